Context: an optimization exercise on an open-source flow, tuned for small area, a short achievable clock period and few clock cycles. The choices shown serve that exercise and are no tape-out recipe. Function was checked by simulation only, so behaviour that the tests miss may differ from the original. Order is by start time. A run may have started before the one above it ended, and the first run may already hold edits. Some runs may be left out. An edit can pass the tests and still lose a function that they never use. No activity file was given, so power comes from the tool's default toggle rates.

$ cat design/flow/config.mk
export PLATFORM = sky130hd
export DESIGN_NAME = lcs
export DESIGN_NICKNAME = lcs
export VERILOG_FILES = /design/flow/design.v
export SDC_FILE = /design/flow/constraint.sdc
export NUM_CORES = 4
export LEC_CHECK = 0
export CAP_MARGIN = 20
export CORE_MARGIN = 2
export CORE_UTILIZATION = 25
export PLACE_DENSITY = 0.45
export SLEW_MARGIN = 20
$ cat design/flow/constraint.sdc
create_clock -name core_clock -period 8.0 [get_ports {ap_clk}]
set_input_delay 1.6000 -clock core_clock [delete_from_list [all_inputs] [get_ports {ap_clk}]]
set_output_delay 1.6000 -clock core_clock [all_outputs]
set_load 0.01 [all_outputs]
$ cat design/flow/design.v
`timescale 1 ns / 1 ps 
module trace_back (
        ap_clk,
        ap_rst,
        ap_start,
        ap_done,
        ap_idle,
        ap_ready,
        n,
        m,
        seq0_address0,
        seq0_ce0,
        seq0_q0,
        subseq_address0,
        subseq_ce0,
        subseq_we0,
        subseq_d0,
        trace_address0,
        trace_ce0,
        trace_q0,
        ap_return
);
parameter    ap_ST_fsm_state1 = 4'd1;
parameter    ap_ST_fsm_state2 = 4'd2;
parameter    ap_ST_fsm_state3 = 4'd4;
parameter    ap_ST_fsm_state4 = 4'd8;
input   ap_clk;
input   ap_rst;
input   ap_start;
output   ap_done;
output   ap_idle;
output   ap_ready;
input  [31:0] n;
input  [31:0] m;
output  [2:0] seq0_address0;
output   seq0_ce0;
input  [7:0] seq0_q0;
output  [2:0] subseq_address0;
output   subseq_ce0;
output   subseq_we0;
output  [7:0] subseq_d0;
output  [5:0] trace_address0;
output   trace_ce0;
input  [6:0] trace_q0;
output  [31:0] ap_return;
reg ap_done;
reg ap_idle;
reg ap_ready;
reg seq0_ce0;
reg[2:0] subseq_address0;
reg subseq_ce0;
reg subseq_we0;
reg[7:0] subseq_d0;
reg trace_ce0;
(* fsm_encoding = "none" *) reg   [3:0] ap_CS_fsm;
wire    ap_CS_fsm_state1;
wire   [31:0] cnt_fu_143_p2;
reg   [31:0] j_0_load_reg_353;
wire    ap_CS_fsm_state2;
wire   [0:0] icmp_ln63_fu_169_p2;
reg   [31:0] i_0_load_reg_359;
wire   [0:0] or_ln64_fu_193_p2;
wire   [0:0] icmp_ln70_fu_236_p2;
reg   [0:0] icmp_ln70_reg_373;
wire    ap_CS_fsm_state3;
wire   [31:0] cnt_1_fu_309_p2;
wire    ap_CS_fsm_state4;
reg   [31:0] cnt_0_reg_109;
wire  signed [63:0] sext_ln68_fu_231_p1;
wire  signed [63:0] sext_ln71_fu_272_p1;
wire   [2:0] subseq_addr_1_gep_fu_100_p3;
reg   [31:0] j_0_fu_32;
wire   [31:0] j_2_fu_255_p3;
wire   [31:0] grp_fu_132_p2;
reg   [31:0] i_0_fu_36;
wire   [31:0] i_2_fu_248_p3;
wire   [31:0] grp_fu_127_p2;
reg   [31:0] len_1_fu_40;
wire   [31:0] len_fu_293_p2;
reg   [63:0] p_0_idx_fu_44;
wire   [63:0] add_ln71_1_fu_287_p2;
wire   [31:0] add_ln63_fu_137_p2;
wire   [0:0] icmp_ln64_fu_181_p2;
wire   [0:0] icmp_ln64_1_fu_187_p2;
wire   [3:0] trunc_ln68_2_fu_207_p1;
wire   [6:0] sext_ln68_2_cast_fu_211_p3;
wire   [6:0] trunc_ln68_1_fu_203_p1;
wire   [6:0] trunc_ln68_fu_199_p1;
wire   [6:0] sub_ln68_fu_219_p2;
wire   [6:0] add_ln68_fu_225_p2;
wire   [0:0] icmp_ln76_fu_242_p2;
wire  signed [31:0] sext_ln71_fu_272_p0;
reg   [3:0] ap_NS_fsm;
always @ (posedge ap_clk) begin
    if (ap_rst == 1'b1) begin
        ap_CS_fsm <= ap_ST_fsm_state1;
    end else begin
        ap_CS_fsm <= ap_NS_fsm;
    end
end
always @ (posedge ap_clk) begin
    if ((1'b1 == ap_CS_fsm_state4)) begin
        cnt_0_reg_109 <= cnt_1_fu_309_p2;
    end else if (((ap_start == 1'b1) & (1'b1 == ap_CS_fsm_state1))) begin
        cnt_0_reg_109 <= cnt_fu_143_p2;
    end
end
always @ (posedge ap_clk) begin
    if (((icmp_ln70_fu_236_p2 == 1'd1) & (1'b1 == ap_CS_fsm_state3))) begin
        i_0_fu_36 <= grp_fu_127_p2;
    end else if (((icmp_ln70_fu_236_p2 == 1'd0) & (1'b1 == ap_CS_fsm_state3))) begin
        i_0_fu_36 <= i_2_fu_248_p3;
    end else if (((ap_start == 1'b1) & (1'b1 == ap_CS_fsm_state1))) begin
        i_0_fu_36 <= n;
    end
end
always @ (posedge ap_clk) begin
    if (((icmp_ln70_fu_236_p2 == 1'd1) & (1'b1 == ap_CS_fsm_state3))) begin
        j_0_fu_32 <= grp_fu_132_p2;
    end else if (((icmp_ln70_fu_236_p2 == 1'd0) & (1'b1 == ap_CS_fsm_state3))) begin
        j_0_fu_32 <= j_2_fu_255_p3;
    end else if (((ap_start == 1'b1) & (1'b1 == ap_CS_fsm_state1))) begin
        j_0_fu_32 <= m;
    end
end
always @ (posedge ap_clk) begin
    if (((icmp_ln70_reg_373 == 1'd1) & (1'b1 == ap_CS_fsm_state4))) begin
        len_1_fu_40 <= len_fu_293_p2;
    end else if (((ap_start == 1'b1) & (1'b1 == ap_CS_fsm_state1))) begin
        len_1_fu_40 <= 32'd0;
    end
end
always @ (posedge ap_clk) begin
    if (((icmp_ln70_reg_373 == 1'd1) & (1'b1 == ap_CS_fsm_state4))) begin
        p_0_idx_fu_44 <= add_ln71_1_fu_287_p2;
    end else if (((ap_start == 1'b1) & (1'b1 == ap_CS_fsm_state1))) begin
        p_0_idx_fu_44 <= 64'd0;
    end
end
always @ (posedge ap_clk) begin
    if (((icmp_ln63_fu_169_p2 == 1'd1) & (1'b1 == ap_CS_fsm_state2))) begin
        i_0_load_reg_359 <= i_0_fu_36;
        j_0_load_reg_353 <= j_0_fu_32;
    end
end
always @ (posedge ap_clk) begin
    if ((1'b1 == ap_CS_fsm_state3)) begin
        icmp_ln70_reg_373 <= icmp_ln70_fu_236_p2;
    end
end
always @ (*) begin
    if ((((1'b1 == ap_CS_fsm_state2) & ((or_ln64_fu_193_p2 == 1'd1) | (icmp_ln63_fu_169_p2 == 1'd0))) | ((ap_start == 1'b0) & (1'b1 == ap_CS_fsm_state1)))) begin
        ap_done = 1'b1;
    end else begin
        ap_done = 1'b0;
    end
end
always @ (*) begin
    if (((ap_start == 1'b0) & (1'b1 == ap_CS_fsm_state1))) begin
        ap_idle = 1'b1;
    end else begin
        ap_idle = 1'b0;
    end
end
always @ (*) begin
    if (((1'b1 == ap_CS_fsm_state2) & ((or_ln64_fu_193_p2 == 1'd1) | (icmp_ln63_fu_169_p2 == 1'd0)))) begin
        ap_ready = 1'b1;
    end else begin
        ap_ready = 1'b0;
    end
end
always @ (*) begin
    if ((1'b1 == ap_CS_fsm_state3)) begin
        seq0_ce0 = 1'b1;
    end else begin
        seq0_ce0 = 1'b0;
    end
end
always @ (*) begin
    if ((1'b1 == ap_CS_fsm_state4)) begin
        subseq_address0 = subseq_addr_1_gep_fu_100_p3;
    end else if ((1'b1 == ap_CS_fsm_state2)) begin
        subseq_address0 = p_0_idx_fu_44;
    end else begin
        subseq_address0 = 'bx;
    end
end
always @ (*) begin
    if (((1'b1 == ap_CS_fsm_state4) | (1'b1 == ap_CS_fsm_state2))) begin
        subseq_ce0 = 1'b1;
    end else begin
        subseq_ce0 = 1'b0;
    end
end
always @ (*) begin
    if ((1'b1 == ap_CS_fsm_state4)) begin
        subseq_d0 = seq0_q0;
    end else if ((1'b1 == ap_CS_fsm_state2)) begin
        subseq_d0 = 8'd0;
    end else begin
        subseq_d0 = 'bx;
    end
end
always @ (*) begin
    if ((((icmp_ln70_reg_373 == 1'd1) & (1'b1 == ap_CS_fsm_state4)) | ((or_ln64_fu_193_p2 == 1'd1) & (icmp_ln63_fu_169_p2 == 1'd1) & (1'b1 == ap_CS_fsm_state2)))) begin
        subseq_we0 = 1'b1;
    end else begin
        subseq_we0 = 1'b0;
    end
end
always @ (*) begin
    if ((1'b1 == ap_CS_fsm_state2)) begin
        trace_ce0 = 1'b1;
    end else begin
        trace_ce0 = 1'b0;
    end
end
always @ (*) begin
    case (ap_CS_fsm)
        ap_ST_fsm_state1 : begin
            if (((ap_start == 1'b1) & (1'b1 == ap_CS_fsm_state1))) begin
                ap_NS_fsm = ap_ST_fsm_state2;
            end else begin
                ap_NS_fsm = ap_ST_fsm_state1;
            end
        end
        ap_ST_fsm_state2 : begin
            if (((1'b1 == ap_CS_fsm_state2) & ((or_ln64_fu_193_p2 == 1'd1) | (icmp_ln63_fu_169_p2 == 1'd0)))) begin
                ap_NS_fsm = ap_ST_fsm_state1;
            end else begin
                ap_NS_fsm = ap_ST_fsm_state3;
            end
        end
        ap_ST_fsm_state3 : begin
            ap_NS_fsm = ap_ST_fsm_state4;
        end
        ap_ST_fsm_state4 : begin
            ap_NS_fsm = ap_ST_fsm_state2;
        end
        default : begin
            ap_NS_fsm = 'bx;
        end
    endcase
end
assign add_ln63_fu_137_p2 = (m + 32'd1);
assign add_ln68_fu_225_p2 = (trunc_ln68_fu_199_p1 + sub_ln68_fu_219_p2);
assign add_ln71_1_fu_287_p2 = (p_0_idx_fu_44 + 64'd1);
assign ap_CS_fsm_state1 = ap_CS_fsm[32'd0];
assign ap_CS_fsm_state2 = ap_CS_fsm[32'd1];
assign ap_CS_fsm_state3 = ap_CS_fsm[32'd2];
assign ap_CS_fsm_state4 = ap_CS_fsm[32'd3];
assign ap_return = len_1_fu_40;
assign cnt_1_fu_309_p2 = ($signed(cnt_0_reg_109) + $signed(32'd4294967295));
assign cnt_fu_143_p2 = (add_ln63_fu_137_p2 + n);
assign grp_fu_127_p2 = ($signed(i_0_load_reg_359) + $signed(32'd4294967295));
assign grp_fu_132_p2 = ($signed(j_0_load_reg_353) + $signed(32'd4294967295));
assign i_2_fu_248_p3 = ((icmp_ln76_fu_242_p2[0:0] === 1'b1) ? grp_fu_127_p2 : i_0_load_reg_359);
assign icmp_ln63_fu_169_p2 = (($signed(cnt_0_reg_109) > $signed(32'd0)) ? 1'b1 : 1'b0);
assign icmp_ln64_1_fu_187_p2 = ((j_0_fu_32 == 32'd0) ? 1'b1 : 1'b0);
assign icmp_ln64_fu_181_p2 = ((i_0_fu_36 == 32'd0) ? 1'b1 : 1'b0);
assign icmp_ln70_fu_236_p2 = ((trace_q0 == 7'd68) ? 1'b1 : 1'b0);
assign icmp_ln76_fu_242_p2 = ((trace_q0 == 7'd85) ? 1'b1 : 1'b0);
assign j_2_fu_255_p3 = ((icmp_ln76_fu_242_p2[0:0] === 1'b1) ? j_0_load_reg_353 : grp_fu_132_p2);
assign len_fu_293_p2 = (len_1_fu_40 + 32'd1);
assign or_ln64_fu_193_p2 = (icmp_ln64_fu_181_p2 | icmp_ln64_1_fu_187_p2);
assign seq0_address0 = sext_ln71_fu_272_p1;
assign sext_ln68_2_cast_fu_211_p3 = {{trunc_ln68_2_fu_207_p1}, {3'd0}};
assign sext_ln68_fu_231_p1 = $signed(add_ln68_fu_225_p2);
assign sext_ln71_fu_272_p0 = grp_fu_127_p2;
assign sext_ln71_fu_272_p1 = sext_ln71_fu_272_p0;
assign sub_ln68_fu_219_p2 = (sext_ln68_2_cast_fu_211_p3 - trunc_ln68_1_fu_203_p1);
assign subseq_addr_1_gep_fu_100_p3 = p_0_idx_fu_44;
assign trace_address0 = sext_ln68_fu_231_p1;
assign trunc_ln68_1_fu_203_p1 = i_0_fu_36[6:0];
assign trunc_ln68_2_fu_207_p1 = i_0_fu_36[3:0];
assign trunc_ln68_fu_199_p1 = j_0_fu_32[6:0];
endmodule  
`timescale 1 ns / 1 ps
module lcs_alnmat_ram (addr0, ce0, d0, we0, q0, addr1, ce1, q1,  clk);
parameter DWIDTH = 32;
parameter AWIDTH = 6;
parameter MEM_SIZE = 56;
input[AWIDTH-1:0] addr0;
input ce0;
input[DWIDTH-1:0] d0;
input we0;
output reg[DWIDTH-1:0] q0;
input[AWIDTH-1:0] addr1;
input ce1;
output reg[DWIDTH-1:0] q1;
input clk;
(* ram_style = "block" *)reg [DWIDTH-1:0] ram[0:MEM_SIZE-1];
always @(posedge clk)  
begin 
    if (ce0) begin
        if (we0) 
            ram[addr0] <= d0; 
        q0 <= ram[addr0];
    end
end
always @(posedge clk)  
begin 
    if (ce1) begin
        q1 <= ram[addr1];
    end
end
endmodule
`timescale 1 ns / 1 ps
module lcs_alnmat(
    reset,
    clk,
    address0,
    ce0,
    we0,
    d0,
    q0,
    address1,
    ce1,
    q1);
parameter DataWidth = 32'd32;
parameter AddressRange = 32'd56;
parameter AddressWidth = 32'd6;
input reset;
input clk;
input[AddressWidth - 1:0] address0;
input ce0;
input we0;
input[DataWidth - 1:0] d0;
output[DataWidth - 1:0] q0;
input[AddressWidth - 1:0] address1;
input ce1;
output[DataWidth - 1:0] q1;
lcs_alnmat_ram lcs_alnmat_ram_U(
    .clk( clk ),
    .addr0( address0 ),
    .ce0( ce0 ),
    .we0( we0 ),
    .d0( d0 ),
    .q0( q0 ),
    .addr1( address1 ),
    .ce1( ce1 ),
    .q1( q1 ));
endmodule
`timescale 1 ns / 1 ps
module lcs_seq0_ram (addr0, ce0, d0, we0, q0,  clk);
parameter DWIDTH = 8;
parameter AWIDTH = 3;
parameter MEM_SIZE = 7;
input[AWIDTH-1:0] addr0;
input ce0;
input[DWIDTH-1:0] d0;
input we0;
output reg[DWIDTH-1:0] q0;
input clk;
(* ram_style = "distributed" *)reg [DWIDTH-1:0] ram[0:MEM_SIZE-1];
always @(posedge clk)  
begin 
    if (ce0) begin
        if (we0) 
            ram[addr0] <= d0; 
        q0 <= ram[addr0];
    end
end
endmodule
`timescale 1 ns / 1 ps
module lcs_seq0(
    reset,
    clk,
    address0,
    ce0,
    we0,
    d0,
    q0);
parameter DataWidth = 32'd8;
parameter AddressRange = 32'd7;
parameter AddressWidth = 32'd3;
input reset;
input clk;
input[AddressWidth - 1:0] address0;
input ce0;
input we0;
input[DataWidth - 1:0] d0;
output[DataWidth - 1:0] q0;
lcs_seq0_ram lcs_seq0_ram_U(
    .clk( clk ),
    .addr0( address0 ),
    .ce0( ce0 ),
    .we0( we0 ),
    .d0( d0 ),
    .q0( q0 ));
endmodule
`timescale 1 ns / 1 ps
module lcs_seq1_ram (addr0, ce0, d0, we0, q0,  clk);
parameter DWIDTH = 8;
parameter AWIDTH = 3;
parameter MEM_SIZE = 6;
input[AWIDTH-1:0] addr0;
input ce0;
input[DWIDTH-1:0] d0;
input we0;
output reg[DWIDTH-1:0] q0;
input clk;
(* ram_style = "distributed" *)reg [DWIDTH-1:0] ram[0:MEM_SIZE-1];
always @(posedge clk)  
begin 
    if (ce0) begin
        if (we0) 
            ram[addr0] <= d0; 
        q0 <= ram[addr0];
    end
end
endmodule
`timescale 1 ns / 1 ps
module lcs_seq1(
    reset,
    clk,
    address0,
    ce0,
    we0,
    d0,
    q0);
parameter DataWidth = 32'd8;
parameter AddressRange = 32'd6;
parameter AddressWidth = 32'd3;
input reset;
input clk;
input[AddressWidth - 1:0] address0;
input ce0;
input we0;
input[DataWidth - 1:0] d0;
output[DataWidth - 1:0] q0;
lcs_seq1_ram lcs_seq1_ram_U(
    .clk( clk ),
    .addr0( address0 ),
    .ce0( ce0 ),
    .we0( we0 ),
    .d0( d0 ),
    .q0( q0 ));
endmodule
`timescale 1 ns / 1 ps
module lcs_subseq_ram (addr0, ce0, d0, we0, q0,  clk);
parameter DWIDTH = 8;
parameter AWIDTH = 3;
parameter MEM_SIZE = 8;
input[AWIDTH-1:0] addr0;
input ce0;
input[DWIDTH-1:0] d0;
input we0;
output reg[DWIDTH-1:0] q0;
input clk;
(* ram_style = "distributed" *)reg [DWIDTH-1:0] ram[0:MEM_SIZE-1];
always @(posedge clk)  
begin 
    if (ce0) begin
        if (we0) 
            ram[addr0] <= d0; 
        q0 <= ram[addr0];
    end
end
endmodule
`timescale 1 ns / 1 ps
module lcs_subseq(
    reset,
    clk,
    address0,
    ce0,
    we0,
    d0,
    q0);
parameter DataWidth = 32'd8;
parameter AddressRange = 32'd8;
parameter AddressWidth = 32'd3;
input reset;
input clk;
input[AddressWidth - 1:0] address0;
input ce0;
input we0;
input[DataWidth - 1:0] d0;
output[DataWidth - 1:0] q0;
lcs_subseq_ram lcs_subseq_ram_U(
    .clk( clk ),
    .addr0( address0 ),
    .ce0( ce0 ),
    .we0( we0 ),
    .d0( d0 ),
    .q0( q0 ));
endmodule
`timescale 1 ns / 1 ps
module lcs_trace_ram (addr0, ce0, d0, we0, q0,  clk);
parameter DWIDTH = 7;
parameter AWIDTH = 6;
parameter MEM_SIZE = 56;
input[AWIDTH-1:0] addr0;
input ce0;
input[DWIDTH-1:0] d0;
input we0;
output reg[DWIDTH-1:0] q0;
input clk;
(* ram_style = "distributed" *)reg [DWIDTH-1:0] ram[0:MEM_SIZE-1];
always @(posedge clk)  
begin 
    if (ce0) begin
        if (we0) 
            ram[addr0] <= d0; 
        q0 <= ram[addr0];
    end
end
endmodule
`timescale 1 ns / 1 ps
module lcs_trace(
    reset,
    clk,
    address0,
    ce0,
    we0,
    d0,
    q0);
parameter DataWidth = 32'd7;
parameter AddressRange = 32'd56;
parameter AddressWidth = 32'd6;
input reset;
input clk;
input[AddressWidth - 1:0] address0;
input ce0;
input we0;
input[DataWidth - 1:0] d0;
output[DataWidth - 1:0] q0;
lcs_trace_ram lcs_trace_ram_U(
    .clk( clk ),
    .addr0( address0 ),
    .ce0( ce0 ),
    .we0( we0 ),
    .d0( d0 ),
    .q0( q0 ));
endmodule
`timescale 1 ns / 1 ps 
(* CORE_GENERATION_INFO="lcs,hls_ip_2019_2,{HLS_INPUT_TYPE=c,HLS_INPUT_FLOAT=0,HLS_INPUT_FIXED=0,HLS_INPUT_PART=xc7a75ti-ftg256-1L,HLS_INPUT_CLOCK=10.000000,HLS_INPUT_ARCH=others,HLS_SYN_CLOCK=7.359000,HLS_SYN_LAT=-1,HLS_SYN_TPT=none,HLS_SYN_MEM=2,HLS_SYN_DSP=0,HLS_SYN_FF=1215,HLS_SYN_LUT=1930,HLS_VERSION=2019_2}" *)
module lcs (
        ap_clk,
        ap_rst,
        ap_start,
        ap_done,
        ap_idle,
        ap_ready,
        data_in_address0,
        data_in_ce0,
        data_in_q0,
        data_out_address0,
        data_out_ce0,
        data_out_we0,
        data_out_d0,
        n,
        m
);
parameter    ap_ST_fsm_state1 = 22'd1;
parameter    ap_ST_fsm_state2 = 22'd2;
parameter    ap_ST_fsm_state3 = 22'd4;
parameter    ap_ST_fsm_state4 = 22'd8;
parameter    ap_ST_fsm_state5 = 22'd16;
parameter    ap_ST_fsm_state6 = 22'd32;
parameter    ap_ST_fsm_state7 = 22'd64;
parameter    ap_ST_fsm_state8 = 22'd128;
parameter    ap_ST_fsm_state9 = 22'd256;
parameter    ap_ST_fsm_state10 = 22'd512;
parameter    ap_ST_fsm_state11 = 22'd1024;
parameter    ap_ST_fsm_state12 = 22'd2048;
parameter    ap_ST_fsm_state13 = 22'd4096;
parameter    ap_ST_fsm_state14 = 22'd8192;
parameter    ap_ST_fsm_state15 = 22'd16384;
parameter    ap_ST_fsm_state16 = 22'd32768;
parameter    ap_ST_fsm_state17 = 22'd65536;
parameter    ap_ST_fsm_state18 = 22'd131072;
parameter    ap_ST_fsm_state19 = 22'd262144;
parameter    ap_ST_fsm_state20 = 22'd524288;
parameter    ap_ST_fsm_state21 = 22'd1048576;
parameter    ap_ST_fsm_state22 = 22'd2097152;
input   ap_clk;
input   ap_rst;
input   ap_start;
output   ap_done;
output   ap_idle;
output   ap_ready;
output  [3:0] data_in_address0;
output   data_in_ce0;
input  [7:0] data_in_q0;
output  [2:0] data_out_address0;
output   data_out_ce0;
output   data_out_we0;
output  [7:0] data_out_d0;
input  [31:0] n;
input  [31:0] m;
reg ap_done;
reg ap_idle;
reg ap_ready;
reg[3:0] data_in_address0;
reg data_in_ce0;
reg[2:0] data_out_address0;
reg data_out_ce0;
reg data_out_we0;
reg[7:0] data_out_d0;
(* fsm_encoding = "none" *) reg   [21:0] ap_CS_fsm;
wire    ap_CS_fsm_state1;
reg   [5:0] trace_address0;
reg    trace_ce0;
reg    trace_we0;
wire   [6:0] trace_q0;
wire   [30:0] i_fu_345_p2;
reg   [30:0] i_reg_709;
wire    ap_CS_fsm_state2;
wire   [63:0] zext_ln10_fu_351_p1;
reg   [63:0] zext_ln10_reg_714;
wire   [0:0] icmp_ln9_fu_340_p2;
wire   [30:0] i_4_fu_365_p2;
reg   [30:0] i_4_reg_727;
wire    ap_CS_fsm_state4;
wire   [0:0] icmp_ln13_fu_360_p2;
wire   [31:0] i_5_fu_391_p2;
reg   [31:0] i_5_reg_740;
wire    ap_CS_fsm_state6;
wire   [6:0] sub_ln24_fu_413_p2;
reg   [6:0] sub_ln24_reg_745;
wire   [0:0] icmp_ln22_fu_386_p2;
wire   [31:0] j_fu_424_p2;
wire    ap_CS_fsm_state7;
wire   [31:0] add_ln30_fu_449_p2;
reg   [31:0] add_ln30_reg_761;
wire    ap_CS_fsm_state8;
wire   [0:0] icmp_ln28_fu_444_p2;
wire   [6:0] trunc_ln30_fu_480_p1;
reg   [6:0] trunc_ln30_reg_772;
wire    ap_CS_fsm_state9;
wire  signed [36:0] sext_ln30_fu_484_p1;
reg  signed [36:0] sext_ln30_reg_777;
wire   [35:0] sub_ln36_fu_504_p2;
reg   [35:0] sub_ln36_reg_782;
wire   [6:0] trunc_ln36_fu_510_p1;
reg   [6:0] trunc_ln36_reg_787;
wire   [7:0] seq0_q0;
reg   [7:0] seq0_load_reg_792;
wire  signed [35:0] add_ln30_3_fu_538_p2;
reg  signed [35:0] add_ln30_3_reg_800;
wire    ap_CS_fsm_state10;
wire   [0:0] icmp_ln29_fu_514_p2;
reg   [5:0] alnmat_addr_4_reg_806;
wire   [31:0] i_7_fu_553_p2;
wire  signed [36:0] add_ln30_2_fu_563_p2;
reg  signed [36:0] add_ln30_2_reg_821;
wire    ap_CS_fsm_state11;
wire   [0:0] icmp_ln31_fu_577_p2;
reg   [0:0] icmp_ln31_reg_836;
wire   [31:0] alnmat_q0;
reg   [31:0] alnmat_load_1_reg_840;
wire    ap_CS_fsm_state12;
wire   [31:0] alnmat_q1;
reg   [31:0] alnmat_load_3_reg_845;
wire   [36:0] select_ln87_fu_591_p3;
reg   [36:0] select_ln87_reg_850;
wire    ap_CS_fsm_state13;
reg   [5:0] trace_addr_reg_860;
wire    ap_CS_fsm_state14;
reg   [5:0] alnmat_addr_3_reg_865;
reg   [31:0] alnmat_load_4_reg_871;
wire   [31:0] add_ln32_1_fu_617_p2;
reg   [31:0] add_ln32_1_reg_877;
wire    ap_CS_fsm_state15;
wire   [6:0] select_ln37_fu_644_p3;
wire    ap_CS_fsm_state18;
wire   [0:0] icmp_ln35_fu_634_p2;
wire   [31:0] j_4_fu_652_p2;
reg   [31:0] j_4_reg_891;
wire   [31:0] grp_trace_back_fu_326_ap_return;
reg  signed [31:0] len_reg_896;
wire    ap_CS_fsm_state20;
wire    grp_trace_back_fu_326_ap_ready;
wire    grp_trace_back_fu_326_ap_done;
wire   [31:0] i_6_fu_663_p2;
reg   [31:0] i_6_reg_902;
wire    ap_CS_fsm_state21;
wire   [31:0] j_3_fu_675_p2;
reg   [31:0] j_3_reg_910;
wire   [0:0] icmp_ln49_fu_669_p2;
reg   [2:0] seq0_address0;
reg    seq0_ce0;
reg    seq0_we0;
reg   [2:0] seq1_address0;
reg    seq1_ce0;
reg    seq1_we0;
wire   [7:0] seq1_q0;
reg   [2:0] subseq_address0;
reg    subseq_ce0;
reg    subseq_we0;
wire   [7:0] subseq_q0;
reg   [5:0] alnmat_address0;
reg    alnmat_ce0;
reg    alnmat_we0;
reg   [31:0] alnmat_d0;
reg   [5:0] alnmat_address1;
reg    alnmat_ce1;
wire    grp_trace_back_fu_326_ap_start;
wire    grp_trace_back_fu_326_ap_idle;
wire   [2:0] grp_trace_back_fu_326_seq0_address0;
wire    grp_trace_back_fu_326_seq0_ce0;
wire   [2:0] grp_trace_back_fu_326_subseq_address0;
wire    grp_trace_back_fu_326_subseq_ce0;
wire    grp_trace_back_fu_326_subseq_we0;
wire   [7:0] grp_trace_back_fu_326_subseq_d0;
wire   [5:0] grp_trace_back_fu_326_trace_address0;
wire    grp_trace_back_fu_326_trace_ce0;
reg   [30:0] i_0_reg_236;
wire    ap_CS_fsm_state3;
reg   [30:0] i_1_reg_247;
wire    ap_CS_fsm_state5;
reg   [31:0] i_2_reg_259;
wire   [0:0] icmp_ln23_fu_419_p2;
reg   [31:0] j_0_reg_270;
reg  signed [31:0] i_3_reg_281;
reg  signed [31:0] j_1_reg_293;
wire    ap_CS_fsm_state19;
reg   [6:0] storemerge_reg_305;
reg   [31:0] i_4_in_reg_317;
wire    ap_CS_fsm_state22;
reg    grp_trace_back_fu_326_ap_start_reg;
wire  signed [63:0] sext_ln14_fu_376_p1;
wire   [63:0] zext_ln14_fu_381_p1;
wire  signed [63:0] sext_ln24_fu_439_p1;
wire   [63:0] zext_ln30_fu_455_p1;
wire  signed [63:0] sext_ln32_fu_548_p1;
wire   [63:0] zext_ln30_1_fu_525_p1;
wire  signed [63:0] sext_ln30_1_fu_568_p1;
wire  signed [63:0] sext_ln30_3_fu_573_p1;
wire  signed [63:0] sext_ln87_fu_598_p1;
wire  signed [63:0] sext_ln36_3_fu_611_p1;
wire  signed [63:0] sext_ln48_fu_658_p1;
wire   [63:0] zext_ln51_fu_680_p1;
wire  signed [63:0] sext_ln51_fu_685_p1;
wire    ap_CS_fsm_state16;
wire   [31:0] select_ln87_1_fu_627_p3;
wire    ap_CS_fsm_state17;
wire   [31:0] zext_ln9_fu_336_p1;
wire   [31:0] zext_ln13_fu_356_p1;
wire   [31:0] add_ln14_fu_371_p2;
wire   [3:0] trunc_ln24_1_fu_401_p1;
wire   [6:0] sext_ln24_2_cast_fu_405_p3;
wire   [6:0] trunc_ln24_fu_397_p1;
wire   [6:0] trunc_ln24_2_fu_430_p1;
wire   [6:0] add_ln24_fu_434_p2;
wire   [34:0] tmp_1_fu_463_p3;
wire   [35:0] zext_ln30_3_fu_470_p1;
wire   [35:0] zext_ln30_2_fu_460_p1;
wire  signed [35:0] sub_ln30_fu_474_p2;
wire   [34:0] tmp_2_fu_492_p3;
wire  signed [35:0] sext_ln36_1_fu_500_p1;
wire  signed [35:0] sext_ln36_fu_488_p1;
wire   [31:0] add_ln30_1_fu_519_p2;
wire   [35:0] zext_ln30_4_fu_534_p1;
wire   [6:0] trunc_ln30_1_fu_530_p1;
wire   [6:0] add_ln32_fu_543_p2;
wire  signed [36:0] sext_ln36_2_fu_559_p1;
wire   [0:0] icmp_ln87_fu_585_p2;
wire  signed [36:0] sext_ln30_2_fu_582_p1;
wire   [6:0] trunc_ln36_1_fu_602_p1;
wire   [6:0] add_ln36_fu_606_p2;
wire   [0:0] icmp_ln87_1_fu_623_p2;
wire   [0:0] icmp_ln37_fu_639_p2;
wire  signed [31:0] sext_ln48_fu_658_p0;
reg   [21:0] ap_NS_fsm;
lcs_trace #(
    .DataWidth( 7 ),
    .AddressRange( 56 ),
    .AddressWidth( 6 ))
trace_U(
    .clk(ap_clk),
    .reset(ap_rst),
    .address0(trace_address0),
    .ce0(trace_ce0),
    .we0(trace_we0),
    .d0(storemerge_reg_305),
    .q0(trace_q0)
);
lcs_seq0 #(
    .DataWidth( 8 ),
    .AddressRange( 7 ),
    .AddressWidth( 3 ))
seq0_U(
    .clk(ap_clk),
    .reset(ap_rst),
    .address0(seq0_address0),
    .ce0(seq0_ce0),
    .we0(seq0_we0),
    .d0(data_in_q0),
    .q0(seq0_q0)
);
lcs_seq1 #(
    .DataWidth( 8 ),
    .AddressRange( 6 ),
    .AddressWidth( 3 ))
seq1_U(
    .clk(ap_clk),
    .reset(ap_rst),
    .address0(seq1_address0),
    .ce0(seq1_ce0),
    .we0(seq1_we0),
    .d0(data_in_q0),
    .q0(seq1_q0)
);
lcs_subseq #(
    .DataWidth( 8 ),
    .AddressRange( 8 ),
    .AddressWidth( 3 ))
subseq_U(
    .clk(ap_clk),
    .reset(ap_rst),
    .address0(subseq_address0),
    .ce0(subseq_ce0),
    .we0(subseq_we0),
    .d0(grp_trace_back_fu_326_subseq_d0),
    .q0(subseq_q0)
);
lcs_alnmat #(
    .DataWidth( 32 ),
    .AddressRange( 56 ),
    .AddressWidth( 6 ))
alnmat_U(
    .clk(ap_clk),
    .reset(ap_rst),
    .address0(alnmat_address0),
    .ce0(alnmat_ce0),
    .we0(alnmat_we0),
    .d0(alnmat_d0),
    .q0(alnmat_q0),
    .address1(alnmat_address1),
    .ce1(alnmat_ce1),
    .q1(alnmat_q1)
);
trace_back grp_trace_back_fu_326(
    .ap_clk(ap_clk),
    .ap_rst(ap_rst),
    .ap_start(grp_trace_back_fu_326_ap_start),
    .ap_done(grp_trace_back_fu_326_ap_done),
    .ap_idle(grp_trace_back_fu_326_ap_idle),
    .ap_ready(grp_trace_back_fu_326_ap_ready),
    .n(n),
    .m(m),
    .seq0_address0(grp_trace_back_fu_326_seq0_address0),
    .seq0_ce0(grp_trace_back_fu_326_seq0_ce0),
    .seq0_q0(seq0_q0),
    .subseq_address0(grp_trace_back_fu_326_subseq_address0),
    .subseq_ce0(grp_trace_back_fu_326_subseq_ce0),
    .subseq_we0(grp_trace_back_fu_326_subseq_we0),
    .subseq_d0(grp_trace_back_fu_326_subseq_d0),
    .trace_address0(grp_trace_back_fu_326_trace_address0),
    .trace_ce0(grp_trace_back_fu_326_trace_ce0),
    .trace_q0(trace_q0),
    .ap_return(grp_trace_back_fu_326_ap_return)
);
always @ (posedge ap_clk) begin
    if (ap_rst == 1'b1) begin
        ap_CS_fsm <= ap_ST_fsm_state1;
    end else begin
        ap_CS_fsm <= ap_NS_fsm;
    end
end
always @ (posedge ap_clk) begin
    if (ap_rst == 1'b1) begin
        grp_trace_back_fu_326_ap_start_reg <= 1'b0;
    end else begin
        if (((icmp_ln28_fu_444_p2 == 1'd1) & (1'b1 == ap_CS_fsm_state8))) begin
            grp_trace_back_fu_326_ap_start_reg <= 1'b1;
        end else if ((grp_trace_back_fu_326_ap_ready == 1'b1)) begin
            grp_trace_back_fu_326_ap_start_reg <= 1'b0;
        end
    end
end
always @ (posedge ap_clk) begin
    if ((1'b1 == ap_CS_fsm_state3)) begin
        i_0_reg_236 <= i_reg_709;
    end else if (((ap_start == 1'b1) & (1'b1 == ap_CS_fsm_state1))) begin
        i_0_reg_236 <= 31'd0;
    end
end
always @ (posedge ap_clk) begin
    if (((icmp_ln9_fu_340_p2 == 1'd0) & (1'b1 == ap_CS_fsm_state2))) begin
        i_1_reg_247 <= 31'd0;
    end else if ((1'b1 == ap_CS_fsm_state5)) begin
        i_1_reg_247 <= i_4_reg_727;
    end
end
always @ (posedge ap_clk) begin
    if (((icmp_ln13_fu_360_p2 == 1'd0) & (1'b1 == ap_CS_fsm_state4))) begin
        i_2_reg_259 <= 32'd0;
    end else if (((icmp_ln23_fu_419_p2 == 1'd1) & (1'b1 == ap_CS_fsm_state7))) begin
        i_2_reg_259 <= i_5_reg_740;
    end
end
always @ (posedge ap_clk) begin
    if (((icmp_ln22_fu_386_p2 == 1'd1) & (1'b1 == ap_CS_fsm_state6))) begin
        i_3_reg_281 <= 32'd1;
    end else if (((icmp_ln29_fu_514_p2 == 1'd1) & (1'b1 == ap_CS_fsm_state10))) begin
        i_3_reg_281 <= i_7_fu_553_p2;
    end
end
always @ (posedge ap_clk) begin
    if ((1'b1 == ap_CS_fsm_state22)) begin
        i_4_in_reg_317 <= i_6_reg_902;
    end else if (((grp_trace_back_fu_326_ap_done == 1'b1) & (1'b1 == ap_CS_fsm_state20))) begin
        i_4_in_reg_317 <= grp_trace_back_fu_326_ap_return;
    end
end
always @ (posedge ap_clk) begin
    if (((1'b1 == ap_CS_fsm_state6) & (icmp_ln22_fu_386_p2 == 1'd0))) begin
        j_0_reg_270 <= 32'd0;
    end else if (((1'b1 == ap_CS_fsm_state7) & (icmp_ln23_fu_419_p2 == 1'd0))) begin
        j_0_reg_270 <= j_fu_424_p2;
    end
end
always @ (posedge ap_clk) begin
    if ((1'b1 == ap_CS_fsm_state9)) begin
        j_1_reg_293 <= 32'd1;
    end else if ((1'b1 == ap_CS_fsm_state19)) begin
        j_1_reg_293 <= j_4_reg_891;
    end
end
always @ (posedge ap_clk) begin
    if ((1'b1 == ap_CS_fsm_state18)) begin
        if ((icmp_ln35_fu_634_p2 == 1'd1)) begin
                        storemerge_reg_305[0] <= 1'b1;
            storemerge_reg_305[3] <= 1'b0;
            storemerge_reg_305[4] <= 1'b1;
        end else if ((icmp_ln35_fu_634_p2 == 1'd0)) begin
                        storemerge_reg_305[0] <= select_ln37_fu_644_p3[0];
            storemerge_reg_305[4 : 3] <= select_ln37_fu_644_p3[4 : 3];
        end
    end
end
always @ (posedge ap_clk) begin
    if ((1'b1 == ap_CS_fsm_state11)) begin
        add_ln30_2_reg_821 <= add_ln30_2_fu_563_p2;
        icmp_ln31_reg_836 <= icmp_ln31_fu_577_p2;
    end
end
always @ (posedge ap_clk) begin
    if (((1'b1 == ap_CS_fsm_state10) & (icmp_ln29_fu_514_p2 == 1'd0))) begin
        add_ln30_3_reg_800 <= add_ln30_3_fu_538_p2;
        alnmat_addr_4_reg_806 <= sext_ln32_fu_548_p1;
    end
end
always @ (posedge ap_clk) begin
    if (((1'b1 == ap_CS_fsm_state8) & (icmp_ln28_fu_444_p2 == 1'd0))) begin
        add_ln30_reg_761 <= add_ln30_fu_449_p2;
    end
end
always @ (posedge ap_clk) begin
    if ((1'b1 == ap_CS_fsm_state15)) begin
        add_ln32_1_reg_877 <= add_ln32_1_fu_617_p2;
    end
end
always @ (posedge ap_clk) begin
    if ((1'b1 == ap_CS_fsm_state14)) begin
        alnmat_addr_3_reg_865 <= sext_ln36_3_fu_611_p1;
        alnmat_load_4_reg_871 <= alnmat_q1;
        trace_addr_reg_860 <= sext_ln36_3_fu_611_p1;
    end
end
always @ (posedge ap_clk) begin
    if ((1'b1 == ap_CS_fsm_state12)) begin
        alnmat_load_1_reg_840 <= alnmat_q0;
        alnmat_load_3_reg_845 <= alnmat_q1;
        select_ln87_reg_850 <= select_ln87_fu_591_p3;
    end
end
always @ (posedge ap_clk) begin
    if ((1'b1 == ap_CS_fsm_state4)) begin
        i_4_reg_727 <= i_4_fu_365_p2;
    end
end
always @ (posedge ap_clk) begin
    if ((1'b1 == ap_CS_fsm_state6)) begin
        i_5_reg_740 <= i_5_fu_391_p2;
    end
end
always @ (posedge ap_clk) begin
    if ((1'b1 == ap_CS_fsm_state21)) begin
        i_6_reg_902 <= i_6_fu_663_p2;
    end
end
always @ (posedge ap_clk) begin
    if ((1'b1 == ap_CS_fsm_state2)) begin
        i_reg_709 <= i_fu_345_p2;
    end
end
always @ (posedge ap_clk) begin
    if (((icmp_ln49_fu_669_p2 == 1'd1) & (1'b1 == ap_CS_fsm_state21))) begin
        j_3_reg_910 <= j_3_fu_675_p2;
    end
end
always @ (posedge ap_clk) begin
    if ((1'b1 == ap_CS_fsm_state18)) begin
        j_4_reg_891 <= j_4_fu_652_p2;
    end
end
always @ (posedge ap_clk) begin
    if (((grp_trace_back_fu_326_ap_done == 1'b1) & (1'b1 == ap_CS_fsm_state20))) begin
        len_reg_896 <= grp_trace_back_fu_326_ap_return;
    end
end
always @ (posedge ap_clk) begin
    if ((1'b1 == ap_CS_fsm_state9)) begin
        seq0_load_reg_792 <= seq0_q0;
        sext_ln30_reg_777 <= sext_ln30_fu_484_p1;
        sub_ln36_reg_782 <= sub_ln36_fu_504_p2;
        trunc_ln30_reg_772 <= trunc_ln30_fu_480_p1;
        trunc_ln36_reg_787 <= trunc_ln36_fu_510_p1;
    end
end
always @ (posedge ap_clk) begin
    if (((1'b1 == ap_CS_fsm_state6) & (icmp_ln22_fu_386_p2 == 1'd0))) begin
        sub_ln24_reg_745 <= sub_ln24_fu_413_p2;
    end
end
always @ (posedge ap_clk) begin
    if (((icmp_ln9_fu_340_p2 == 1'd1) & (1'b1 == ap_CS_fsm_state2))) begin
        zext_ln10_reg_714[30 : 0] <= zext_ln10_fu_351_p1[30 : 0];
    end
end
always @ (*) begin
    if ((1'b1 == ap_CS_fsm_state16)) begin
        alnmat_address0 = alnmat_addr_3_reg_865;
    end else if ((1'b1 == ap_CS_fsm_state14)) begin
        alnmat_address0 = sext_ln36_3_fu_611_p1;
    end else if ((1'b1 == ap_CS_fsm_state11)) begin
        alnmat_address0 = sext_ln30_1_fu_568_p1;
    end else if ((1'b1 == ap_CS_fsm_state7)) begin
        alnmat_address0 = sext_ln24_fu_439_p1;
    end else begin
        alnmat_address0 = 'bx;
    end
end
always @ (*) begin
    if ((1'b1 == ap_CS_fsm_state17)) begin
        alnmat_address1 = alnmat_addr_3_reg_865;
    end else if ((1'b1 == ap_CS_fsm_state14)) begin
        alnmat_address1 = alnmat_addr_4_reg_806;
    end else if ((1'b1 == ap_CS_fsm_state13)) begin
        alnmat_address1 = sext_ln87_fu_598_p1;
    end else if ((1'b1 == ap_CS_fsm_state11)) begin
        alnmat_address1 = sext_ln30_3_fu_573_p1;
    end else begin
        alnmat_address1 = 'bx;
    end
end
always @ (*) begin
    if (((1'b1 == ap_CS_fsm_state16) | (1'b1 == ap_CS_fsm_state14) | (1'b1 == ap_CS_fsm_state11) | (1'b1 == ap_CS_fsm_state7))) begin
        alnmat_ce0 = 1'b1;
    end else begin
        alnmat_ce0 = 1'b0;
    end
end
always @ (*) begin
    if (((1'b1 == ap_CS_fsm_state17) | (1'b1 == ap_CS_fsm_state14) | (1'b1 == ap_CS_fsm_state13) | (1'b1 == ap_CS_fsm_state11))) begin
        alnmat_ce1 = 1'b1;
    end else begin
        alnmat_ce1 = 1'b0;
    end
end
always @ (*) begin
    if ((1'b1 == ap_CS_fsm_state16)) begin
        alnmat_d0 = select_ln87_1_fu_627_p3;
    end else if ((1'b1 == ap_CS_fsm_state14)) begin
        alnmat_d0 = alnmat_q1;
    end else if ((1'b1 == ap_CS_fsm_state7)) begin
        alnmat_d0 = 32'd0;
    end else begin
        alnmat_d0 = 'bx;
    end
end
always @ (*) begin
    if (((1'b1 == ap_CS_fsm_state14) | ((icmp_ln31_reg_836 == 1'd1) & (1'b1 == ap_CS_fsm_state16)) | ((1'b1 == ap_CS_fsm_state7) & (icmp_ln23_fu_419_p2 == 1'd0)))) begin
        alnmat_we0 = 1'b1;
    end else begin
        alnmat_we0 = 1'b0;
    end
end
always @ (*) begin
    if (((1'b1 == ap_CS_fsm_state21) & (icmp_ln49_fu_669_p2 == 1'd0))) begin
        ap_done = 1'b1;
    end else begin
        ap_done = 1'b0;
    end
end
always @ (*) begin
    if (((ap_start == 1'b0) & (1'b1 == ap_CS_fsm_state1))) begin
        ap_idle = 1'b1;
    end else begin
        ap_idle = 1'b0;
    end
end
always @ (*) begin
    if (((1'b1 == ap_CS_fsm_state21) & (icmp_ln49_fu_669_p2 == 1'd0))) begin
        ap_ready = 1'b1;
    end else begin
        ap_ready = 1'b0;
    end
end
always @ (*) begin
    if ((1'b1 == ap_CS_fsm_state4)) begin
        data_in_address0 = sext_ln14_fu_376_p1;
    end else if ((1'b1 == ap_CS_fsm_state2)) begin
        data_in_address0 = zext_ln10_fu_351_p1;
    end else begin
        data_in_address0 = 'bx;
    end
end
always @ (*) begin
    if (((1'b1 == ap_CS_fsm_state4) | (1'b1 == ap_CS_fsm_state2))) begin
        data_in_ce0 = 1'b1;
    end else begin
        data_in_ce0 = 1'b0;
    end
end
always @ (*) begin
    if ((1'b1 == ap_CS_fsm_state22)) begin
        data_out_address0 = sext_ln51_fu_685_p1;
    end else if ((1'b1 == ap_CS_fsm_state20)) begin
        data_out_address0 = sext_ln48_fu_658_p1;
    end else begin
        data_out_address0 = 'bx;
    end
end
always @ (*) begin
    if (((1'b1 == ap_CS_fsm_state22) | ((grp_trace_back_fu_326_ap_done == 1'b1) & (1'b1 == ap_CS_fsm_state20)))) begin
        data_out_ce0 = 1'b1;
    end else begin
        data_out_ce0 = 1'b0;
    end
end
always @ (*) begin
    if ((1'b1 == ap_CS_fsm_state22)) begin
        data_out_d0 = subseq_q0;
    end else if ((1'b1 == ap_CS_fsm_state20)) begin
        data_out_d0 = 8'd0;
    end else begin
        data_out_d0 = 'bx;
    end
end
always @ (*) begin
    if (((1'b1 == ap_CS_fsm_state22) | ((grp_trace_back_fu_326_ap_done == 1'b1) & (1'b1 == ap_CS_fsm_state20)))) begin
        data_out_we0 = 1'b1;
    end else begin
        data_out_we0 = 1'b0;
    end
end
always @ (*) begin
    if (((1'b1 == ap_CS_fsm_state8) & (icmp_ln28_fu_444_p2 == 1'd0))) begin
        seq0_address0 = zext_ln30_fu_455_p1;
    end else if ((1'b1 == ap_CS_fsm_state3)) begin
        seq0_address0 = zext_ln10_reg_714;
    end else if ((1'b1 == ap_CS_fsm_state20)) begin
        seq0_address0 = grp_trace_back_fu_326_seq0_address0;
    end else begin
        seq0_address0 = 'bx;
    end
end
always @ (*) begin
    if (((1'b1 == ap_CS_fsm_state3) | ((1'b1 == ap_CS_fsm_state8) & (icmp_ln28_fu_444_p2 == 1'd0)))) begin
        seq0_ce0 = 1'b1;
    end else if ((1'b1 == ap_CS_fsm_state20)) begin
        seq0_ce0 = grp_trace_back_fu_326_seq0_ce0;
    end else begin
        seq0_ce0 = 1'b0;
    end
end
always @ (*) begin
    if ((1'b1 == ap_CS_fsm_state3)) begin
        seq0_we0 = 1'b1;
    end else begin
        seq0_we0 = 1'b0;
    end
end
always @ (*) begin
    if ((1'b1 == ap_CS_fsm_state10)) begin
        seq1_address0 = zext_ln30_1_fu_525_p1;
    end else if ((1'b1 == ap_CS_fsm_state5)) begin
        seq1_address0 = zext_ln14_fu_381_p1;
    end else begin
        seq1_address0 = 'bx;
    end
end
always @ (*) begin
    if (((1'b1 == ap_CS_fsm_state5) | (1'b1 == ap_CS_fsm_state10))) begin
        seq1_ce0 = 1'b1;
    end else begin
        seq1_ce0 = 1'b0;
    end
end
always @ (*) begin
    if ((1'b1 == ap_CS_fsm_state5)) begin
        seq1_we0 = 1'b1;
    end else begin
        seq1_we0 = 1'b0;
    end
end
always @ (*) begin
    if ((1'b1 == ap_CS_fsm_state21)) begin
        subseq_address0 = zext_ln51_fu_680_p1;
    end else if ((1'b1 == ap_CS_fsm_state20)) begin
        subseq_address0 = grp_trace_back_fu_326_subseq_address0;
    end else begin
        subseq_address0 = 'bx;
    end
end
always @ (*) begin
    if ((1'b1 == ap_CS_fsm_state21)) begin
        subseq_ce0 = 1'b1;
    end else if ((1'b1 == ap_CS_fsm_state20)) begin
        subseq_ce0 = grp_trace_back_fu_326_subseq_ce0;
    end else begin
        subseq_ce0 = 1'b0;
    end
end
always @ (*) begin
    if ((1'b1 == ap_CS_fsm_state20)) begin
        subseq_we0 = grp_trace_back_fu_326_subseq_we0;
    end else begin
        subseq_we0 = 1'b0;
    end
end
always @ (*) begin
    if ((1'b1 == ap_CS_fsm_state19)) begin
        trace_address0 = trace_addr_reg_860;
    end else if ((1'b1 == ap_CS_fsm_state20)) begin
        trace_address0 = grp_trace_back_fu_326_trace_address0;
    end else begin
        trace_address0 = 'bx;
    end
end
always @ (*) begin
    if ((1'b1 == ap_CS_fsm_state19)) begin
        trace_ce0 = 1'b1;
    end else if ((1'b1 == ap_CS_fsm_state20)) begin
        trace_ce0 = grp_trace_back_fu_326_trace_ce0;
    end else begin
        trace_ce0 = 1'b0;
    end
end
always @ (*) begin
    if ((1'b1 == ap_CS_fsm_state19)) begin
        trace_we0 = 1'b1;
    end else begin
        trace_we0 = 1'b0;
    end
end
always @ (*) begin
    case (ap_CS_fsm)
        ap_ST_fsm_state1 : begin
            if (((ap_start == 1'b1) & (1'b1 == ap_CS_fsm_state1))) begin
                ap_NS_fsm = ap_ST_fsm_state2;
            end else begin
                ap_NS_fsm = ap_ST_fsm_state1;
            end
        end
        ap_ST_fsm_state2 : begin
            if (((icmp_ln9_fu_340_p2 == 1'd0) & (1'b1 == ap_CS_fsm_state2))) begin
                ap_NS_fsm = ap_ST_fsm_state4;
            end else begin
                ap_NS_fsm = ap_ST_fsm_state3;
            end
        end
        ap_ST_fsm_state3 : begin
            ap_NS_fsm = ap_ST_fsm_state2;
        end
        ap_ST_fsm_state4 : begin
            if (((icmp_ln13_fu_360_p2 == 1'd0) & (1'b1 == ap_CS_fsm_state4))) begin
                ap_NS_fsm = ap_ST_fsm_state6;
            end else begin
                ap_NS_fsm = ap_ST_fsm_state5;
            end
        end
        ap_ST_fsm_state5 : begin
            ap_NS_fsm = ap_ST_fsm_state4;
        end
        ap_ST_fsm_state6 : begin
            if (((icmp_ln22_fu_386_p2 == 1'd1) & (1'b1 == ap_CS_fsm_state6))) begin
                ap_NS_fsm = ap_ST_fsm_state8;
            end else begin
                ap_NS_fsm = ap_ST_fsm_state7;
            end
        end
        ap_ST_fsm_state7 : begin
            if (((icmp_ln23_fu_419_p2 == 1'd1) & (1'b1 == ap_CS_fsm_state7))) begin
                ap_NS_fsm = ap_ST_fsm_state6;
            end else begin
                ap_NS_fsm = ap_ST_fsm_state7;
            end
        end
        ap_ST_fsm_state8 : begin
            if (((icmp_ln28_fu_444_p2 == 1'd1) & (1'b1 == ap_CS_fsm_state8))) begin
                ap_NS_fsm = ap_ST_fsm_state20;
            end else begin
                ap_NS_fsm = ap_ST_fsm_state9;
            end
        end
        ap_ST_fsm_state9 : begin
            ap_NS_fsm = ap_ST_fsm_state10;
        end
        ap_ST_fsm_state10 : begin
            if (((icmp_ln29_fu_514_p2 == 1'd1) & (1'b1 == ap_CS_fsm_state10))) begin
                ap_NS_fsm = ap_ST_fsm_state8;
            end else begin
                ap_NS_fsm = ap_ST_fsm_state11;
            end
        end
        ap_ST_fsm_state11 : begin
            ap_NS_fsm = ap_ST_fsm_state12;
        end
        ap_ST_fsm_state12 : begin
            ap_NS_fsm = ap_ST_fsm_state13;
        end
        ap_ST_fsm_state13 : begin
            ap_NS_fsm = ap_ST_fsm_state14;
        end
        ap_ST_fsm_state14 : begin
            if (((1'b1 == ap_CS_fsm_state14) & (icmp_ln31_reg_836 == 1'd0))) begin
                ap_NS_fsm = ap_ST_fsm_state16;
            end else begin
                ap_NS_fsm = ap_ST_fsm_state15;
            end
        end
        ap_ST_fsm_state15 : begin
            ap_NS_fsm = ap_ST_fsm_state16;
        end
        ap_ST_fsm_state16 : begin
            ap_NS_fsm = ap_ST_fsm_state17;
        end
        ap_ST_fsm_state17 : begin
            ap_NS_fsm = ap_ST_fsm_state18;
        end
        ap_ST_fsm_state18 : begin
            ap_NS_fsm = ap_ST_fsm_state19;
        end
        ap_ST_fsm_state19 : begin
            ap_NS_fsm = ap_ST_fsm_state10;
        end
        ap_ST_fsm_state20 : begin
            if (((grp_trace_back_fu_326_ap_done == 1'b1) & (1'b1 == ap_CS_fsm_state20))) begin
                ap_NS_fsm = ap_ST_fsm_state21;
            end else begin
                ap_NS_fsm = ap_ST_fsm_state20;
            end
        end
        ap_ST_fsm_state21 : begin
            if (((1'b1 == ap_CS_fsm_state21) & (icmp_ln49_fu_669_p2 == 1'd0))) begin
                ap_NS_fsm = ap_ST_fsm_state1;
            end else begin
                ap_NS_fsm = ap_ST_fsm_state22;
            end
        end
        ap_ST_fsm_state22 : begin
            ap_NS_fsm = ap_ST_fsm_state21;
        end
        default : begin
            ap_NS_fsm = 'bx;
        end
    endcase
end
assign add_ln14_fu_371_p2 = (zext_ln13_fu_356_p1 + n);
assign add_ln24_fu_434_p2 = (sub_ln24_reg_745 + trunc_ln24_2_fu_430_p1);
assign add_ln30_1_fu_519_p2 = ($signed(32'd4294967295) + $signed(j_1_reg_293));
assign add_ln30_2_fu_563_p2 = ($signed(sext_ln30_reg_777) + $signed(sext_ln36_2_fu_559_p1));
assign add_ln30_3_fu_538_p2 = (sub_ln36_reg_782 + zext_ln30_4_fu_534_p1);
assign add_ln30_fu_449_p2 = ($signed(32'd4294967295) + $signed(i_3_reg_281));
assign add_ln32_1_fu_617_p2 = (alnmat_q1 + 32'd1);
assign add_ln32_fu_543_p2 = (trunc_ln30_reg_772 + trunc_ln30_1_fu_530_p1);
assign add_ln36_fu_606_p2 = (trunc_ln36_reg_787 + trunc_ln36_1_fu_602_p1);
assign ap_CS_fsm_state1 = ap_CS_fsm[32'd0];
assign ap_CS_fsm_state10 = ap_CS_fsm[32'd9];
assign ap_CS_fsm_state11 = ap_CS_fsm[32'd10];
assign ap_CS_fsm_state12 = ap_CS_fsm[32'd11];
assign ap_CS_fsm_state13 = ap_CS_fsm[32'd12];
assign ap_CS_fsm_state14 = ap_CS_fsm[32'd13];
assign ap_CS_fsm_state15 = ap_CS_fsm[32'd14];
assign ap_CS_fsm_state16 = ap_CS_fsm[32'd15];
assign ap_CS_fsm_state17 = ap_CS_fsm[32'd16];
assign ap_CS_fsm_state18 = ap_CS_fsm[32'd17];
assign ap_CS_fsm_state19 = ap_CS_fsm[32'd18];
assign ap_CS_fsm_state2 = ap_CS_fsm[32'd1];
assign ap_CS_fsm_state20 = ap_CS_fsm[32'd19];
assign ap_CS_fsm_state21 = ap_CS_fsm[32'd20];
assign ap_CS_fsm_state22 = ap_CS_fsm[32'd21];
assign ap_CS_fsm_state3 = ap_CS_fsm[32'd2];
assign ap_CS_fsm_state4 = ap_CS_fsm[32'd3];
assign ap_CS_fsm_state5 = ap_CS_fsm[32'd4];
assign ap_CS_fsm_state6 = ap_CS_fsm[32'd5];
assign ap_CS_fsm_state7 = ap_CS_fsm[32'd6];
assign ap_CS_fsm_state8 = ap_CS_fsm[32'd7];
assign ap_CS_fsm_state9 = ap_CS_fsm[32'd8];
assign grp_trace_back_fu_326_ap_start = grp_trace_back_fu_326_ap_start_reg;
assign i_4_fu_365_p2 = (i_1_reg_247 + 31'd1);
assign i_5_fu_391_p2 = (i_2_reg_259 + 32'd1);
assign i_6_fu_663_p2 = ($signed(i_4_in_reg_317) + $signed(32'd4294967295));
assign i_7_fu_553_p2 = ($signed(i_3_reg_281) + $signed(32'd1));
assign i_fu_345_p2 = (i_0_reg_236 + 31'd1);
assign icmp_ln13_fu_360_p2 = (($signed(zext_ln13_fu_356_p1) < $signed(m)) ? 1'b1 : 1'b0);
assign icmp_ln22_fu_386_p2 = (($signed(i_2_reg_259) > $signed(n)) ? 1'b1 : 1'b0);
assign icmp_ln23_fu_419_p2 = (($signed(j_0_reg_270) > $signed(m)) ? 1'b1 : 1'b0);
assign icmp_ln28_fu_444_p2 = (($signed(i_3_reg_281) > $signed(n)) ? 1'b1 : 1'b0);
assign icmp_ln29_fu_514_p2 = (($signed(j_1_reg_293) > $signed(m)) ? 1'b1 : 1'b0);
assign icmp_ln31_fu_577_p2 = ((seq0_load_reg_792 == seq1_q0) ? 1'b1 : 1'b0);
assign icmp_ln35_fu_634_p2 = ((alnmat_q1 == alnmat_load_1_reg_840) ? 1'b1 : 1'b0);
assign icmp_ln37_fu_639_p2 = ((alnmat_q1 == alnmat_load_3_reg_845) ? 1'b1 : 1'b0);
assign icmp_ln49_fu_669_p2 = (($signed(i_4_in_reg_317) > $signed(32'd0)) ? 1'b1 : 1'b0);
assign icmp_ln87_1_fu_623_p2 = (($signed(alnmat_load_4_reg_871) > $signed(add_ln32_1_reg_877)) ? 1'b1 : 1'b0);
assign icmp_ln87_fu_585_p2 = (($signed(alnmat_q0) > $signed(alnmat_q1)) ? 1'b1 : 1'b0);
assign icmp_ln9_fu_340_p2 = (($signed(zext_ln9_fu_336_p1) < $signed(n)) ? 1'b1 : 1'b0);
assign j_3_fu_675_p2 = ($signed(len_reg_896) - $signed(i_4_in_reg_317));
assign j_4_fu_652_p2 = ($signed(j_1_reg_293) + $signed(32'd1));
assign j_fu_424_p2 = (j_0_reg_270 + 32'd1);
assign select_ln37_fu_644_p3 = ((icmp_ln37_fu_639_p2[0:0] === 1'b1) ? 7'd76 : 7'd68);
assign select_ln87_1_fu_627_p3 = ((icmp_ln87_1_fu_623_p2[0:0] === 1'b1) ? alnmat_load_4_reg_871 : add_ln32_1_reg_877);
assign select_ln87_fu_591_p3 = ((icmp_ln87_fu_585_p2[0:0] === 1'b1) ? add_ln30_2_reg_821 : sext_ln30_2_fu_582_p1);
assign sext_ln14_fu_376_p1 = $signed(add_ln14_fu_371_p2);
assign sext_ln24_2_cast_fu_405_p3 = {{trunc_ln24_1_fu_401_p1}, {3'd0}};
assign sext_ln24_fu_439_p1 = $signed(add_ln24_fu_434_p2);
assign sext_ln30_1_fu_568_p1 = add_ln30_2_fu_563_p2;
assign sext_ln30_2_fu_582_p1 = add_ln30_3_reg_800;
assign sext_ln30_3_fu_573_p1 = add_ln30_3_reg_800;
assign sext_ln30_fu_484_p1 = sub_ln30_fu_474_p2;
assign sext_ln32_fu_548_p1 = $signed(add_ln32_fu_543_p2);
assign sext_ln36_1_fu_500_p1 = $signed(tmp_2_fu_492_p3);
assign sext_ln36_2_fu_559_p1 = j_1_reg_293;
assign sext_ln36_3_fu_611_p1 = $signed(add_ln36_fu_606_p2);
assign sext_ln36_fu_488_p1 = i_3_reg_281;
assign sext_ln48_fu_658_p0 = grp_trace_back_fu_326_ap_return;
assign sext_ln48_fu_658_p1 = sext_ln48_fu_658_p0;
assign sext_ln51_fu_685_p1 = $signed(j_3_reg_910);
assign sext_ln87_fu_598_p1 = $signed(select_ln87_reg_850);
assign sub_ln24_fu_413_p2 = (sext_ln24_2_cast_fu_405_p3 - trunc_ln24_fu_397_p1);
assign sub_ln30_fu_474_p2 = (zext_ln30_3_fu_470_p1 - zext_ln30_2_fu_460_p1);
assign sub_ln36_fu_504_p2 = ($signed(sext_ln36_1_fu_500_p1) - $signed(sext_ln36_fu_488_p1));
assign tmp_1_fu_463_p3 = {{add_ln30_reg_761}, {3'd0}};
assign tmp_2_fu_492_p3 = {{i_3_reg_281}, {3'd0}};
assign trunc_ln24_1_fu_401_p1 = i_2_reg_259[3:0];
assign trunc_ln24_2_fu_430_p1 = j_0_reg_270[6:0];
assign trunc_ln24_fu_397_p1 = i_2_reg_259[6:0];
assign trunc_ln30_1_fu_530_p1 = add_ln30_1_fu_519_p2[6:0];
assign trunc_ln30_fu_480_p1 = sub_ln30_fu_474_p2[6:0];
assign trunc_ln36_1_fu_602_p1 = j_1_reg_293[6:0];
assign trunc_ln36_fu_510_p1 = sub_ln36_fu_504_p2[6:0];
assign zext_ln10_fu_351_p1 = i_0_reg_236;
assign zext_ln13_fu_356_p1 = i_1_reg_247;
assign zext_ln14_fu_381_p1 = i_1_reg_247;
assign zext_ln30_1_fu_525_p1 = add_ln30_1_fu_519_p2;
assign zext_ln30_2_fu_460_p1 = add_ln30_reg_761;
assign zext_ln30_3_fu_470_p1 = tmp_1_fu_463_p3;
assign zext_ln30_4_fu_534_p1 = add_ln30_1_fu_519_p2;
assign zext_ln30_fu_455_p1 = add_ln30_fu_449_p2;
assign zext_ln51_fu_680_p1 = i_6_fu_663_p2;
assign zext_ln9_fu_336_p1 = i_0_reg_236;
always @ (posedge ap_clk) begin
    zext_ln10_reg_714[63:31] <= 33'b000000000000000000000000000000000;
    storemerge_reg_305[2:1] <= 2'b10;
    storemerge_reg_305[6:5] <= 2'b10;
end
endmodule  
$ cat design/flow/run.sh
#!/bin/bash
# synth_recipe.tcl (not shown) runs the flow's synth.tcl, then flattens the netlist and writes it again
# the make line also repeats each setting of config.mk as NAME=value (left out here)
make -C /OpenROAD-flow-scripts/flow DESIGN_CONFIG=/design/flow/config.mk WORK_HOME=/design/flow/orfs CLKGATE_MAP_FILE= SYNTH_SCRIPT=/design/flow/synth_recipe.tcl finish
==> results of run 1 <==
[layout make-up]
cell class,instances,share of cell area
tap,7506,0.0569
multi-input combinational,6781,0.312
sequential,2967,0.529
clock inverter,194,0.0122
inverter,229,0.00522
antenna,16,0.000243
timing repair buffer,509,0.0297
clock buffer,428,0.0548
[kinds of logic (layout without fill, tap and decap cells)]
logic type,Yosys count,count (layout),synth area share
adder cells (fa/ha/maj),354,354,0.0319
AND/OR/NAND/NOR,3118,3118,0.102
other,0,16,0
buffers and inverters,862,1360,0.0264
multiplexers,793,793,0.0976
flip-flops,2967,2967,0.617
AO/OA/AOI/OAI,2013,2013,0.0938
XOR/XNOR,503,503,0.0312
[worst reg2reg max path, stage by stage (launching register included)]
cell and delay (ns):
dfxtp_1 0.76, ha_1 0.40, xor2_1 0.18, mux2i_2 0.31, o21a_1 0.75, nor2_8 0.34
buf_4 0.46, nand2_1 0.91, o22ai_1 0.14, a21oi_1 0.16, o21ai_0 0.12, a21oi_1 0.78
nand4_1 0.44
[through the flow]
step | util | instance area (sq um) | setup slack [ns] | instances | hold WS, ns
2_1_floorplan | - | 141000 | 1.11 | 10610 | 0.418
3_3_place_gp | 0.273 | 154000 | 1.41 | 17984 | 0.430
3_5_place_dp | 0.273 | 154000 | 1.37 | 17990 | 0.437
4_1_cts | 0.292 | 165000 | 0.893 | 18612 | 0.452
5_1_grt | 0.293 | 165000 | 0.901 | 18617 | 0.456
6_report | 0.293 | 165000 | 1.05 | 18630 | 0.451
[how the worst max path moves through the flow]
stage	slack, ns	start	endpoint	cells past startpoint
5_1_grt	0.90	grp_trace_back_fu_326.cnt_0_reg_109[23]	data_out_we0	9
2_1_floorplan	1.11	alnmat_load_4_reg_871[9]	alnmat_U.lcs_alnmat_ram_U.ram[0][31]	11
3_3_place_gp	1.41	m[31]	alnmat_U.lcs_alnmat_ram_U.ram[45][23]	14
6_report	1.05	grp_trace_back_fu_326.cnt_0_reg_109[23]	data_out_ce0	9
3_5_place_dp	1.37	n[1]	seq0_U.lcs_seq0_ram_U.ram[3][4]	13
4_1_cts	0.89	grp_trace_back_fu_326.cnt_0_reg_109[23]	data_out_ce0	9
[metal layers]
metal / vias up / GRT usage / share of wire
met2: 4932 / 0.291 / 0.44
met1: 50565 / 0.258 / 0.42
met5: - / 0 / 0.00017
li1: 41422 / - / -
met4: 14 / 0.0599 / 0.036
met3: 949 / 0.0461 / 0.099
[cell usage after synthesis, types with 119 or more instances]
| library cell | instances | area (sq um) |
|---|---|---|
| and2_1 | 128 | 801 |
| inv_1 | 228 | 856 |
| nor2_1 | 620 | 2330 |
| nor4_1 | 136 | 851 |
| o21ai_0 | 201 | 1010 |
| nand4_1 | 160 | 1000 |
| o22ai_1 | 129 | 807 |
| nand2_1 | 1344 | 5040 |
| mux2i_1 | 273 | 2730 |
| clkbuf_1 | 304 | 1140 |
| a21oi_1 | 644 | 3220 |
| mux4_2 | 461 | 10400 |
| nand3_1 | 305 | 1530 |
| a22oi_1 | 281 | 2110 |
| a31oi_1 | 119 | 744 |
| ha_1 | 343 | 4290 |
| buf_2 | 225 | 1130 |
| dfxtp_1 | 186 | 3720 |
| edfxtp_1 | 2781 | 83500 |
| xor2_1 | 232 | 2030 |
| xnor2_1 | 271 | 2370 |
[placed cells by master (no fill, tap or decap), types with 84 or more instances in the layout]
master           Yosys  layout
mux2i_1            273     270
xnor2_1            271     271
inv_1              228     227
dfxtp_1            186     170
and2_1             128     128
o22ai_1            129     126
ha_1               343     343
o21ai_0            201     194
a221oi_1            85      84
a21o_1             103     102
nand2_1           1344    1341
a31oi_1            119     118
nand4_1            160     160
nand3_1            305     300
a22oi_1            281     281
nor4_1             136     133
clkbuf_16            0     344
clkdlybuf4s50_1      0      95
edfxtp_1          2781    2781
a21oi_1            644     639
nor2_1             620     560
nor3_1             111     104
a211oi_1           104     102
mux4_2             461     461
xor2_1             232     232
buf_4               30     348
==> impl_metrics.ini, run 1 <==
[run_status]
status = no timing/DRC/antenna violations

[layout]
largest_reg_flops = 1792
reg.largest.list = alnmat_U.lcs_alnmat_ram_U.ram x1792, trace_U.lcs_trace_ram_U.ram x112, subseq_U.lcs_subseq_ram_U.ram x64
num-fill-cells = 57012
multi_input_area_sq_mm = 0.0515
drive_gt1_frac = 0.149
largest_register = alnmat_U.lcs_alnmat_ram_U.ram
finalNetCount = 11254
area_delta_synth_final_pct = 16.8
regArea_sq_mm = 0.0873

[placement]
place.gp.congestion = 0.908
portBuffers = 95
hpwl_um = 371000

[setup_path]
arrival_ns = 5.35
critPathLaunchType = flip-flop
path_class = reg -> out
r2r-end = alnmat_U.lcs_alnmat_ram_U.q0[28]
crit_path_max_incr_delay_ns = 0.94
cp-end-kind = output port
ff2ff_setup_slack_ns = 1.90
crit_chain = or3_4 -> or4_4 -> or4_4 -> nor4_2 -> o31a_1 -> o21ai_0 -> nand2b_2 -> buf_4 -> clkdlybuf4s50_1
critical_path_buf_inv_count = 2
slowest_stage = nor4_2
timing.rr.start = j_1_reg_293[2]
reg2regPathDepth = 12
critical-path-top-delay-family = simple AND/OR/NAND/NOR gates
cpMostUsedCell = or4_4
crit_fanout = 34
crit_required_ns = 6.40

[logic_synthesis]
avgSynthCellArea_sq_um = 13.3
synthCells = 10610
syn_nets = 11039
synth_cell_types = 113
synth_ff_type = edfxtp_1
ys_seq_area_frac = 0.617
synth_edf_count = 2781
synth_async_sr_flop_share = 0
netlist_area_sq_mm = 0.141
yosys_register_bits = 2967
synth_warnings = 7

[timing]
fin_skew_ns = 0.120
drv_slew = 0
finalHoldViolCount = 0
min_period_over_period = 0.868
final.setup.tns_ns = 0
finalSetupViolations = 0
fin_crit_ns = 6.95
rsz0062_at_grt = false
slew_headroom = 0.139
tightest_slew_ns = 1.28
max_freq_mhz = 144

[clocking]
cts-resized-gates = 0
cts_tree = yes
clk_latency_ns = 1.04
ctsHtreeMaxLevel = 5
numCtsBuffers = 337
clock-sinks = 2967
clk_pin_slew_ns = 0.06
postCtsHoldBufs = 0
clockBufferDepth = 4
root_buffer = clkbuf_16
cts_post_setup_buffers_inserted = 0

[global_routing]
gr-total-overflow = 0
antenna_found_initial = 41
first_global_vias = 94203
grt_usage = 0.188
grt_pass1_wl_um = 768000
grt_max_degree = 76

[route]
dr.first_iter.drc_count = 12150
drcViolationCount = 0
num_vias = 97882
drt-pass1-iter-count = 7
vias_per_cell = 5.25
routed_wl_um = 557000
ant_nets = 0
wl_per_cell_um = 29.9

[run]
drv_cap = 0

[floorplanning]
die_w_um = 756
dieArea_sq_mm = 0.571
start_util = 0.251
rows = 276
die_h_um = 756
boundaryPins = 96
core_sq_mm = 0.564

[worst_hold_path]
hp-class = reg -> reg
holdPathStages = 0
min_from = grp_trace_back_fu_326.i_0_fu_36[12]
whs_endpoint = grp_trace_back_fu_326.i_0_load_reg_359[12]
Testbench counts, summed over its fixed seeds: cycles 806,144.
Power of run 1 is not shown: the default activity estimate is doubtful for this run.
==> run 2: changes to the inputs <==
==> design/flow/design.v (replaced) <==
`timescale 1 ns / 1 ps
module lcs (
        ap_clk,
        ap_rst,
        ap_start,
        ap_done,
        ap_idle,
        ap_ready,
        data_in_address0,
        data_in_ce0,
        data_in_q0,
        data_out_address0,
        data_out_ce0,
        data_out_we0,
        data_out_d0,
        n,
        m
);
input   ap_clk;
input   ap_rst;
input   ap_start;
output   ap_done;
output   ap_idle;
output   ap_ready;
output  [3:0] data_in_address0;
output   data_in_ce0;
input  [7:0] data_in_q0;
output  [2:0] data_out_address0;
output   data_out_ce0;
output   data_out_we0;
output  [7:0] data_out_d0;
input  [31:0] n;
input  [31:0] m;
localparam ST_IDLE = 2'd0, ST_RD = 2'd1, ST_WT = 2'd2, ST_OUT = 2'd3;
reg  [1:0] st;
reg  [3:0] ra;       
reg        ph;       
reg        dsh;      
reg        drow;     
reg  [2:0] oa;       
reg  [7:0] sr0, sr1, sr2, sr3, sr4, sr5;    
reg  [5:0] V;        
reg  [0:0] S0;       
reg  [1:0] S1;
reg  [2:0] S2;
reg  [3:0] S3;
reg  [4:0] S4;
reg  [5:0] S5;
wire [2:0] n3 = n[2:0];
wire [2:0] m3 = m[2:0];
wire       idle = (st == ST_IDLE);
wire       nz = (n3 != 3'd0) && (m3 != 3'd0);
wire       iss = idle ? (ap_start && nz) : (st == ST_RD);
wire [3:0] caddr = idle ? {1'b0, n3} : ra;
wire       cph = idle ? 1'b1 : ph;
wire [3:0] last1 = {1'b0, n3} + {1'b0, m3} - 4'd1;
wire       end1 = (caddr == last1);
wire       end0 = (caddr[2:0] == n3 - 3'd1);
assign data_in_ce0 = iss;
assign data_in_address0 = caddr;
wire [5:0] valid = {m3 >= 3'd1, m3 >= 3'd2, m3 >= 3'd3,
                    m3 >= 3'd4, m3 >= 3'd5, m3 >= 3'd6};
wire [7:0] c = data_in_q0;
wire [5:0] M = valid & {sr5 == c, sr4 == c, sr3 == c, sr2 == c, sr1 == c, sr0 == c};
wire [5:0] y = V & M;
wire [6:0] sum = {1'b0, V} + {1'b0, y};
wire [5:0] Vn = sum[5:0] | (V & ~M);
wire [6:0] cx = {1'b0, V} ^ {1'b0, y} ^ sum;
wire [5:0] U = ~cx[6:1];       
wire [5:0] L = Vn;             
wire [0:0] T0 = U[0] ? S0 : (L[0] ? 1'b0 : 1'b1);
wire [1:0] T1 = U[1] ? S1 : (L[1] ? {1'b0, T0} : {1'b1, S0});
wire [2:0] T2 = U[2] ? S2 : (L[2] ? {1'b0, T1} : {1'b1, S1});
wire [3:0] T3 = U[3] ? S3 : (L[3] ? {1'b0, T2} : {1'b1, S2});
wire [4:0] T4 = U[4] ? S4 : (L[4] ? {1'b0, T3} : {1'b1, S3});
wire [5:0] T5 = U[5] ? S5 : (L[5] ? {1'b0, T4} : {1'b1, S4});
wire [5:0] low = S5 & (~S5 + 6'd1);
wire [7:0] ch = ({8{low[0]}} & sr0) | ({8{low[1]}} & sr1) | ({8{low[2]}} & sr2) |
                ({8{low[3]}} & sr3) | ({8{low[4]}} & sr4) | ({8{low[5]}} & sr5);
wire       outp = (st == ST_OUT);
wire       fin = outp && (S5 == 6'd0);
assign data_out_ce0 = outp;
assign data_out_we0 = outp;
assign data_out_address0 = oa;
assign data_out_d0 = ch;
assign ap_done = fin;
assign ap_ready = fin;
assign ap_idle = idle && !ap_start;
always @(posedge ap_clk) begin
    if (ap_rst) begin
        st <= ST_IDLE;
        dsh <= 1'b0;
        drow <= 1'b0;
    end else begin
        dsh <= iss && cph;
        drow <= iss && !cph;
        case (st)
        ST_IDLE: if (ap_start) st <= nz ? ST_RD : ST_OUT;
        ST_RD:   if (!ph && end0) st <= ST_WT;
        ST_WT:   st <= ST_OUT;
        ST_OUT:  if (fin) st <= ST_IDLE;
        endcase
    end
end
always @(posedge ap_clk) begin
    if (iss) begin
        ph <= cph && !end1;
        ra <= (cph && end1) ? 4'd0 : caddr + 4'd1;
    end
    if (dsh) begin
        sr0 <= sr1; sr1 <= sr2; sr2 <= sr3; sr3 <= sr4; sr4 <= sr5; sr5 <= c;
    end
    if (idle) begin
        V <= 6'b111111;
        S0 <= 0; S1 <= 0; S2 <= 0; S3 <= 0; S4 <= 0; S5 <= 0;
        oa <= 3'd0;
    end else if (drow) begin
        V <= Vn;
        S0 <= T0; S1 <= T1; S2 <= T2; S3 <= T3; S4 <= T4; S5 <= T5;
    end else if (outp) begin
        S5 <= S5 & ~low;
        oa <= oa + 3'd1;
    end
end
endmodule
==> impl_metrics.ini, run 2 <==
[timing]
max_freq_mhz = 179
drv_slew = 0
finalHoldViolCount = 0
finalSetupViolations = 0
fin_crit_ns = 5.60
final.setup.tns_ns = 0
slew_headroom = 0.349
fin_skew_ns = 0.00579
rsz0062_at_grt = false
hold_ws_ns = 0.439
min_period_over_period = 0.700
tightest_slew_ns = 0.972

[setup_path]
worstSetupEndpoint = S5[3]
critPathLaunchType = input port
cp-end-kind = flip-flop
crit_required_ns = 8.23
crit_fanout = 7
timing.rr.start = sr0[2]
startpoint = data_in_q0[4]
path_class = in -> reg
arrival_ns = 5.83
r2r-end = S5[3]
reg2regPathDepth = 15
ff2ff_setup_slack_ns = 3.94

[logic_synthesis]
yosysTopAreaCellShare = 0.320
netlist_area_sq_mm = 0.00497
yosys_register_bits = 87
synth_area_leader_cell = edfxtp_1
ys_top_cells_by_count = nand2_1 (58), edfxtp_1 (53), nor2_1 (36), xor2_1 (36), dfxtp_1 (34)
yosysMostFrequentCell = nand2_1
syn_nets = 591
synth_warnings = 1
avgSynthCellArea_sq_um = 10.0
synth_cell_types = 60
ys_top_cells_by_area = edfxtp_1 (32%), dfxtp_1 (14%), xor2_1 (6.3%)
synth_edf_count = 53
synth_ff_type = edfxtp_1
synth_async_sr_flop_share = 0
synthCells = 495
ys_seq_area_frac = 0.457

[floorplanning]
core_sq_mm = 0.0195
boundaryPins = 96
dieArea_sq_mm = 0.0210
start_util = 0.255
rows = 51
die_w_um = 145
die_h_um = 145

[global_routing]
gr-total-overflow = 0
grt_usage = 0.118
antenna_found_initial = 0
grt_pass1_wl_um = 19400
first_global_vias = 3444
grt_max_degree = 49

[route]
routed_wl_um = 12200
num_vias = 3562
dr.first_iter.drc_count = 272
drt-pass1-iter-count = 5
ant_nets = 0
vias_per_cell = 4.53
drcViolationCount = 0
wl_per_cell_um = 15.5

[worst_hold_path]
min_from = ph
hp-class = reg -> reg

[placement]
hpwl_um = 8900
place.gp.congestion = 0.828
portBuffers = 37

[power_and_ir_drop]
leakagePower_nw = 2.10
ir_drop_v = 0.000104
p_per_area_mw_per_mm2 = 268

[clocking]
root_buffer = clkbuf_16
numCtsBuffers = 9
clk_pin_slew_ns = 0.06
cts_tree = yes
clockBufferDepth = 2
cts_post_setup_buffers_inserted = 0
cts-resized-gates = 0
postCtsHoldBufs = 0
clk_latency_ns = 0.35
ctsHtreeMaxLevel = 3
clock-sinks = 87

[layout]
finalNetCount = 613
drive_gt1_frac = 0.0614
area_delta_synth_final_pct = 17.8
final_common_cell = nand2_1
n_antenna_cell = 0
final_cell_mix = nand2_1 (58), edfxtp_1 (53), clkdlybuf4s50_1 (37)

[run_status]
status = no timing/DRC/antenna violations

[run]
drv_cap = 0
-- run 2: cell types whose count changed after synthesis, sizes merged, moves of 252 or more --
cell	delta
a21oi	-634
buf	-316
edfxtp	-2728
nor2	-586
ha	-323
a22oi	-275
nand2	-1290
xnor2	-252
mux4	-461
nand3	-296
clkbuf	-289
mux2i	-262
-- run 2: worst max-delay path: stages --
cell and delay [ns]:
clkdlybuf4s50_1 0.60, xor2_1 0.25, nor4_1 0.42, and2_1 0.20
and3_1 0.21, ha_1 0.17, a31o_1 0.35, o311ai_4 0.19
ha_1 0.31, inv_1 0.04, ha_1 0.31, nor2b_1 0.41
mux2i_1 0.37, nor2_1 0.07, a21oi_1 0.22, o2bb2ai_1 0.11
-- run 2: per-stage QoR --
stage          total power [mW]  setup WS [ns]  instances  cell area [sq um]  utilization
2_1_floorplan             0.954           3.23        495               4970            -
3_3_place_gp               1.09           2.11        771               5520        0.283
3_5_place_dp               1.11           2.09        771               5520        0.283
4_1_cts                    1.59           2.42        786               5850        0.301
5_1_grt                    1.66           2.06        786               5850        0.301
6_report                   1.57           2.40        786               5850        0.301
-- run 2: kinds of logic after synthesis --
| family | Yosys count | synth area share |
|---|---|---|
| AND/OR/NAND/NOR | 170 | 0.165 |
| buffers and inverters | 56 | 0.0559 |
| flip-flops | 87 | 0.457 |
| multiplexers | 13 | 0.0269 |
| XOR/XNOR | 60 | 0.113 |
| adder cells (fa/ha/maj) | 21 | 0.0544 |
| AO/OA/AOI/OAI | 88 | 0.128 |
-- run 2: worst min path at each step --
stage,end,slack (ns),depth (start not counted)
2_1_floorplan,drow,0.41,1
3_3_place_gp,drow,0.42,1
3_5_place_dp,drow,0.43,1
4_1_cts,drow,0.44,1
5_1_grt,drow,0.47,1
6_report,drow,0.44,1
-- run 2: layout make-up --
| type | instances | area (sq um) |
|---|---|---|
| Sequential cell | 87 | 2280 |
| Clock inverter | 6 | 110 |
| Inverter | 28 | 105 |
| Tap cell | 265 | 332 |
| Multi-Input combinational cell | 352 | 2420 |
| Fill cell | 2005 | 13600 |
| Timing Repair Buffer | 39 | 385 |
| Clock buffer | 9 | 225 |
-- run 2: where the power goes --
group,internal (mW),total [mW],switching [mW]
clock network,0.303,0.483,0.180
registers,0.605,0.702,0.0970
logic,0.157,0.385,0.228
total,1.06,1.57,0.505
-- run 2: layer usage --
metal | global-route usage | wire (um) | share of wire | up-vias
met5 | 0 | 0 | 0 | -
met2 | 0.182 | 5650 | 0.46 | 73
li1 | - | - | - | 1781
met1 | 0.162 | 5840 | 0.48 | 1698
met4 | 0.0411 | 200 | 0.016 | 0
met3 | 0.0286 | 503 | 0.041 | 10
Testbench counts for the RTL of run 2, summed over its fixed seeds: cycles 38,422.
==> run 3: changes to the inputs <==
==> design/flow/design.v (replaced) <==
`timescale 1 ns / 1 ps
module lcs (
        ap_clk,
        ap_rst,
        ap_start,
        ap_done,
        ap_idle,
        ap_ready,
        data_in_address0,
        data_in_ce0,
        data_in_q0,
        data_out_address0,
        data_out_ce0,
        data_out_we0,
        data_out_d0,
        n,
        m
);
input   ap_clk;
input   ap_rst;
input   ap_start;
output   ap_done;
output   ap_idle;
output   ap_ready;
output  [3:0] data_in_address0;
output   data_in_ce0;
input  [7:0] data_in_q0;
output  [2:0] data_out_address0;
output   data_out_ce0;
output   data_out_we0;
output  [7:0] data_out_d0;
input  [31:0] n;
input  [31:0] m;
localparam ST_IDLE = 3'd0, ST_RD = 3'd1, ST_W1 = 3'd2, ST_TRM = 3'd3, ST_OUT = 3'd4;
reg  [2:0] st;
reg  [3:0] ra;       
reg        ph;       
reg        dsh;      
reg        drow;     
reg        mrow;     
reg  [5:0] Mr;       
reg        incr;     
reg  [2:0] oa;       
reg  [5:0] hs;       
reg  [7:0] sr0, sr1, sr2, sr3, sr4, sr5;    
reg  [5:0] V;        
reg  [0:0] S0;       
reg  [1:0] S1;
reg  [2:0] S2;
reg  [3:0] S3;
reg  [4:0] S4;
reg  [5:0] S5;       
wire [2:0] n3 = n[2:0];
wire [2:0] m3 = m[2:0];
wire       idle = (st == ST_IDLE);
wire       w1 = (st == ST_W1);
wire       trm = (st == ST_TRM);
wire       outp = (st == ST_OUT);
wire       nz = (n3 != 3'd0) && (m3 != 3'd0);
wire       iss = idle ? ap_start : (st == ST_RD);
wire [3:0] caddr = idle ? {1'b0, n3} : ra;
wire       cph = idle ? 1'b1 : ph;
wire [3:0] last1 = {1'b0, n3} + {1'b0, m3} - 4'd1;
wire       end1 = (caddr == last1);
wire       end0 = (caddr[2:0] == n3 - 3'd1);
assign data_in_ce0 = !idle || ap_start;    
assign data_in_address0 = caddr;
wire [5:0] valid = {m3 >= 3'd1, m3 >= 3'd2, m3 >= 3'd3,
                    m3 >= 3'd4, m3 >= 3'd5, m3 >= 3'd6};
wire [7:0] c = data_in_q0;
wire [5:0] M = {sr5 == c, sr4 == c, sr3 == c, sr2 == c, sr1 == c, sr0 == c};
wire [6:0] cy;                 
assign cy[0] = 1'b0;
genvar g;
generate for (g = 0; g < 6; g = g + 1) begin : carry
    assign cy[g+1] = V[g] & (Mr[g] | cy[g]);
end endgenerate
wire [5:0] Vn = (V & ~Mr) | cy[5:0];
wire [0:0] T0 = cy[1] ? 1'b1 : S0;
wire [1:0] T1 = cy[2] ? (cy[1] ? {1'b0, T0} : {1'b1, S0}) : S1;
wire [2:0] T2 = cy[3] ? (cy[2] ? {1'b0, T1} : {1'b1, S1}) : S2;
wire [3:0] T3 = cy[4] ? (cy[3] ? {1'b0, T2} : {1'b1, S2}) : S3;
wire [4:0] T4 = cy[5] ? (cy[4] ? {1'b0, T3} : {1'b1, S3}) : S4;
wire [5:0] T5 = cy[6] ? (cy[5] ? {1'b0, T4} : {1'b1, S4}) : S5;
wire [5:0] Vc = mrow ? Vn : V;
wire [6:0] cc6;
assign cc6[0] = 1'b0;
generate for (g = 0; g < 6; g = g + 1) begin : carryc
    assign cc6[g+1] = Vc[g] & (M[g] | cc6[g]);
end endgenerate
wire       cc = cc6[6];
wire [5:0] X = (outp ? S5 : T5) & ~hs;      
wire [5:0] lx = {X[5] & ~|X[4:0], X[4] & ~|X[3:0], X[3] & ~|X[2:0],
                 X[2] & ~|X[1:0], X[1] & ~X[0], X[0]};    
wire [7:0] ch = ({8{hs[0]}} & sr0) | ({8{hs[1]}} & sr1) | ({8{hs[2]}} & sr2) |
                ({8{hs[3]}} & sr3) | ({8{hs[4]}} & sr4) | ({8{hs[5]}} & sr5);
wire       fin = (trm && !incr && (oa[2:1] == 2'd0)) || (outp && (S5 == 6'd0));
assign data_out_ce0 = w1 || trm || outp;
assign data_out_we0 = w1 || trm || outp;
assign data_out_address0 = incr ? oa + 3'd1 : (trm ? 3'd0 : oa);
assign data_out_d0 = ch;
assign ap_done = fin;
assign ap_ready = fin;
assign ap_idle = idle && !ap_start;
always @(posedge ap_clk) begin
    if (ap_rst) begin
        st <= ST_IDLE;
        dsh <= 1'b0;
        drow <= 1'b0;
        mrow <= 1'b0;
    end else begin
        dsh <= iss && cph && nz;
        drow <= iss && !cph && nz;
        mrow <= drow;
        case (st)
        ST_IDLE: if (ap_start) st <= nz ? ST_RD : ST_TRM;
        ST_RD:   if (!ph && end0) st <= ST_W1;
        ST_W1:   st <= ST_TRM;
        default: st <= fin ? ST_IDLE : ST_OUT;
        endcase
    end
end
always @(posedge ap_clk) begin
    if (iss) begin
        ph <= cph && !end1;
        ra <= (cph && end1) ? 4'd0 : caddr + 4'd1;
    end
    Mr <= M & {6{drow}};
    incr <= drow && cc;
    if (dsh) begin
        sr0 <= sr1; sr1 <= sr2; sr2 <= sr3; sr3 <= sr4; sr4 <= sr5; sr5 <= c;
    end
    if (w1)
        hs <= cc ? 6'd0 : lx;
    else if (trm || outp)
        hs <= lx;
    else
        hs <= 6'd0;
    if (idle) begin
        V <= valid;
        S0 <= 0; S1 <= 0; S2 <= 0; S3 <= 0; S4 <= 0; S5 <= 0;
        oa <= 3'd0;
    end else begin
        V <= Vn;
        S0 <= T0; S1 <= T1; S2 <= T2; S3 <= T3; S4 <= T4;
        S5 <= (trm || outp) ? X & ~lx : T5;
        oa <= trm ? {2'b00, !incr} : (outp ? oa + 3'd1 : oa + {2'b00, incr});
    end
end
endmodule
==> design/flow/flow/run.sh (new file) <==
#!/bin/bash
# Own layout flow: the standard ORFS flow (standard.sh), with smaller
# port buffers and a clock tree of mid-size buffers without dummy loads.
set -uo pipefail
bash standard.sh \
  "BUFFER_PORTS_ARGS=-buffer_cell sky130_fd_sc_hd__buf_2" \
  "CTS_ARGS=-sink_clustering_enable -repair_clock_nets -buf_list sky130_fd_sc_hd__clkbuf_8 -dont_use_dummy_load" \
  finish > flow.log 2>&1
==> design/flow/standard.sh (new file) <==
#!/bin/bash
# synth_recipe.tcl (not shown) runs the flow's synth.tcl, then flattens the netlist and writes it again
# the make line also repeats each setting of config.mk as NAME=value (left out here)
make -C /OpenROAD-flow-scripts/flow DESIGN_CONFIG=/design/flow/config.mk WORK_HOME=/design/flow/orfs CLKGATE_MAP_FILE= SYNTH_SCRIPT=/design/flow/synth_recipe.tcl "${@:-finish}"
--- a/design/flow/config.mk
+++ b/design/flow/config.mk
@@ -7,6 +7,7 @@
 export LEC_CHECK = 0
 export CAP_MARGIN = 20
 export CORE_MARGIN = 2
-export CORE_UTILIZATION = 25
-export PLACE_DENSITY = 0.45
+export CORE_UTILIZATION = 40
+export PLACE_DENSITY = 0.6
+export SETUP_SLACK_MARGIN = 4.5
 export SLEW_MARGIN = 20
removed: design/flow/run.sh
==> impl_metrics.ini, run 3 <==
[setup_path]
arrival_ns = 2.03
critPathLaunchType = input port
crit_fanout = 2
cp-end-kind = output port
crit_required_ns = 6.40
cp.depth = 4
crit_path_max_incr_delay_ns = 0.15
critical_path_buf_inv_count = 3
crit_chain = buf_8 -> mux2i_4 -> inv_2 -> buf_6
slowest_stage = mux2i_4
critical-path-top-delay-family = buffers and inverters
reg2regPathDepth = 8
path_class = in -> out

[placement]
hpwl_um = 8710
place.gp.congestion = 0.844
dp_slack_ns = 4.18
portBuffers = 37

[floorplanning]
start_util = 0.414
core_sq_mm = 0.0127
boundaryPins = 96
dieArea_sq_mm = 0.0141
die_h_um = 119
die_w_um = 119
rows = 41

[clocking]
cts_tree = yes
clock-sinks = 102
numCtsBuffers = 9
clk_pin_slew_ns = 0.07
postCtsHoldBufs = 0
clk_latency_ns = 0.39
root_buffer = clkbuf_8
clockBufferDepth = 2
ctsHtreeMaxLevel = 3

[timing]
hold_ws_ns = 0.459
drv_slew = 0
max_freq_mhz = 275
slew_headroom = 0.455
fin_crit_ns = 3.63
finalHoldViolCount = 0
final.setup.tns_ns = 0
layout_setup_ws_ns = 4.37
rsz0062_at_grt = true
finalSetupViolations = 0
fin_skew_ns = 0.0314
min_period_over_period = 0.454
tightest_slew_ns = 0.814

[route]
num_vias = 4075
wl_per_cell_um = 17.7
vias_per_cell = 5.72
ant_nets = 0
drt-pass1-iter-count = 5
dr.first_iter.drc_count = 369
routed_wl_um = 12600
drcViolationCount = 0

[layout]
finalNetCount = 629
final_cell_mix = edfxtp_1 (53), dfxtp_1 (47), nor2_1 (40)
final_common_cell = edfxtp_1
num-fill-cells = 1244
drive_gt1_frac = 0.165
area_delta_synth_final_pct = 11.2
n_antenna_cell = 0

[global_routing]
antenna_found_initial = 0
grt_usage = 0.182
grt_max_degree = 49
gr-total-overflow = 0
grt_pass1_wl_um = 20100
first_global_vias = 3868

[logic_synthesis]
synth_async_sr_flop_share = 0
yosysTopAreaCellShare = 0.302
yosysMostFrequentCell = edfxtp_1
netlist_area_sq_mm = 0.00526
synth_edf_count = 53
ys_top_cells_by_area = edfxtp_1 (30%), dfxtp_1 (19%), xnor2_1 (6.5%)
ys_seq_area_frac = 0.489
ys_top_cells_by_count = edfxtp_1 (53), dfxtp_1 (49), nor2_1 (44)
synth_cell_types = 63
synth_area_leader_cell = edfxtp_1
synth_warnings = 1
synthCells = 514
yosys_register_bits = 102
synth_ff_type = edfxtp_1
syn_nets = 600
avgSynthCellArea_sq_um = 10.2

[power_and_ir_drop]
totalPowerFinal_mw = 1.26
ir_drop_v = 0.000140
leakagePower_nw = 2.14
p_per_area_mw_per_mm2 = 215

[worst_hold_path]
hp-class = reg -> reg
holdPathStages = 2

[run]
drv_cap = 0

[run_status]
status = no timing/DRC/antenna violations
-- run 3: cell count changes after synthesis, sizes merged, moves of 6 or more --
cell,previous run,this run
a22oi,8,27
dfxtp,34,49
ha,20,10
mux2i,13,7
nand2,58,31
nand4,4,13
nor2,36,44
nor2b,13,3
o211ai,1,7
xnor2,19,39
xor2,41,21
-- run 3: metal layers --
layer | track usage | up-vias | routed length [um]
met4 | 0.0685 | 0 | 252
met3 | 0.0425 | 22 | 548
met5 | 0 | - | 0
met2 | 0.267 | 112 | 5580
met1 | 0.259 | 1997 | 6250
li1 | - | 1944 | -
-- run 3: layout make-up --
class	instances	area, sq um	area share
flip-flops and latches	102	2580	0.440
multi-input cells	357	2520	0.431
repair buffers	50	329	0.0562
well taps	172	215	0.0368
clock buffers	9	124	0.0212
inverters	23	86.3	0.0148
-- run 3: what timing repair did --
action,4_1_cts,5_1_grt
cloned,0,1
endpoints found under the hold margin,0,0
gates resized for setup,16,10
endpoints found under the setup margin,8,15
pin swaps,1,0
buffers inserted,7,4
-- run 3: cells by family (layout without fill, tap and decap cells) --
logic type,after synthesis,in the layout,share of synthesized area
xor gates and xnor gates,60,60,0.0999
adders and majority gates,11,11,0.0276
AOI/OAI and AO/OA,127,127,0.175
muxes,7,7,0.0133
DFF,102,102,0.489
buffers and inverters,55,82,0.0476
and+or+nand+nor,152,152,0.147
-- run 3: through the flow --
step / util / instance area, sq um / std cells
floorplan: - / 5290 / 514
global placement: 0.435 / 5540 / 692
detailed placement: 0.435 / 5540 / 692
CTS: 0.454 / 5780 / 708
global route: 0.460 / 5850 / 713
finish: 0.460 / 5850 / 713
-- run 3: tightest hold or removal path, cell delays in order, from the launching register on --
cell     delay [ns]
dfxtp_1        0.31
a21oi_1        0.05
nor2_1         0.07
-- run 3: path summary, 6_finish.rpt --
check             from  slack [ns]             endpoint
setup / recovery  n[0]        4.37  data_in_address0[0]
hold / removal      S0        0.46                   S0
setup reg to reg  V[1]        5.18                S5[5]
hold reg to reg     S0        0.46                   S0
-- run 3: power by group --
group / total [mW] / switching [mW] / internal, mW
sequential: 0.698 / 0.0791 / 0.619
clock: 0.268 / 0.167 / 0.101
combinational: 0.294 / 0.157 / 0.137
Testbench counts for the RTL of run 3, summed over its fixed seeds: cycles 36,565.
==> run 4: changes to the inputs <==
==> design/flow/design.v (replaced) <==
`timescale 1 ns / 1 ps
module lcs (
        ap_clk,
        ap_rst,
        ap_start,
        ap_done,
        ap_idle,
        ap_ready,
        data_in_address0,
        data_in_ce0,
        data_in_q0,
        data_out_address0,
        data_out_ce0,
        data_out_we0,
        data_out_d0,
        n,
        m
);
input   ap_clk;
input   ap_rst;
input   ap_start;
output   ap_done;
output   ap_idle;
output   ap_ready;
output  [3:0] data_in_address0;
output   data_in_ce0;
input  [7:0] data_in_q0;
output  [2:0] data_out_address0;
output   data_out_ce0;
output   data_out_we0;
output  [7:0] data_out_d0;
input  [31:0] n;
input  [31:0] m;
localparam ST_IDLE = 3'd0, ST_RD = 3'd1, ST_W1 = 3'd2, ST_TRM = 3'd3, ST_OUT = 3'd4;
reg  [2:0] st;
reg  [3:0] ra;       
reg        ph;       
reg        dsh;      
reg        drow;     
reg        incr;     
reg  [2:0] oa;       
reg  [5:0] hs;       
reg  [7:0] sr0, sr1, sr2, sr3, sr4, sr5;    
reg  [5:0] V;        
reg  [0:0] S0;       
reg  [1:0] S1;
reg  [2:0] S2;
reg  [3:0] S3;
reg  [4:0] S4;
reg  [5:0] S5;       
wire [2:0] n3 = n[2:0];
wire [2:0] m3 = m[2:0];
wire       idle = (st == ST_IDLE);
wire       w1 = (st == ST_W1);
wire       trm = (st == ST_TRM);
wire       outp = (st == ST_OUT);
wire       nz = (n3 != 3'd0) && (m3 != 3'd0);
wire       iss = idle ? ap_start : (st == ST_RD);
wire       cph = idle ? 1'b1 : ph;
wire [3:0] last1 = {1'b0, n3} + {1'b0, m3} - 4'd1;
wire       end1 = idle ? (m3 == 3'd1) : (ra == last1);
wire       end0 = (ra[2:0] == n3 - 3'd1);
wire [3:0] nra = idle ? {1'b0, n3} + 4'd1 : ra + 4'd1;
assign data_in_ce0 = !idle || ap_start;    
assign data_in_address0 = idle ? {1'b0, n3} : ra;
wire [5:0] valid = {m3 >= 3'd1, m3 >= 3'd2, m3 >= 3'd3,
                    m3 >= 3'd4, m3 >= 3'd5, m3 >= 3'd6};
wire [7:0] c = data_in_q0;
wire [5:0] M = {sr5 == c, sr4 == c, sr3 == c, sr2 == c, sr1 == c, sr0 == c} & {6{drow}};
wire [6:0] cy;                 
assign cy[0] = 1'b0;
genvar g;
generate for (g = 0; g < 6; g = g + 1) begin : carry
    assign cy[g+1] = V[g] & (M[g] | cy[g]);
end endgenerate
wire [5:0] Vn = (V & ~M) | cy[5:0];
wire [0:0] T0 = cy[1] ? 1'b1 : S0;
wire [1:0] T1 = cy[2] ? {~cy[1], T0} : S1;
wire [2:0] T2 = cy[3] ? {~cy[2], T1} : S2;
wire [3:0] T3 = cy[4] ? {~cy[3], T2} : S3;
wire [4:0] T4 = cy[5] ? {~cy[4], T3} : S4;
wire [5:0] T5 = cy[6] ? {~cy[5], T4} : S5;
wire [5:0] X = S5 & ~hs;       
wire [5:0] lx = {X[5] & ~|X[4:0], X[4] & ~|X[3:0], X[3] & ~|X[2:0],
                 X[2] & ~|X[1:0], X[1] & ~X[0], X[0]};    
wire [7:0] ch = ({8{hs[0]}} & sr0) | ({8{hs[1]}} & sr1) | ({8{hs[2]}} & sr2) |
                ({8{hs[3]}} & sr3) | ({8{hs[4]}} & sr4) | ({8{hs[5]}} & sr5);
wire       fin = (trm && !incr && (oa[2:1] == 2'd0)) || (outp && (S5 == 6'd0));
assign data_out_ce0 = w1 || trm || outp;
assign data_out_we0 = w1 || trm || outp;
assign data_out_address0 = (trm && !incr) ? 3'd0 : oa;
assign data_out_d0 = ch;
assign ap_done = fin;
assign ap_ready = fin;
assign ap_idle = idle && !ap_start;
always @(posedge ap_clk) begin
    if (ap_rst) begin
        st <= ST_IDLE;
        dsh <= 1'b0;
        drow <= 1'b0;
    end else begin
        dsh <= iss && cph && nz;
        drow <= iss && !cph && nz;
        case (st)
        ST_IDLE: if (ap_start) st <= nz ? ST_RD : ST_TRM;
        ST_RD:   if (!ph && end0) st <= ST_W1;
        ST_W1:   st <= ST_TRM;
        default: st <= fin ? ST_IDLE : ST_OUT;
        endcase
    end
end
always @(posedge ap_clk) begin
    if (iss) begin
        ph <= cph && !end1;
        ra <= (cph && end1) ? 4'd0 : nra;
    end
    incr <= cy[6];
    if (dsh) begin
        sr0 <= sr1; sr1 <= sr2; sr2 <= sr3; sr3 <= sr4; sr4 <= sr5; sr5 <= c;
    end
    if (w1 || trm || outp)
        hs <= (w1 && cy[6]) ? 6'd0 : lx;
    else
        hs <= 6'd0;
    if (idle) begin
        V <= valid;
        S0 <= 0; S1 <= 0; S2 <= 0; S3 <= 0; S4 <= 0; S5 <= 0;
        oa <= 3'd0;
    end else begin
        V <= Vn;
        S0 <= T0; S1 <= T1; S2 <= T2; S3 <= T3; S4 <= T4;
        S5 <= (trm || outp) ? X & ~lx : T5;
        oa <= trm ? {2'b00, !incr} : (outp ? oa + 3'd1 : oa + {2'b00, cy[6]});
    end
end
endmodule
==> impl_metrics.ini, run 4 <==
[global_routing]
grt_pass1_wl_um = 17700
gr-total-overflow = 0
antenna_found_initial = 0
grt_max_degree = 49
first_global_vias = 3428
grt_usage = 0.180

[route]
drcViolationCount = 0
dr.first_iter.drc_count = 229
vias_per_cell = 5.53
ant_nets = 0
num_vias = 3451
routed_wl_um = 11200
drt-pass1-iter-count = 16
wl_per_cell_um = 18.0

[logic_synthesis]
synth_cell_types = 63
synth_area_leader_cell = edfxtp_1
synth_edf_count = 53
yosys_register_bits = 95
synth_warnings = 1
syn_nets = 530
synth_async_sr_flop_share = 0
yosysMostFrequentCell = edfxtp_1
netlist_area_sq_mm = 0.00477
ys_top_cells_by_area = edfxtp_1 (33%), dfxtp_1 (18%), xnor2_1 (8.4%)
synthCells = 445
ys_top_cells_by_count = edfxtp_1 (53), xnor2_1 (46), dfxtp_1 (42)
yosysTopAreaCellShare = 0.333
synth_ff_type = edfxtp_1
ys_seq_area_frac = 0.509
avgSynthCellArea_sq_um = 10.7

[clocking]
numCtsBuffers = 9
postCtsHoldBufs = 0
clk_latency_ns = 0.38
clock-sinks = 95
clk_pin_slew_ns = 0.07
clockBufferDepth = 2
cts_tree = yes
ctsHtreeMaxLevel = 3
root_buffer = clkbuf_8

[setup_path]
crit_fanout = 2
r2r-end = S5[2]
crit_required_ns = 6.40
arrival_ns = 2.03
ff2ff_setup_slack_ns = 5.41
cp-end-kind = output port
path_class = in -> out
reg2regPathDepth = 8
critPathLaunchType = input port
timing.rr.start = sr1[1]

[run]
drv_cap = 0

[floorplanning]
die_w_um = 113
start_util = 0.415
boundaryPins = 96
rows = 39
dieArea_sq_mm = 0.0128
die_h_um = 113
core_sq_mm = 0.0115

[timing]
finalSetupViolations = 0
max_freq_mhz = 276
final.setup.tns_ns = 0
hold_ws_ns = 0.461
tightest_slew_ns = 0.619
drv_slew = 0
rsz0062_at_grt = true
fin_skew_ns = 0.0263
finalHoldViolCount = 0
min_period_over_period = 0.454
fin_crit_ns = 3.63
slew_headroom = 0.588

[layout]
area_delta_synth_final_pct = 18.4
drive_gt1_frac = 0.247
final_common_cell = edfxtp_1
final_cell_mix = edfxtp_1 (53), xnor2_1 (40), dfxtp_1 (39)
finalNetCount = 568
n_antenna_cell = 0
final_area_sq_mm = 0.00565

[power_and_ir_drop]
p_per_area_mw_per_mm2 = 231
leakagePower_nw = 2.05
ir_drop_v = 0.0000997

[worst_hold_path]
min_from = S0
holdPathStages = 2
hp-class = reg -> reg
whs_endpoint = S0

[placement]
placed_cell_area_sq_mm = 0.00508
hpwl_um = 7700
portBuffers = 37
place.gp.congestion = 0.845

[run_status]
status = no timing/DRC/antenna violations
==> run 4: changes by cell type after synthesis, sizes merged, moves of 6 or more <==
cell / change
xor2: -8
xnor2: +7
dfxtp: -7
nand2: -10
nand4: -7
nand3: +6
nor2: -15
==> run 4: routing by layer <==
metal	wire length, um	global-route usage
met1	5080	0.250
met2	5270	0.271
met3	624	0.0343
met4	267	0.0862
met5	0	0
==> run 4: logic make-up (layout without fill, tap and decap cells) <==
kind of cell | Yosys count | after routing | synth area share
and+or+nand+nor | 135 | 135 | 0.153
AOI/OAI and AO/OA | 97 | 97 | 0.143
DFF | 95 | 95 | 0.509
xor gates and xnor gates | 59 | 59 | 0.111
buffers and inverters | 46 | 82 | 0.0482
adders and majority gates | 10 | 10 | 0.0278
muxes | 3 | 3 | 0.00655
==> run 4: layout make-up <==
cell class,instances,area [sq um]
fillers,1040,5860
flip-flops and latches,95,2440
clock buffers,9,124
inverters,21,83.8
well taps,143,179
repair buffers,52,367
multi-input cells,304,2460
==> run 4: what timing repair did <==
item	in CTS	in global routing
buffers inserted	11	3
setup endpoints to repair	22	23
pin swaps	5	8
resized for setup	25	44
==> run 4: worst max-delay path, stage by stage <==
cell and delay, ns:
buf_8 0.10, mux2i_4 0.15, inv_2 0.06, buf_6 0.12
==> run 4: worst max path at each step <==
stage | endpoint | slack [ns] | start
3_5_place_dp | oa[0] | 3.58 | data_in_q0[6]
4_1_cts | data_in_address0[2] | 4.35 | n[2]
3_3_place_gp | oa[0] | 3.64 | data_in_q0[6]
2_1_floorplan | oa[0] | 4.29 | data_in_q0[2]
5_1_grt | data_in_address0[2] | 4.36 | n[2]
6_report | data_in_address0[2] | 4.37 | n[2]
==> run 4: through the flow <==
step	util	instances	worst slack (ns)	power, mW
detailed placement	0.441	601	3.58	0.993
global route	0.491	624	4.36	1.37
CTS	0.470	621	4.35	1.27
finish	0.491	624	4.37	1.31
floorplan	-	445	4.29	0.900
global placement	0.441	601	3.64	0.985
==> run 4: power breakdown <==
group	total [mW]	leakage, nW	switching (mW)	internal, mW
Combinational	0.363	1.15	0.202	0.161
Sequential	0.690	0.835	0.0911	0.599
Clock	0.252	0.0647	0.151	0.101
Total	1.31	2.05	0.444	0.861
Testbench counts for the RTL of run 4, summed over its fixed seeds: cycles 36,565.
==> run 5: changes to the inputs <==
--- a/design/flow/design.v
+++ b/design/flow/design.v
@@ -62,7 +62,7 @@
 wire       end0 = (ra[2:0] == n3 - 3'd1);
 wire [3:0] nra = idle ? {1'b0, n3} + 4'd1 : ra + 4'd1;
 assign data_in_ce0 = !idle || ap_start;    
-assign data_in_address0 = idle ? {1'b0, n3} : ra;
+assign data_in_address0 = ra | {1'b0, n3 & {3{idle}}};
 wire [5:0] valid = {m3 >= 3'd1, m3 >= 3'd2, m3 >= 3'd3,
                     m3 >= 3'd4, m3 >= 3'd5, m3 >= 3'd6};
 wire [7:0] c = data_in_q0;
@@ -110,10 +110,12 @@
     end
 end
 always @(posedge ap_clk) begin
-    if (iss) begin
+    if (ap_rst)
+        ra <= 4'd0;
+    else if (iss)
+        ra <= (cph ? end1 : end0) || !nz ? 4'd0 : nra;
+    if (iss)
         ph <= cph && !end1;
-        ra <= (cph && end1) ? 4'd0 : nra;
-    end
     incr <= cy[6];
     if (dsh) begin
         sr0 <= sr1; sr1 <= sr2; sr2 <= sr3; sr3 <= sr4; sr4 <= sr5; sr5 <= c;
==> impl_metrics.ini, run 5 <==
[layout]
final_area_sq_mm = 0.00583
num-fill-cells = 1100
final_common_cell = edfxtp_1
finalNetCount = 611
n_antenna_cell = 0
utilization = 0.489
drive_gt1_frac = 0.275
stdcell_count = 671
final_cell_mix = edfxtp_1 (49), dfxtp_1 (42), nor2_1 (41)
area_delta_synth_final_pct = 20.7

[setup_path]
crit_chain = buf_6 -> nand2b_4 -> buf_2
arrival_ns = 1.98
critPathLaunchType = input port
crit_path_max_incr_delay_ns = 0.14
crit_required_ns = 6.40
path_class = in -> out
slowest_stage = nand2b_4
timing.rr.start = st[2]
crit_fanout = 3
ff2ff_setup_slack_ns = 4.65
cp-end-kind = output port
critical-path-top-delay-family = buffers and inverters
startpoint = ap_start
critical_path_buf_inv_count = 2

[floorplanning]
die_h_um = 114
dieArea_sq_mm = 0.0130
die_w_um = 114
boundaryPins = 96
core_sq_mm = 0.0119
rows = 40
start_util = 0.405

[timing]
max_freq_mhz = 279
finalSetupViolations = 0
slew_headroom = 0.484
rsz0062_at_grt = true
tightest_slew_ns = 0.774
finalHoldViolCount = 0
fin_crit_ns = 3.58
layout_setup_ws_ns = 4.42
hold_ws_ns = 0.478
fin_skew_ns = 0.0179
drv_slew = 0
final.setup.tns_ns = 0
min_period_over_period = 0.447

[global_routing]
grtUsageMet3 = 0.0351
grt_max_degree = 49
grt_usage = 0.184
use_met2 = 0.294
grt_pass1_wl_um = 18300
antenna_found_initial = 0
gr-total-overflow = 0
first_global_vias = 3612
use_met1 = 0.237
grt_most_used_layer = met2

[route]
dr.first_iter.drc_count = 280
num_vias = 3628
drt-pass1-iter-count = 4
routed_wl_um = 11600
drcViolationCount = 0
ant_nets = 0
vias_per_cell = 5.41
wl_per_cell_um = 17.3

[clocking]
clockBufferDepth = 2
clk_latency_ns = 0.38
root_buffer = clkbuf_8
ctsHtreeMaxLevel = 3
cts_tree = yes
postCtsHoldBufs = 0
numCtsBuffers = 9
clock-sinks = 95
clk_pin_slew_ns = 0.07

[logic_synthesis]
synth_cell_types = 62
avgSynthCellArea_sq_um = 10.4
ys_top_cells_by_count = edfxtp_1 (49), dfxtp_1 (46), xnor2_1 (42)
netlist_area_sq_mm = 0.00483
synth_warnings = 1
ys_top_cells_by_area = edfxtp_1 (30%), dfxtp_1 (19%), xnor2_1 (7.6%)
syn_nets = 549
ys_seq_area_frac = 0.495
synth_area_leader_cell = edfxtp_1
synth_edf_count = 49
synth_ff_type = edfxtp_1
synth_async_sr_flop_share = 0
yosys_register_bits = 95
yosysMostFrequentCell = edfxtp_1
synthCells = 464
yosysTopAreaCellShare = 0.305

[power_and_ir_drop]
totalPowerFinal_mw = 1.17
leakagePower_nw = 2.20
p_per_area_mw_per_mm2 = 200
ir_drop_v = 0.000116

[run_status]
status = no timing/DRC/antenna violations

[placement]
placed_cell_area_sq_mm = 0.00510
place.gp.congestion = 0.840
dp_slack_ns = 3.72
dp_cells = 622
portBuffers = 37
hpwl_um = 7510

[worst_hold_path]
min_from = S4[4]
hp-class = reg -> reg

[run]
drv_cap = 0
run 5: worst paths after layout:
| path | depth (start not counted) | endpoint |
|---|---|---|
| setup / recovery | 3 | data_in_ce0 |
| setup reg to reg | 21 | ra[3] |
| hold / removal | 2 | S4[4] |
| hold reg to reg | 2 | S4[4] |
run 5: logic make-up (layout without fill, tap and decap cells):
group                    count (synthesis)  in the layout  synth area share
AND/OR/NAND/NOR                        140            140             0.162
AO/OA/AOI/OAI                          104            104             0.150
flip-flops                              95             95             0.495
XOR/XNOR                                56             56             0.102
adder cells (fa/ha/maj)                 10             10            0.0275
buffers and inverters                   54            114            0.0531
multiplexers                             5              5            0.0104
run 5: power by group:
group          total [mW]  leakage (nW)  switching [mW]  internal, mW
logic               0.286          1.30           0.152         0.134
registers           0.628         0.829          0.0625         0.566
clock network       0.251        0.0647           0.150         0.101
run 5: cell type report:
class,count,area (sq um),share of cell area
multi-input cells,315,2440,0.418
flip-flops and latches,95,2400,0.412
repair buffers,78,568,0.0975
well taps,147,184,0.0316
clock buffers,9,124,0.0213
inverters,27,116,0.0200
run 5: timing repair:
action,in CTS,in global routing
gates cloned,0,0
buffers inserted,31,9
endpoints found under the setup margin,26,20
pin swaps,2,28
resized for setup,22,40
run 5: per-layer routing:
| layer | up-vias | part of all wire |
|---|---|---|
| met5 | - | 0 |
| met4 | 0 | 0.029 |
| met3 | 25 | 0.035 |
| met2 | 77 | 0.49 |
| met1 | 1750 | 0.45 |
| li1 | 1776 | - |
run 5: worst min-delay path, cell delays in order, from the launching register on:
cell and delay, ns:
dfxtp_1 0.32, a21oi_1 0.06, nor2_1 0.07
Testbench counts for the RTL of run 5, summed over its fixed seeds: cycles 36,565.
==> run 6: changes to the inputs <==
--- a/design/flow/design.v
+++ b/design/flow/design.v
@@ -62,7 +62,7 @@
 wire       end0 = (ra[2:0] == n3 - 3'd1);
 wire [3:0] nra = idle ? {1'b0, n3} + 4'd1 : ra + 4'd1;
 assign data_in_ce0 = !idle || ap_start;    
-assign data_in_address0 = ra | {1'b0, n3 & {3{idle}}};
+assign data_in_address0 = idle ? {1'b0, n3} : ra;
 wire [5:0] valid = {m3 >= 3'd1, m3 >= 3'd2, m3 >= 3'd3,
                     m3 >= 3'd4, m3 >= 3'd5, m3 >= 3'd6};
 wire [7:0] c = data_in_q0;
@@ -110,12 +110,10 @@
     end
 end
 always @(posedge ap_clk) begin
-    if (ap_rst)
-        ra <= 4'd0;
-    else if (iss)
-        ra <= (cph ? end1 : end0) || !nz ? 4'd0 : nra;
-    if (iss)
+    if (iss) begin
         ph <= cph && !end1;
+        ra <= (cph && end1) ? 4'd0 : nra;
+    end
     incr <= cy[6];
     if (dsh) begin
         sr0 <= sr1; sr1 <= sr2; sr2 <= sr3; sr3 <= sr4; sr4 <= sr5; sr5 <= c;
--- a/design/flow/config.mk
+++ b/design/flow/config.mk
@@ -11,3 +11,4 @@
 export PLACE_DENSITY = 0.6
 export SETUP_SLACK_MARGIN = 4.5
 export SLEW_MARGIN = 20
+export TNS_END_PERCENT = 2
==> impl_metrics.ini, run 6 <==
[run_status]
status = no timing/DRC/antenna violations

[route]
routed_wl_um = 10900
drcViolationCount = 0
drt-pass1-iter-count = 16
wl_per_cell_um = 17.5
ant_nets = 0
num_vias = 3426
dr.first_iter.drc_count = 199
vias_per_cell = 5.51

[logic_synthesis]
synth_cell_types = 63
synth_area_leader_cell = edfxtp_1
ys_seq_area_frac = 0.509
syn_nets = 530
synth_ff_type = edfxtp_1
synth-simple-area-share = 0.153
synth_adder_area_share = 0.0278
synth_warnings = 1
yosysMostFrequentCell = edfxtp_1
synth_xor_area_frac = 0.111
avgSynthCellArea_sq_um = 10.7
synth-compound-area-share = 0.143
netlist_area_sq_mm = 0.00477
yosysTopAreaCellShare = 0.333
ys_top_cells_by_count = edfxtp_1 (53), xnor2_1 (46), dfxtp_1 (42)
yosys_register_bits = 95
synthCells = 445
synth_top_family_by_area = simple AND/OR/NAND/NOR gates
muxShareOfSynthArea = 0.00655
ys_top_cells_by_area = edfxtp_1 (33%), dfxtp_1 (18%), xnor2_1 (8.4%)
synth_edf_count = 53
synth_async_sr_flop_share = 0

[layout]
utilization = 0.469
multi_input_area_sq_mm = 0.00227
final_common_cell = edfxtp_1
regArea_sq_mm = 0.00244
area_delta_synth_final_pct = 13.1
finalNetCount = 566
num-fill-cells = 1113
stdcell_count = 622
final_area_sq_mm = 0.00540
final_cell_mix = edfxtp_1 (53), xnor2_1 (44), dfxtp_1 (41)
n_antenna_cell = 0
drive_gt1_frac = 0.207

[timing]
fin_crit_ns = 3.66
slew_headroom = 0.559
rsz0062_at_grt = true
tightest_slew_ns = 0.662
finalHoldViolCount = 0
final.setup.tns_ns = 0
fin_skew_ns = 0.0212
layout_setup_ws_ns = 4.34
min_period_over_period = 0.457
hold_ws_ns = 0.469
max_freq_mhz = 273
drv_slew = 0
finalSetupViolations = 0

[setup_path]
crit_fanout = 2
critPathLaunchType = input port
cp-end-kind = output port
r2r-end = oa[0]
arrival_ns = 2.06
timing.rr.start = sr1[5]
crit_required_ns = 6.40
ff2ff_setup_slack_ns = 5.37
reg2regPathDepth = 10
worstSetupEndpoint = data_in_address0[2]
path_class = in -> out
startpoint = n[2]

[placement]
dp_slack_ns = 3.56
hpwl_um = 7630
place.gp.congestion = 0.820
placed_cell_area_sq_mm = 0.00505
portBuffers = 37
dp_cells = 601

[power_and_ir_drop]
leakagePower_nw = 1.98
totalPowerFinal_mw = 1.27
comb_power_share = 0.262
p_per_area_mw_per_mm2 = 235
clockPowerShare = 0.196
ir_drop_v = 0.000152
p_sw_mw = 0.422
p_seq_frac = 0.542
power_switching_share = 0.333
p_int_mw = 0.844

[floorplanning]
die_w_um = 113
start_util = 0.415
boundaryPins = 96
rows = 39
core_sq_mm = 0.0115
dieArea_sq_mm = 0.0128
die_h_um = 113

[global_routing]
grt_usage = 0.177
grt_pass1_wl_um = 17700
antenna_found_initial = 0
first_global_vias = 3381
grt_max_degree = 49
gr-total-overflow = 0

[clocking]
clockBufferDepth = 2
numCtsBuffers = 9
clock-sinks = 95
ctsHtreeMaxLevel = 3
clk_pin_slew_ns = 0.08
root_buffer = clkbuf_8
cts_tree = yes
clk_latency_ns = 0.36

[run]
drv_cap = 0

[worst_hold_path]
hp-class = reg -> reg
[run 6: cell count changes after synthesis, moves of 4 or more]
cell      before  now
nor2_1        41   29
dfxtp_1       46   42
edfxtp_1      49   53
inv_1         26   21
o21a_1         1    5
xnor2_1       42   46
a22oi_1       29   24
[run 6: cells by family after synthesis]
family	Yosys count
DFF	95
buffers and inverters	46
AOI/OAI and AO/OA	97
xor gates and xnor gates	59
adders and majority gates	10
and+or+nand+nor	135
muxes	3
[run 6: per-layer routing]
metal	share of wire	track usage	up-vias
met2	0.48	0.292	76
met5	0	0	-
met4	0.013	0.0463	0
li1	-	-	1678
met1	0.46	0.238	1661
met3	0.045	0.0364	11
[run 6: power groups by stage]
stage | sequential (mW) | clock [mW] | combinational [mW]
after global placement | 0.692 | 0 | 0.287
final | 0.686 | 0.248 | 0.332
after detailed placement | 0.695 | 0 | 0.291
after CTS | 0.686 | 0.259 | 0.322
after floorplan | 0.664 | 0 | 0.230
after global routing | 0.699 | 0.274 | 0.368
[run 6: cell type report]
class,count,area share
inverters,21,0.0146
multi-input cells,304,0.420
repair buffers,50,0.0577
well taps,143,0.0331
flip-flops and latches,95,0.451
clock buffers,9,0.0229
[run 6: worst max-delay path, cell delays in order]
cell and delay [ns]:
buf_8 0.10, mux2i_4 0.16, inv_2 0.07, buf_6 0.12
[run 6: worst min path at each step]
stage	startpoint	endpoint	slack, ns	depth (start not counted)
after floorplan	S0	S0	0.43	2
after global placement	S0	S0	0.44	2
after detailed placement	S0	S0	0.45	2
after CTS	S0	S0	0.47	2
after global routing	V[0]	V[0]	0.51	2
final	S0	S0	0.47	2
[run 6: what timing repair did]
| action | 4_1_cts | 5_1_grt |
|---|---|---|
| gates resized for setup | 20 | 11 |
| pin swaps | 3 | 1 |
| hold buffers | 0 | 0 |
| endpoints found under the hold margin | 0 | 0 |
| buffers inserted | 7 | 5 |
| setup endpoints to repair | 27 | 25 |
| cloned | 0 | 0 |
Testbench counts for the RTL of run 6, summed over its fixed seeds: cycles 36,565.
==> run 7: changes to the inputs <==
--- a/design/flow/design.v
+++ b/design/flow/design.v
@@ -31,13 +31,12 @@
 output  [7:0] data_out_d0;
 input  [31:0] n;
 input  [31:0] m;
-localparam ST_IDLE = 3'd0, ST_RD = 3'd1, ST_W1 = 3'd2, ST_TRM = 3'd3, ST_OUT = 3'd4;
+localparam ST_IDLE = 3'd0, ST_RD1 = 3'd1, ST_RD0 = 3'd3, ST_W1 = 3'd2,
+           ST_TRN = 3'd4, ST_TRI = 3'd5, ST_OUT = 3'd6;
 reg  [2:0] st;
 reg  [3:0] ra;       
-reg        ph;       
 reg        dsh;      
 reg        drow;     
-reg        incr;     
 reg  [2:0] oa;       
 reg  [5:0] hs;       
 reg  [7:0] sr0, sr1, sr2, sr3, sr4, sr5;    
@@ -52,17 +51,18 @@
 wire [2:0] m3 = m[2:0];
 wire       idle = (st == ST_IDLE);
 wire       w1 = (st == ST_W1);
-wire       trm = (st == ST_TRM);
+wire       trm = (st == ST_TRN) || (st == ST_TRI);
+wire       incr = (st == ST_TRI);    
 wire       outp = (st == ST_OUT);
 wire       nz = (n3 != 3'd0) && (m3 != 3'd0);
-wire       iss = idle ? ap_start : (st == ST_RD);
-wire       cph = idle ? 1'b1 : ph;
+wire       iss = idle ? ap_start : (st == ST_RD1) || (st == ST_RD0);
+wire       cph = idle || (st == ST_RD1);
 wire [3:0] last1 = {1'b0, n3} + {1'b0, m3} - 4'd1;
 wire       end1 = idle ? (m3 == 3'd1) : (ra == last1);
 wire       end0 = (ra[2:0] == n3 - 3'd1);
 wire [3:0] nra = idle ? {1'b0, n3} + 4'd1 : ra + 4'd1;
 assign data_in_ce0 = !idle || ap_start;    
-assign data_in_address0 = idle ? {1'b0, n3} : ra;
+assign data_in_address0 = ra | {1'b0, n3 & {3{idle}}};
 wire [5:0] valid = {m3 >= 3'd1, m3 >= 3'd2, m3 >= 3'd3,
                     m3 >= 3'd4, m3 >= 3'd5, m3 >= 3'd6};
 wire [7:0] c = data_in_q0;
@@ -102,19 +102,19 @@
         dsh <= iss && cph && nz;
         drow <= iss && !cph && nz;
         case (st)
-        ST_IDLE: if (ap_start) st <= nz ? ST_RD : ST_TRM;
-        ST_RD:   if (!ph && end0) st <= ST_W1;
-        ST_W1:   st <= ST_TRM;
+        ST_IDLE: if (ap_start) st <= !nz ? ST_TRN : (end1 ? ST_RD0 : ST_RD1);
+        ST_RD1:  if (end1) st <= ST_RD0;
+        ST_RD0:  if (end0) st <= ST_W1;
+        ST_W1:   st <= cy[6] ? ST_TRI : ST_TRN;
         default: st <= fin ? ST_IDLE : ST_OUT;
         endcase
     end
 end
 always @(posedge ap_clk) begin
-    if (iss) begin
-        ph <= cph && !end1;
-        ra <= (cph && end1) ? 4'd0 : nra;
-    end
-    incr <= cy[6];
+    if (ap_rst)
+        ra <= 4'd0;
+    else if (iss)
+        ra <= (cph ? end1 : end0) || !nz ? 4'd0 : nra;
     if (dsh) begin
         sr0 <= sr1; sr1 <= sr2; sr2 <= sr3; sr3 <= sr4; sr4 <= sr5; sr5 <= c;
     end
==> impl_metrics.ini, run 7 <==
[run_status]
status = no timing/DRC/antenna violations

[setup_path]
cp-end-kind = output port
crit_required_ns = 6.40
timing.rr.start = sr5[2]
crit_fanout = 6
slowest_stage = nand2b_4
path_class = in -> out
critPathLaunchType = input port
startpoint = ap_start
ff2ff_setup_slack_ns = 5.49
arrival_ns = 2.00
crit_path_max_incr_delay_ns = 0.14
crit_chain = buf_8 -> nand2b_4 -> inv_2 -> buf_6

[floorplanning]
start_util = 0.405
dieArea_sq_mm = 0.0129
die_w_um = 114
core_sq_mm = 0.0119
boundaryPins = 96
rows = 40
die_h_um = 114

[layout]
utilization = 0.443
final_common_cell = edfxtp_1
drive_gt1_frac = 0.166
final_area_sq_mm = 0.00527
area_delta_synth_final_pct = 9.34
n_antenna_cell = 0
final_cell_mix = edfxtp_1 (48), dfxtp_1 (44), xnor2_1 (38)
finalNetCount = 574
stdcell_count = 634

[route]
ant_nets = 0
routed_wl_um = 10600
drcViolationCount = 0
wl_per_cell_um = 16.8
dr.first_iter.drc_count = 209
num_vias = 3441
drt-pass1-iter-count = 4
vias_per_cell = 5.43

[power_and_ir_drop]
leakagePower_nw = 1.95
ir_drop_v = 0.0000913
totalPowerFinal_mw = 1.05
p_per_area_mw_per_mm2 = 199

[logic_synthesis]
ys_top_cells_by_area = edfxtp_1 (30%), dfxtp_1 (19%), xnor2_1 (6.9%)
synthCells = 466
synth_edf_count = 48
ys_top_cells_by_count = edfxtp_1 (48), dfxtp_1 (45), xnor2_1 (38)
avgSynthCellArea_sq_um = 10.3
yosys_register_bits = 93
ys_seq_area_frac = 0.486
syn_nets = 551
synth_async_sr_flop_share = 0
yosysMostFrequentCell = edfxtp_1
synth_cell_types = 61
synth_ff_type = edfxtp_1
yosysTopAreaCellShare = 0.299
synth_area_leader_cell = edfxtp_1
synth_warnings = 1
netlist_area_sq_mm = 0.00482

[clocking]
postCtsHoldBufs = 0
clock-sinks = 93
clk_latency_ns = 0.37
numCtsBuffers = 9
root_buffer = clkbuf_8
ctsHtreeMaxLevel = 3
cts_tree = yes
clk_pin_slew_ns = 0.08
clockBufferDepth = 2

[placement]
place.gp.congestion = 0.809
dp_cells = 621
placed_cell_area_sq_mm = 0.00505
hpwl_um = 7640
dp_slack_ns = 3.95
portBuffers = 37

[global_routing]
gr-total-overflow = 0
grt_pass1_wl_um = 17600
grt_usage = 0.173
grt_max_degree = 49
antenna_found_initial = 0
first_global_vias = 3342

[timing]
min_period_over_period = 0.450
fin_skew_ns = 0.0219
finalHoldViolCount = 0
layout_setup_ws_ns = 4.40
final.setup.tns_ns = 0
slew_headroom = 0.415
hold_ws_ns = 0.455
fin_crit_ns = 3.60
rsz0062_at_grt = true
drv_slew = 0
finalSetupViolations = 0
tightest_slew_ns = 0.871
max_freq_mhz = 278

[worst_hold_path]
hp-class = reg -> reg
min_from = S2[1]

[run]
drv_cap = 0
run 7: changes by cell type after synthesis, sizes merged, moves of 4 or more:
cell    delta
nand3     +12
edfxtp     -5
xor2       +8
nor2       +7
o31ai     +10
xnor2      -8
a21o       +4
a21oi      -6
buf        +7
run 7: layout make-up:
type	count	area, sq um
sequential	93	2350
fill	1138	6640
multi-input combinational	322	2280
inverter	21	78.8
clock buffer	9	124
tap	147	184
timing repair buffer	42	264
run 7: worst max-delay path: cells and delay by family:
family	cells	cell delay [ns]
buffers and inverters	3	0.26
AND/OR/NAND/NOR	1	0.14
run 7: power breakdown:
group	switching (mW)	total, mW	internal [mW]	leakage, nW
clock network	0.148	0.249	0.101	0.0647
registers	0.0552	0.602	0.547	0.812
logic	0.117	0.200	0.0839	1.07
total	0.320	1.05	0.732	1.95
run 7: routing by layer:
layer  vias up  wire (um)  GRT usage
met2        56       4950      0.278
met3        10        280     0.0276
met4         0        160     0.0593
met5         -          0          0
met1      1657       5250      0.240
li1       1718          -          -
run 7: timing repair:
item	in CTS	in global routing
pin swaps	1	4
resized for setup	1	18
setup buffers	2	2
endpoints found under the setup margin	12	29
run 7: cell families after synthesis:
kind of cell / count (synthesis) / synth area share
AO/OA/AOI/OAI: 100 / 0.155
XOR/XNOR: 59 / 0.107
adder cells (fa/ha/maj): 10 / 0.0275
buffers and inverters: 51 / 0.0506
flip-flops: 93 / 0.486
multiplexers: 5 / 0.0112
AND/OR/NAND/NOR: 148 / 0.163
run 7: path summary, 6_finish.rpt:
path / to / depth (start not counted)
worst max register to register: oa[1] / 9
worst min register to register: S2[1] / 2
worst min-delay path: S2[1] / 2
worst max-delay path: ap_idle / 4
Testbench counts for the RTL of run 7, summed over its fixed seeds: cycles 36,565.

port drivers added, routing unchanged:
Ports are ideal in the flow. The routed layouts listed here were re-timed in OpenROAD. Step 1, drivers: a clkbuf_16 drives ap_clk and a buf_2 each remaining input, both assumed. Step 2 also shifts input and output timing later by t, the mid clock arrival at the registers, as if the neighbouring blocks saw the same clock. a / b / c = no drivers / after step 1 / after step 2; a / b = the first two.
run | t, ns | setup slack, ns | worst hold slack (ns)
run 1 | 1.092 | 1.055 / 0.938 / 1.417 | 0.451 / 0.451 / 0.451
run 2 | 0.385 | 2.402 / 2.421 / 2.036 | 0.439 / 0.439 / 0.439
run 3 | 0.410 | 4.369 / 4.329 / 4.229 | 0.459 / 0.459 / 0.459
run 4 | 0.397 | 4.371 / 4.332 / 4.133 | 0.461 / 0.461 / 0.461
run 5 | 0.407 | 4.421 / 4.388 / 4.051 | 0.478 / 0.478 / 0.478
run 6 | 0.381 | 4.343 / 4.306 / 4.053 | 0.469 / 0.469 / 0.469
run 7 | 0.392 | 4.404 / 4.366 / 4.126 | 0.455 / 0.455 / 0.455
After both steps every run listed still meets setup and hold. The setup slack of run 5, which loses most, moves by -0.033 ns with the drivers and by -0.370 ns with both steps.
